Background: an optimization exercise with open tools, aiming at small area and a short achievable clock period. Do not read the settings as production practice.
At most, simulation tests tie the RTL to the original design; equivalence was not proved.
Order is by start time. A run may have started before the one above it ended, and the first run may already hold edits.
Not every run is shown, and edits may drop behaviour that the tests do not exercise.
The RTL of runs 1 to 5 was laid out without a check of its function.
No activity file was given, so power comes from the tool's default toggle rates.

**flow/run.sh**
```bash
#!/bin/bash
# synth_recipe.tcl (not shown) runs the flow's synth.tcl, then flattens the netlist and writes it again
# the make line also repeats each setting of config.mk as NAME=value (left out here)
make -C /OpenROAD-flow-scripts/flow DESIGN_CONFIG=/design/flow/config.mk WORK_HOME=/design/flow/orfs CLKGATE_MAP_FILE= SYNTH_SCRIPT=/design/flow/synth_recipe.tcl finish
```
**flow/design.v**
```verilog
module fp_add (
    input  [15:0] a,
    input  [15:0] b,
    output [15:0] c
    );
    wire        sub   = a[15] ^ b[15];
    wire        a_gt  = a[14:0] > b[14:0];
    wire [14:0] big   = a_gt ? a[14:0] : b[14:0];
    wire [14:0] sml = a_gt ? b[14:0] : a[14:0];
    wire        sign  = a_gt ? a[15] : b[15];
    wire [4:0]  sh    = big[14:10] - sml[14:10];
    wire [10:0] al    = {1'b1, sml[9:0]} >> sh;
    wire [11:0] s     = {1'b0, 1'b1, big[9:0]} + {1'b0, al ^ {11{sub}}} + sub;
    wire [2:0]  lz    = s[10] ? 3'd0 : s[9] ? 3'd1 : s[8] ? 3'd2 : s[7] ? 3'd3 :
                        s[6] ? 3'd4 : s[5] ? 3'd5 : s[4] ? 3'd6 : 3'd0;
    wire [10:0] ns    = s[10:0] << lz;
    wire [4:0]  e_add = big[14:10] + s[11];
    wire [9:0]  m_add = s[11] ? s[10:1] : s[9:0];
    wire [4:0]  e_sub = big[14:10] - lz;
    assign c = sub ? {sign, e_sub, ns[9:0]} : {sign, e_add, m_add};
endmodule
module fp_mul (
    input  [15:0] a,
    input  [15:0] b,
    output [15:0] c
    );
    wire        zero = ~(|a) | ~(|b);
    wire [21:0] p    = {1'b1, a[9:0]} * {1'b1, b[9:0]};
    wire [4:0]  e    = a[14:10] + b[14:10] + 5'd17 + p[21];
    wire [9:0]  m    = p[21] ? p[20:11] : p[19:10];
    assign c = zero ? 16'b0 : {a[15] ^ b[15], e, m};
endmodule
module systolic_array_is
#(
  parameter INPUT_WIDTH = 16,
  parameter WEIGHT_WIDTH = 16,
  parameter PSUM_WIDTH = 16,
  parameter ARRAY_HEIGHT = 4,
  parameter ARRAY_WIDTH = 4
)(
  input clk,
  input rst_n,
  input process_en,
  input input_en,
  input [INPUT_WIDTH * ARRAY_HEIGHT - 1 : 0] packed_input_in,
  input [WEIGHT_WIDTH * ARRAY_WIDTH - 1 : 0] packed_weight_in,
  output [PSUM_WIDTH * ARRAY_HEIGHT - 1 : 0] packed_psum_out
);
  genvar x, y, k;
  wire [15:0] wsk_q [0:3][0:3];
  wire [15:0] wsk_d [0:3][0:3];
  generate
    for (y = 1; y < 4; y = y + 1) begin : wcol
      for (k = 0; k < y; k = k + 1) begin : wst
        reg [15:0] r;
        wire [15:0] src;
        if (k == 0) begin : first
          assign src = packed_weight_in[16*y +: 16];
        end else begin : next
          assign src = wsk_q[y][k-1];
        end
        assign wsk_d[y][k] = !rst_n ? 16'd0 : process_en ? src : r;
        always @(posedge clk) r <= wsk_d[y][k];
        assign wsk_q[y][k] = r;
      end
    end
  endgenerate
  wire [15:0] in_q   [0:3][0:3];    
  wire [15:0] in_d   [0:3][0:3];    
  wire [15:0] w_in   [0:3][0:3];    
  wire [15:0] w_next [0:3][0:3];    
  wire [15:0] wr_q   [0:3][0:3];    
  wire [15:0] wr_d   [0:3][0:3];
  wire [15:0] psum   [0:3][0:3];    
  generate
    for (x = 0; x < 4; x = x + 1) begin : row
      for (y = 0; y < 4; y = y + 1) begin : col
        reg [15:0] input_reg;
        wire [15:0] in_src;
        if (y == 0) begin : inport
          assign in_src = packed_input_in[16*x +: 16];
        end else begin : inleft
          assign in_src = in_q[x][y-1];
        end
        assign in_d[x][y] = !rst_n ? 16'd0 : input_en ? in_src : input_reg;
        always @(posedge clk) input_reg <= in_d[x][y];
        assign in_q[x][y] = input_reg;
        if (x == 0) begin : wtop
          if (y == 0) begin : w00
            assign w_in[x][y]   = packed_weight_in[15:0];
            assign w_next[x][y] = 16'd0;   
          end else begin : wsk
            assign w_in[x][y]   = wsk_q[y][y-1];
            assign w_next[x][y] = wsk_d[y][y-1];
          end
        end else begin : wbelow
          assign w_in[x][y]   = wr_q[x-1][y];
          assign w_next[x][y] = wr_d[x-1][y];
        end
        if (x < 3) begin : wreg
          reg [15:0] weight_reg;
          assign wr_d[x][y] = !rst_n ? 16'd0 : process_en ? w_in[x][y] : weight_reg;
          always @(posedge clk) weight_reg <= wr_d[x][y];
          assign wr_q[x][y] = weight_reg;
        end
        if (x == 0 && y == 0) begin : pe00
          reg [15:0] m00;
          wire [15:0] m00_d;
          fp_mul mul (.a(input_reg), .b(w_in[x][y]), .c(m00_d));
          always @(posedge clk)
            if (!rst_n) m00 <= 16'h8000;      
            else if (process_en) m00 <= m00_d;
          fp_add add (.a(m00), .b(16'h0000), .c(psum[x][y]));
        end else begin : pe
          reg  [15:0] prod;
          wire [15:0] prod_d;
          wire [15:0] sum;
          reg  [15:0] psum_reg;
          fp_mul mul (.a(in_d[x][y]), .b(w_next[x][y]), .c(prod_d));
          always @(posedge clk) prod <= prod_d;
          wire [15:0] psum_in;
          if (y == 0) begin : c0
            assign psum_in = 16'h0000;
          end else begin : cl
            assign psum_in = psum[x][y-1];
          end
          fp_add add (.a(prod), .b(psum_in), .c(sum));
          always @(posedge clk)
            if (!rst_n) psum_reg <= 16'd0;
            else if (process_en) psum_reg <= sum;
          assign psum[x][y] = psum_reg;
        end
      end
    end
  endgenerate
  generate
    for (x = 0; x < 4; x = x + 1) begin : dsk
      wire [15:0] st [0:3];
      assign st[0] = psum[x][3];
      for (k = 0; k < 3 - x; k = k + 1) begin : dst
        reg [15:0] r;
        always @(posedge clk)
          if (!rst_n) r <= 16'd0;
          else if (process_en) r <= st[k];
        assign st[k+1] = r;
      end
      assign packed_psum_out[16*x +: 16] = st[3-x];
    end
  endgenerate
endmodule
```
**flow/config.mk**
```make
export PLATFORM = sky130hd
export DESIGN_NAME = systolic_array_is
export DESIGN_NICKNAME = systolic_array_is
export VERILOG_FILES = /design/flow/design.v
export SDC_FILE = /design/flow/constraint.sdc
export NUM_CORES = 4
export LEC_CHECK = 0
export CAP_MARGIN = 20
export CORE_MARGIN = 2
export CORE_UTILIZATION = 40
export SLEW_MARGIN = 20
```
**flow/constraint.sdc**
```tcl
create_clock -name core_clock -period 26.0 [get_ports {clk}]
set_input_delay 5.2000 -clock core_clock [delete_from_list [all_inputs] [get_ports {clk}]]
set_output_delay 5.2000 -clock core_clock [all_outputs]
set_load 0.01 [all_outputs]
```
==> results of run 1 <==
synth_stat cells (171+ instances only):
library cell and count:
inv_1 2563, nor2_1 1943, nand2_1 1613, ha_1 1423, fa_1 1312, dfxtp_1 1136, mux2i_1 875, a21oi_1 651
xnor2_1 503, o21ai_0 497, clkbuf_1 490, mux2_2 348, a21o_1 267, nor3_1 225, xor2_1 190, and2_1 171
cell type report:
class | instances | share of cell area
Multi-Input combinational cell | 12168 | 0.6903
Sequential cell | 1136 | 0.1520
Inverter | 2604 | 0.06540
Tap cell | 4557 | 0.03811
Clock buffer | 197 | 0.02771
Timing Repair Buffer | 330 | 0.02034
Clock inverter | 66 | 0.005938
Antenna cell | 11 | 0.0001840
per-stage QoR:
| stage | area (sq um) | instances | hold WS [ns] | utilization | worst slack (ns) |
|---|---|---|---|---|---|
| 2_1_floorplan | 138100 | 16544 | 0.4221 | - | 9.828 |
| 3_3_place_gp | 144500 | 20795 | 0.4518 | 0.4210 | 9.159 |
| 3_5_place_dp | 144500 | 20795 | 0.4506 | 0.4210 | 8.970 |
| 4_1_cts | 149600 | 21058 | 0.4596 | 0.4357 | 9.858 |
| 5_1_grt | 149600 | 21063 | 0.5066 | 0.4358 | 8.976 |
| 6_report | 149600 | 21069 | 0.4619 | 0.4359 | 9.795 |
critical path, delay by kind of cell:
family,cells,cell delay [ns]
buf+inv,12,3.32
xor+xnor,2,0.27
simple gates,5,1.83
compound gates,12,2.41
mux,2,0.35
fa+ha+maj,9,3.35
per-layer routing:
| metal | GRT usage | share of wire | vias to the layer above |
|---|---|---|---|
| li1 | - | - | 54581 |
| met1 | 0.3350 | 0.48 | 54571 |
| met2 | 0.3554 | 0.43 | 3048 |
| met3 | 0.02891 | 0.061 | 529 |
| met4 | 0.06252 | 0.028 | 4 |
| met5 | 0 | 0.000067 | - |
power breakdown:
part	leakage, uW	switching [uW]	internal [uW]
combinational	0.0608	7610	4700
sequential	0.00927	201	1940
clock	0.00246	886	1270
cell families (layout without fill, tap and decap cells):
| logic type | count (synthesis) | after routing | synth area share |
|---|---|---|---|
| AOI/OAI and AO/OA | 2548 | 2548 | 0.1242 |
| xor gates and xnor gates | 698 | 698 | 0.04467 |
| adders and majority gates | 2736 | 2736 | 0.3192 |
| buffers and inverters | 3240 | 3197 | 0.08875 |
| DFF | 1136 | 1136 | 0.1647 |
| muxes | 1283 | 1283 | 0.1014 |
| other | 0 | 11 | 0 |
| and+or+nand+nor | 4903 | 4903 | 0.1571 |
worst paths after layout:
path	endpoint	slack [ns]	cells after the start
setup reg to reg	row[0].col[1].pe.psum_reg[14]$_SDFFE_PN0P_	12.42	51
hold / removal	row[2].col[1].pe.psum_reg[4]$_SDFFE_PN0P_	0.46	2
hold reg to reg	row[2].col[1].pe.psum_reg[4]$_SDFFE_PN0P_	0.46	2
setup / recovery	row[3].col[3].pe.prod[14]$_SDFF_PP0_	9.80	42
==> impl_metrics.json, run 1 <==
{
  "first_pass_iters": 6,
  "vdd_drop_max_mv": 0.5534,
  "final_common_cell": "inv_1",
  "num_rows": 215,
  "cts_tree": "done",
  "cts_hold_buf": 0,
  "crit_required_ns": 26.70,
  "period_minus_slack_ns": 16.20,
  "ys.flop_type": "dfxtp_1",
  "cp-startpoint": "process_en",
  "multiInputGateArea_sq_um": 103300,
  "post-route-period-util": 0.6233,
  "fillers": 34540,
  "synthDistinctLibCells": 126,
  "drc_errors": 0,
  "ant_nets": 0,
  "arrival_ns": 16.91,
  "syn_avg_cell_area_sq_um": 8.348,
  "gp_congestion": 0.9427,
  "clkLatencyLatePin_ns": 0.87,
  "clockBufferDepth": 4,
  "reg2reg_from": "row[0].col[0].pe00.m00[10]$_SDFFE_PN0P_",
  "grt_max_degree": 141,
  "ioPinCount": 196,
  "initial_utilization": 0.4023,
  "antenna_found_initial": 24,
  "power_uw": 16610,
  "fmax_mhz": 61.71,
  "wirelength_mm": 405.0,
  "detail_route.wl_per_cell_um": 19.22,
  "synth_edf_count": 0,
  "netlist_area_sq_um": 138100,
  "powerDensity_nw_per_um2": 111.0,
  "grt_usage": 0.2297,
  "layout-drive-gt1-share": 0.05891,
  "critPathCaptureType": "flip-flop",
  "port_buffers": 195,
  "drv_cap": 0,
  "setup_viol": 0,
  "grt_pass1_vias": 109971,
  "syn_nets": 19411,
  "post_cts_buffers": 0,
  "hold_start": "row[2].col[1].pe.psum_reg[4]$_SDFFE_PN0P_",
  "root_buffer": "clkbuf_16",
  "status": "finished clean",
  "synth_seq_cells": 1136,
  "cts.repair.resized": 0,
  "drv_slew": 0,
  "crit_type": "in -> reg",
  "finClkSkew_ns": 0.07034,
  "seqCellArea_sq_um": 22740,
  "dp_hpwl_mm": 324.8,
  "gr-total-overflow": 0,
  "via_per_inst": 5.351,
  "synthCells": 16544,
  "final_nets": 19254,
  "num_vias": 112733,
  "yosysTopAreaCell": "fa_1",
  "chipHeight_um": 591.6,
  "cts_made_buffers": 147,
  "max_stage_delay_ns": 0.75,
  "mostFrequentLayoutCells": "2562 x inv_1, 1940 x nor2_1, 1612 x nand2_1",
  "yosys_warnings": 1,
  "core-area_sq_um": 343300,
  "cts_sinks": 1136,
  "async_flop_share": 0,
  "dieArea_sq_um": 350000,
  "rsz0062_at_grt": "false",
  "die_w_um": 591.6,
  "tns_ns": 0,
  "synth_top_area_frac": 0.1902,
  "grt_pass1_wl_mm": 638.9,
  "hold_viol_final": 0,
  "largest_reg_flops": 256,
  "synth.area.top_cells": "fa_1 19%, dfxtp_1 16%, ha_1 13%",
  "syn_to_final_growth_pct": 8.338,
  "min_path_type": "reg -> reg",
  "crit_slowest_cell": "nor2_1",
  "clk_pin_slew_worst_paths_ns": 0.06,
  "cp-start-kind": "input port",
  "synth-seq-area-share": 0.1647,
  "cts_max_level": 4,
  "crit_top_cell": "inv_1",
  "drt_iter0_drc": 8498,
  "critPathMaxFanout": 57,
  "slew_headroom": 0.2520,
  "p_leak_uw": 0.07256,
  "tightest_slew_ns": 1.118
}
==> run 2: changes to the inputs <==
==> flow/design.v (replaced) <==
module fp_add (
    input  [15:0] a,
    input  [15:0] b,
    output [15:0] c
    );
    wire [4:0]  ea = a[14:10], eb = b[14:10];
    wire [9:0]  ma = a[9:0],   mb = b[9:0];
    wire        sub  = a[15] ^ b[15];
    wire [5:0]  dab  = {1'b0, ea} - {1'b0, eb};    
    wire [4:0]  dba  = eb - ea;
    wire        e_eq = (ea == eb);
    wire        m_gt = ma > mb;
    wire        gt   = (~dab[5] & ~e_eq) | (e_eq & m_gt);
    wire [4:0]  sh    = gt ? dab[4:0] : dba;
    wire [9:0]  big_m = gt ? ma : mb;
    wire [9:0]  sml_m = gt ? mb : ma;
    wire [4:0]  big_e = gt ? ea : eb;
    wire        sign  = gt ? a[15] : b[15];
    wire [10:0] al = sh[4] ? 11'd0 : ({1'b1, sml_m} >> sh[3:0]);
    wire [11:0] s  = {1'b0, 1'b1, big_m} + {1'b0, al ^ {11{sub}}} + {11'd0, sub};
    wire [2:0]  lz = s[10] ? 3'd0 : s[9] ? 3'd1 : s[8] ? 3'd2 : s[7] ? 3'd3 :
                     s[6] ? 3'd4 : s[5] ? 3'd5 : s[4] ? 3'd6 : 3'd0;
    wire [9:0]  m_sub = s[9:0] << lz;
    wire [4:0]  e_sub = big_e - {2'b0, lz};
    wire [4:0]  e_add = big_e + {4'd0, s[11]};
    wire [9:0]  m_add = s[11] ? s[10:1] : s[9:0];
    assign c = sub ? {sign, e_sub, m_sub} : {sign, e_add, m_add};
endmodule
module mant_mul (
  input  [9:0]  a,
  input  [9:0]  b,
  output [11:0] ph
);
  wire pp0_0 = a[0] & b[0];
  wire pp0_1 = a[0] & b[1];
  wire pp0_2 = a[0] & b[2];
  wire pp0_3 = a[0] & b[3];
  wire pp0_4 = a[0] & b[4];
  wire pp0_5 = a[0] & b[5];
  wire pp0_6 = a[0] & b[6];
  wire pp0_7 = a[0] & b[7];
  wire pp0_8 = a[0] & b[8];
  wire pp0_9 = a[0] & b[9];
  wire pp1_0 = a[1] & b[0];
  wire pp1_1 = a[1] & b[1];
  wire pp1_2 = a[1] & b[2];
  wire pp1_3 = a[1] & b[3];
  wire pp1_4 = a[1] & b[4];
  wire pp1_5 = a[1] & b[5];
  wire pp1_6 = a[1] & b[6];
  wire pp1_7 = a[1] & b[7];
  wire pp1_8 = a[1] & b[8];
  wire pp1_9 = a[1] & b[9];
  wire pp2_0 = a[2] & b[0];
  wire pp2_1 = a[2] & b[1];
  wire pp2_2 = a[2] & b[2];
  wire pp2_3 = a[2] & b[3];
  wire pp2_4 = a[2] & b[4];
  wire pp2_5 = a[2] & b[5];
  wire pp2_6 = a[2] & b[6];
  wire pp2_7 = a[2] & b[7];
  wire pp2_8 = a[2] & b[8];
  wire pp2_9 = a[2] & b[9];
  wire pp3_0 = a[3] & b[0];
  wire pp3_1 = a[3] & b[1];
  wire pp3_2 = a[3] & b[2];
  wire pp3_3 = a[3] & b[3];
  wire pp3_4 = a[3] & b[4];
  wire pp3_5 = a[3] & b[5];
  wire pp3_6 = a[3] & b[6];
  wire pp3_7 = a[3] & b[7];
  wire pp3_8 = a[3] & b[8];
  wire pp3_9 = a[3] & b[9];
  wire pp4_0 = a[4] & b[0];
  wire pp4_1 = a[4] & b[1];
  wire pp4_2 = a[4] & b[2];
  wire pp4_3 = a[4] & b[3];
  wire pp4_4 = a[4] & b[4];
  wire pp4_5 = a[4] & b[5];
  wire pp4_6 = a[4] & b[6];
  wire pp4_7 = a[4] & b[7];
  wire pp4_8 = a[4] & b[8];
  wire pp4_9 = a[4] & b[9];
  wire pp5_0 = a[5] & b[0];
  wire pp5_1 = a[5] & b[1];
  wire pp5_2 = a[5] & b[2];
  wire pp5_3 = a[5] & b[3];
  wire pp5_4 = a[5] & b[4];
  wire pp5_5 = a[5] & b[5];
  wire pp5_6 = a[5] & b[6];
  wire pp5_7 = a[5] & b[7];
  wire pp5_8 = a[5] & b[8];
  wire pp5_9 = a[5] & b[9];
  wire pp6_0 = a[6] & b[0];
  wire pp6_1 = a[6] & b[1];
  wire pp6_2 = a[6] & b[2];
  wire pp6_3 = a[6] & b[3];
  wire pp6_4 = a[6] & b[4];
  wire pp6_5 = a[6] & b[5];
  wire pp6_6 = a[6] & b[6];
  wire pp6_7 = a[6] & b[7];
  wire pp6_8 = a[6] & b[8];
  wire pp6_9 = a[6] & b[9];
  wire pp7_0 = a[7] & b[0];
  wire pp7_1 = a[7] & b[1];
  wire pp7_2 = a[7] & b[2];
  wire pp7_3 = a[7] & b[3];
  wire pp7_4 = a[7] & b[4];
  wire pp7_5 = a[7] & b[5];
  wire pp7_6 = a[7] & b[6];
  wire pp7_7 = a[7] & b[7];
  wire pp7_8 = a[7] & b[8];
  wire pp7_9 = a[7] & b[9];
  wire pp8_0 = a[8] & b[0];
  wire pp8_1 = a[8] & b[1];
  wire pp8_2 = a[8] & b[2];
  wire pp8_3 = a[8] & b[3];
  wire pp8_4 = a[8] & b[4];
  wire pp8_5 = a[8] & b[5];
  wire pp8_6 = a[8] & b[6];
  wire pp8_7 = a[8] & b[7];
  wire pp8_8 = a[8] & b[8];
  wire pp8_9 = a[8] & b[9];
  wire pp9_0 = a[9] & b[0];
  wire pp9_1 = a[9] & b[1];
  wire pp9_2 = a[9] & b[2];
  wire pp9_3 = a[9] & b[3];
  wire pp9_4 = a[9] & b[4];
  wire pp9_5 = a[9] & b[5];
  wire pp9_6 = a[9] & b[6];
  wire pp9_7 = a[9] & b[7];
  wire pp9_8 = a[9] & b[8];
  wire pp9_9 = a[9] & b[9];
  wire s0 = pp0_9 ^ pp1_8;
  wire c0 = pp0_9 & pp1_8;
  wire s1 = a[0] ^ pp1_9 ^ pp2_8;
  wire c1 = (a[0] & pp1_9) | (a[0] & pp2_8) | (pp1_9 & pp2_8);
  wire s2 = pp3_7 ^ pp4_6;
  wire c2 = pp3_7 & pp4_6;
  wire s3 = a[1] ^ pp2_9 ^ pp3_8;
  wire c3 = (a[1] & pp2_9) | (a[1] & pp3_8) | (pp2_9 & pp3_8);
  wire s4 = pp4_7 ^ pp5_6;
  wire c4 = pp4_7 & pp5_6;
  wire s5 = a[2] ^ pp3_9 ^ pp4_8;
  wire c5 = (a[2] & pp3_9) | (a[2] & pp4_8) | (pp3_9 & pp4_8);
  wire s6 = pp0_6 ^ pp1_5;
  wire c6 = pp0_6 & pp1_5;
  wire s7 = pp0_7 ^ pp1_6 ^ pp2_5;
  wire c7 = (pp0_7 & pp1_6) | (pp0_7 & pp2_5) | (pp1_6 & pp2_5);
  wire s8 = pp3_4 ^ pp4_3;
  wire c8 = pp3_4 & pp4_3;
  wire s9 = pp0_8 ^ pp1_7 ^ pp2_6;
  wire c9 = (pp0_8 & pp1_7) | (pp0_8 & pp2_6) | (pp1_7 & pp2_6);
  wire s10 = pp3_5 ^ pp4_4 ^ pp5_3;
  wire c10 = (pp3_5 & pp4_4) | (pp3_5 & pp5_3) | (pp4_4 & pp5_3);
  wire s11 = pp6_2 ^ pp7_1;
  wire c11 = pp6_2 & pp7_1;
  wire s12 = s0 ^ pp2_7 ^ pp3_6;
  wire c12 = (s0 & pp2_7) | (s0 & pp3_6) | (pp2_7 & pp3_6);
  wire s13 = pp4_5 ^ pp5_4 ^ pp6_3;
  wire c13 = (pp4_5 & pp5_4) | (pp4_5 & pp6_3) | (pp5_4 & pp6_3);
  wire s14 = pp7_2 ^ pp8_1 ^ pp9_0;
  wire c14 = (pp7_2 & pp8_1) | (pp7_2 & pp9_0) | (pp8_1 & pp9_0);
  wire s15 = c0 ^ s1 ^ s2;
  wire c15 = (c0 & s1) | (c0 & s2) | (s1 & s2);
  wire s16 = pp5_5 ^ pp6_4 ^ pp7_3;
  wire c16 = (pp5_5 & pp6_4) | (pp5_5 & pp7_3) | (pp6_4 & pp7_3);
  wire s17 = pp8_2 ^ pp9_1 ^ b[0];
  wire c17 = (pp8_2 & pp9_1) | (pp8_2 & b[0]) | (pp9_1 & b[0]);
  wire s18 = c1 ^ c2 ^ s3;
  wire c18 = (c1 & c2) | (c1 & s3) | (c2 & s3);
  wire s19 = s4 ^ pp6_5 ^ pp7_4;
  wire c19 = (s4 & pp6_5) | (s4 & pp7_4) | (pp6_5 & pp7_4);
  wire s20 = pp8_3 ^ pp9_2 ^ b[1];
  wire c20 = (pp8_3 & pp9_2) | (pp8_3 & b[1]) | (pp9_2 & b[1]);
  wire s21 = c3 ^ c4 ^ s5;
  wire c21 = (c3 & c4) | (c3 & s5) | (c4 & s5);
  wire s22 = pp5_7 ^ pp6_6 ^ pp7_5;
  wire c22 = (pp5_7 & pp6_6) | (pp5_7 & pp7_5) | (pp6_6 & pp7_5);
  wire s23 = pp8_4 ^ pp9_3 ^ b[2];
  wire c23 = (pp8_4 & pp9_3) | (pp8_4 & b[2]) | (pp9_3 & b[2]);
  wire s24 = c5 ^ a[3] ^ pp4_9;
  wire c24 = (c5 & a[3]) | (c5 & pp4_9) | (a[3] & pp4_9);
  wire s25 = pp5_8 ^ pp6_7 ^ pp7_6;
  wire c25 = (pp5_8 & pp6_7) | (pp5_8 & pp7_6) | (pp6_7 & pp7_6);
  wire s26 = pp8_5 ^ pp9_4 ^ b[3];
  wire c26 = (pp8_5 & pp9_4) | (pp8_5 & b[3]) | (pp9_4 & b[3]);
  wire s27 = a[4] ^ pp5_9 ^ pp6_8;
  wire c27 = (a[4] & pp5_9) | (a[4] & pp6_8) | (pp5_9 & pp6_8);
  wire s28 = pp7_7 ^ pp8_6 ^ pp9_5;
  wire c28 = (pp7_7 & pp8_6) | (pp7_7 & pp9_5) | (pp8_6 & pp9_5);
  wire s29 = a[5] ^ pp6_9 ^ pp7_8;
  wire c29 = (a[5] & pp6_9) | (a[5] & pp7_8) | (pp6_9 & pp7_8);
  wire s30 = pp0_4 ^ pp1_3;
  wire c30 = pp0_4 & pp1_3;
  wire s31 = pp0_5 ^ pp1_4 ^ pp2_3;
  wire c31 = (pp0_5 & pp1_4) | (pp0_5 & pp2_3) | (pp1_4 & pp2_3);
  wire s32 = pp3_2 ^ pp4_1;
  wire c32 = pp3_2 & pp4_1;
  wire s33 = s6 ^ pp2_4 ^ pp3_3;
  wire c33 = (s6 & pp2_4) | (s6 & pp3_3) | (pp2_4 & pp3_3);
  wire s34 = pp4_2 ^ pp5_1 ^ pp6_0;
  wire c34 = (pp4_2 & pp5_1) | (pp4_2 & pp6_0) | (pp5_1 & pp6_0);
  wire s35 = c6 ^ s7 ^ s8;
  wire c35 = (c6 & s7) | (c6 & s8) | (s7 & s8);
  wire s36 = pp5_2 ^ pp6_1 ^ pp7_0;
  wire c36 = (pp5_2 & pp6_1) | (pp5_2 & pp7_0) | (pp6_1 & pp7_0);
  wire s37 = c7 ^ c8 ^ s9;
  wire c37 = (c7 & c8) | (c7 & s9) | (c8 & s9);
  wire s38 = s10 ^ s11 ^ pp8_0;
  wire c38 = (s10 & s11) | (s10 & pp8_0) | (s11 & pp8_0);
  wire s39 = c9 ^ c10 ^ c11;
  wire c39 = (c9 & c10) | (c9 & c11) | (c10 & c11);
  wire s40 = s12 ^ s13 ^ s14;
  wire c40 = (s12 & s13) | (s12 & s14) | (s13 & s14);
  wire s41 = c12 ^ c13 ^ c14;
  wire c41 = (c12 & c13) | (c12 & c14) | (c13 & c14);
  wire s42 = s15 ^ s16 ^ s17;
  wire c42 = (s15 & s16) | (s15 & s17) | (s16 & s17);
  wire s43 = c15 ^ c16 ^ c17;
  wire c43 = (c15 & c16) | (c15 & c17) | (c16 & c17);
  wire s44 = s18 ^ s19 ^ s20;
  wire c44 = (s18 & s19) | (s18 & s20) | (s19 & s20);
  wire s45 = c18 ^ c19 ^ c20;
  wire c45 = (c18 & c19) | (c18 & c20) | (c19 & c20);
  wire s46 = s21 ^ s22 ^ s23;
  wire c46 = (s21 & s22) | (s21 & s23) | (s22 & s23);
  wire s47 = c21 ^ c22 ^ c23;
  wire c47 = (c21 & c22) | (c21 & c23) | (c22 & c23);
  wire s48 = s24 ^ s25 ^ s26;
  wire c48 = (s24 & s25) | (s24 & s26) | (s25 & s26);
  wire s49 = c24 ^ c25 ^ c26;
  wire c49 = (c24 & c25) | (c24 & c26) | (c25 & c26);
  wire s50 = s27 ^ s28 ^ b[4];
  wire c50 = (s27 & s28) | (s27 & b[4]) | (s28 & b[4]);
  wire s51 = c27 ^ c28 ^ s29;
  wire c51 = (c27 & c28) | (c27 & s29) | (c28 & s29);
  wire s52 = pp8_7 ^ pp9_6 ^ b[5];
  wire c52 = (pp8_7 & pp9_6) | (pp8_7 & b[5]) | (pp9_6 & b[5]);
  wire s53 = c29 ^ a[6] ^ pp7_9;
  wire c53 = (c29 & a[6]) | (c29 & pp7_9) | (a[6] & pp7_9);
  wire s54 = pp8_8 ^ pp9_7 ^ b[6];
  wire c54 = (pp8_8 & pp9_7) | (pp8_8 & b[6]) | (pp9_7 & b[6]);
  wire s55 = a[7] ^ pp8_9 ^ pp9_8;
  wire c55 = (a[7] & pp8_9) | (a[7] & pp9_8) | (pp8_9 & pp9_8);
  wire s56 = pp0_3 ^ pp1_2;
  wire c56 = pp0_3 & pp1_2;
  wire s57 = s30 ^ pp2_2 ^ pp3_1;
  wire c57 = (s30 & pp2_2) | (s30 & pp3_1) | (pp2_2 & pp3_1);
  wire s58 = c30 ^ s31 ^ s32;
  wire c58 = (c30 & s31) | (c30 & s32) | (s31 & s32);
  wire s59 = c31 ^ c32 ^ s33;
  wire c59 = (c31 & c32) | (c31 & s33) | (c32 & s33);
  wire s60 = c33 ^ c34 ^ s35;
  wire c60 = (c33 & c34) | (c33 & s35) | (c34 & s35);
  wire s61 = c35 ^ c36 ^ s37;
  wire c61 = (c35 & c36) | (c35 & s37) | (c36 & s37);
  wire s62 = c37 ^ c38 ^ s39;
  wire c62 = (c37 & c38) | (c37 & s39) | (c38 & s39);
  wire s63 = c39 ^ c40 ^ s41;
  wire c63 = (c39 & c40) | (c39 & s41) | (c40 & s41);
  wire s64 = c41 ^ c42 ^ s43;
  wire c64 = (c41 & c42) | (c41 & s43) | (c42 & s43);
  wire s65 = c43 ^ c44 ^ s45;
  wire c65 = (c43 & c44) | (c43 & s45) | (c44 & s45);
  wire s66 = c45 ^ c46 ^ s47;
  wire c66 = (c45 & c46) | (c45 & s47) | (c46 & s47);
  wire s67 = c47 ^ c48 ^ s49;
  wire c67 = (c47 & c48) | (c47 & s49) | (c48 & s49);
  wire s68 = c49 ^ c50 ^ s51;
  wire c68 = (c49 & c50) | (c49 & s51) | (c50 & s51);
  wire s69 = c51 ^ c52 ^ s53;
  wire c69 = (c51 & c52) | (c51 & s53) | (c52 & s53);
  wire s70 = c53 ^ c54 ^ s55;
  wire c70 = (c53 & c54) | (c53 & s55) | (c54 & s55);
  wire s71 = c55 ^ a[8] ^ pp9_9;
  wire c71 = (c55 & a[8]) | (c55 & pp9_9) | (a[8] & pp9_9);
  wire s72 = pp0_2 ^ pp1_1;
  wire c72 = pp0_2 & pp1_1;
  wire s73 = s56 ^ pp2_1 ^ pp3_0;
  wire c73 = (s56 & pp2_1) | (s56 & pp3_0) | (pp2_1 & pp3_0);
  wire s74 = c56 ^ s57 ^ pp4_0;
  wire c74 = (c56 & s57) | (c56 & pp4_0) | (s57 & pp4_0);
  wire s75 = c57 ^ s58 ^ pp5_0;
  wire c75 = (c57 & s58) | (c57 & pp5_0) | (s58 & pp5_0);
  wire s76 = c58 ^ s59 ^ s34;
  wire c76 = (c58 & s59) | (c58 & s34) | (s59 & s34);
  wire s77 = c59 ^ s60 ^ s36;
  wire c77 = (c59 & s60) | (c59 & s36) | (s60 & s36);
  wire s78 = c60 ^ s61 ^ s38;
  wire c78 = (c60 & s61) | (c60 & s38) | (s61 & s38);
  wire s79 = c61 ^ s62 ^ s40;
  wire c79 = (c61 & s62) | (c61 & s40) | (s62 & s40);
  wire s80 = c62 ^ s63 ^ s42;
  wire c80 = (c62 & s63) | (c62 & s42) | (s63 & s42);
  wire s81 = c63 ^ s64 ^ s44;
  wire c81 = (c63 & s64) | (c63 & s44) | (s64 & s44);
  wire s82 = c64 ^ s65 ^ s46;
  wire c82 = (c64 & s65) | (c64 & s46) | (s65 & s46);
  wire s83 = c65 ^ s66 ^ s48;
  wire c83 = (c65 & s66) | (c65 & s48) | (s66 & s48);
  wire s84 = c66 ^ s67 ^ s50;
  wire c84 = (c66 & s67) | (c66 & s50) | (s67 & s50);
  wire s85 = c67 ^ s68 ^ s52;
  wire c85 = (c67 & s68) | (c67 & s52) | (s68 & s52);
  wire s86 = c68 ^ s69 ^ s54;
  wire c86 = (c68 & s69) | (c68 & s54) | (s69 & s54);
  wire s87 = c69 ^ s70 ^ b[7];
  wire c87 = (c69 & s70) | (c69 & b[7]) | (s70 & b[7]);
  wire s88 = c70 ^ s71 ^ b[8];
  wire c88 = (c70 & s71) | (c70 & b[8]) | (s71 & b[8]);
  wire s89 = c71 ^ a[9] ^ b[9];
  wire c89 = (c71 & a[9]) | (c71 & b[9]) | (a[9] & b[9]);
  wire [21:0] r0 = {1'b0, c89, c88, c87, c86, c85, c84, c83, c82, c81, c80, c79, c78, c77, c76, c75, c74, c73, c72, s72, pp0_1, pp0_0};
  wire [21:0] r1 = {1'b0, 1'b1, s89, s88, s87, s86, s85, s84, s83, s82, s81, s80, s79, s78, s77, s76, s75, s74, s73, pp2_0, pp1_0, 1'b0};
  wire [9:0] lg = r0[9:0] & r1[9:0];
  wire [9:0] lp = r0[9:0] | r1[9:0];
  wire G90 = lg[9] | (lp[9] & lg[8]);
  wire P90 = lp[9] & lp[8];
  wire G91 = G90 | (P90 & lg[7]);
  wire P91 = P90 & lp[7];
  wire G92 = lg[6] | (lp[6] & lg[5]);
  wire P92 = lp[6] & lp[5];
  wire G93 = G91 | (P91 & G92);
  wire P93 = P91 & P92;
  wire G94 = lg[4] | (lp[4] & lg[3]);
  wire P94 = lp[4] & lp[3];
  wire G95 = G94 | (P94 & lg[2]);
  wire P95 = P94 & lp[2];
  wire G96 = lg[1] | (lp[1] & lg[0]);
  wire P96 = lp[1] & lp[0];
  wire G97 = G95 | (P95 & G96);
  wire P97 = P95 & P96;
  wire G98 = G93 | (P93 & G97);
  wire P98 = P93 & P97;
  wire cin = G98;
  wire [11:0] tg = r0[21:10] & r1[21:10];
  wire [11:0] tp = r0[21:10] ^ r1[21:10];
  wire k0 = tg[0] | (tp[0] & cin);
  wire g1_1 = tg[1] | (tp[1] & k0);
  wire p1_1 = tp[1] & tp[0];
  wire g1_3 = tg[3] | (tp[3] & tg[2]);
  wire p1_3 = tp[3] & tp[2];
  wire g1_5 = tg[5] | (tp[5] & tg[4]);
  wire p1_5 = tp[5] & tp[4];
  wire g1_7 = tg[7] | (tp[7] & tg[6]);
  wire p1_7 = tp[7] & tp[6];
  wire g1_9 = tg[9] | (tp[9] & tg[8]);
  wire p1_9 = tp[9] & tp[8];
  wire g1_11 = tg[11] | (tp[11] & tg[10]);
  wire p1_11 = tp[11] & tp[10];
  wire g2_2 = tg[2] | (tp[2] & g1_1);
  wire p2_2 = tp[2] & p1_1;
  wire g2_3 = g1_3 | (p1_3 & g1_1);
  wire p2_3 = p1_3 & p1_1;
  wire g2_6 = tg[6] | (tp[6] & g1_5);
  wire p2_6 = tp[6] & p1_5;
  wire g2_7 = g1_7 | (p1_7 & g1_5);
  wire p2_7 = p1_7 & p1_5;
  wire g2_10 = tg[10] | (tp[10] & g1_9);
  wire p2_10 = tp[10] & p1_9;
  wire g2_11 = g1_11 | (p1_11 & g1_9);
  wire p2_11 = p1_11 & p1_9;
  wire g3_4 = tg[4] | (tp[4] & g2_3);
  wire p3_4 = tp[4] & p2_3;
  wire g3_5 = g1_5 | (p1_5 & g2_3);
  wire p3_5 = p1_5 & p2_3;
  wire g3_6 = g2_6 | (p2_6 & g2_3);
  wire p3_6 = p2_6 & p2_3;
  wire g3_7 = g2_7 | (p2_7 & g2_3);
  wire p3_7 = p2_7 & p2_3;
  wire g4_8 = tg[8] | (tp[8] & g3_7);
  wire p4_8 = tp[8] & p3_7;
  wire g4_9 = g1_9 | (p1_9 & g3_7);
  wire p4_9 = p1_9 & p3_7;
  wire g4_10 = g2_10 | (p2_10 & g3_7);
  wire p4_10 = p2_10 & p3_7;
  wire g4_11 = g2_11 | (p2_11 & g3_7);
  wire p4_11 = p2_11 & p3_7;
  wire [11:0] tcar = {g4_10, g4_9, g4_8, g3_7, g3_6, g3_5, g3_4, g2_3, g2_2, g1_1, k0, cin};
  assign ph = tp ^ tcar;
endmodule
module mul_normalizer (
  input  [15:0] a,
  input  [15:0] b,
  input  [11:0] ph,
  output [15:0] c
);
  wire       zero = ~(|a) | ~(|b);
  wire [4:0] e0   = a[14:10] + b[14:10] + 5'd17;
  wire [4:0] e    = ph[11] ? e0 + 5'd1 : e0;
  wire [9:0] m    = ph[11] ? ph[10:1] : ph[9:0];
  assign c = zero ? 16'b0 : {a[15] ^ b[15], e, m};
endmodule
module fp_mul (
    input  [15:0] a,
    input  [15:0] b,
    output [15:0] c
    );
    wire [11:0] ph;
    mant_mul        u1 (.a(a[9:0]), .b(b[9:0]), .ph(ph));
    mul_normalizer  u2 (.a(a), .b(b), .ph(ph), .c(c));
endmodule
module systolic_array_is
#(
  parameter INPUT_WIDTH = 16,
  parameter WEIGHT_WIDTH = 16,
  parameter PSUM_WIDTH = 16,
  parameter ARRAY_HEIGHT = 4,
  parameter ARRAY_WIDTH = 4
)(
  input clk,
  input rst_n,
  input process_en,
  input input_en,
  input [INPUT_WIDTH * ARRAY_HEIGHT - 1 : 0] packed_input_in,
  input [WEIGHT_WIDTH * ARRAY_WIDTH - 1 : 0] packed_weight_in,
  output [PSUM_WIDTH * ARRAY_HEIGHT - 1 : 0] packed_psum_out
);
  genvar x, y, k;
  wire [15:0] wsk_q [0:3][0:3];
  wire [15:0] wsk_m [0:3][0:3];    
  generate
    for (y = 1; y < 4; y = y + 1) begin : wcol
      for (k = 0; k < y; k = k + 1) begin : wst
        reg [15:0] r;
        wire [15:0] src;
        if (k == 0) begin : first
          assign src = packed_weight_in[16*y +: 16];
        end else begin : next
          assign src = wsk_q[y][k-1];
        end
        assign wsk_m[y][k] = process_en ? src : r;
        always @(posedge clk) r <= rst_n ? wsk_m[y][k] : 16'd0;
        assign wsk_q[y][k] = r;
      end
    end
  endgenerate
  wire [15:0] in_q   [0:3][0:3];    
  wire [15:0] in_m   [0:3][0:3];    
  wire [15:0] w_in   [0:3][0:3];    
  wire [15:0] w_m    [0:3][0:3];    
  wire [15:0] wr_q   [0:3][0:3];    
  wire [15:0] wr_m   [0:3][0:3];
  wire [15:0] psum   [0:3][0:3];    
  generate
    for (x = 0; x < 4; x = x + 1) begin : row
      for (y = 0; y < 4; y = y + 1) begin : col
        reg [15:0] input_reg;
        wire [15:0] in_src;
        if (y == 0) begin : inport
          assign in_src = packed_input_in[16*x +: 16];
        end else begin : inleft
          assign in_src = in_q[x][y-1];
        end
        assign in_m[x][y] = input_en ? in_src : input_reg;
        always @(posedge clk) input_reg <= rst_n ? in_m[x][y] : 16'd0;
        assign in_q[x][y] = input_reg;
        if (x == 0) begin : wtop
          if (y == 0) begin : w00
            assign w_in[x][y]   = packed_weight_in[15:0];
            assign w_m[x][y]    = 16'd0;   
          end else begin : wsk
            assign w_in[x][y]   = wsk_q[y][y-1];
            assign w_m[x][y]    = wsk_m[y][y-1];
          end
        end else begin : wbelow
          assign w_in[x][y]   = wr_q[x-1][y];
          assign w_m[x][y]    = wr_m[x-1][y];
        end
        if (x < 3) begin : wreg
          reg [15:0] weight_reg;
          assign wr_m[x][y] = process_en ? w_in[x][y] : weight_reg;
          always @(posedge clk) weight_reg <= rst_n ? wr_m[x][y] : 16'd0;
          assign wr_q[x][y] = weight_reg;
        end
        if (x == 0 && y == 0) begin : pe00
          wire [15:0] prod;
          wire [15:0] sum;
          reg  [15:0] psum_reg;
          fp_mul mul (.a(input_reg), .b(w_in[x][y]), .c(prod));
          fp_add add (.a(prod), .b(16'h0000), .c(sum));
          always @(posedge clk)
            if (!rst_n) psum_reg <= 16'd0;
            else if (process_en) psum_reg <= sum;
          assign psum[x][y] = psum_reg;
        end else begin : pe
          reg  [11:0] ph;
          wire [11:0] ph_d;
          wire [15:0] prod;
          wire [15:0] sum;
          reg  [15:0] psum_reg;
          wire [15:0] psum_in;
          mant_mul mm (.a(in_m[x][y][9:0]), .b(w_m[x][y][9:0]), .ph(ph_d));
          always @(posedge clk) ph <= ph_d;
          mul_normalizer mn (.a(input_reg), .b(w_in[x][y]), .ph(ph), .c(prod));
          if (y == 0) begin : c0
            assign psum_in = 16'h0000;
          end else begin : cl
            assign psum_in = psum[x][y-1];
          end
          fp_add add (.a(prod), .b(psum_in), .c(sum));
          always @(posedge clk)
            if (!rst_n) psum_reg <= 16'd0;
            else if (process_en) psum_reg <= sum;
          assign psum[x][y] = psum_reg;
        end
      end
    end
  endgenerate
  generate
    for (x = 0; x < 4; x = x + 1) begin : dsk
      wire [15:0] st [0:3];
      assign st[0] = psum[x][3];
      for (k = 0; k < 3 - x; k = k + 1) begin : dst
        reg [15:0] r;
        always @(posedge clk)
          if (!rst_n) r <= 16'd0;
          else if (process_en) r <= st[k];
        assign st[k+1] = r;
      end
      assign packed_psum_out[16*x +: 16] = st[3-x];
    end
  endgenerate
endmodule
==> run 2 against run 1 <==
Effect of this change:
- global-route usage is 1.3 points lower
- clock power fell by 4%
- synthesized cell count fell by 6.4%
- critical path depth is 12 higher
- largest cell class unchanged
- largest power group unchanged
==> impl_metrics.json, run 2 <==
{
  "num_vias": 105457,
  "period_minus_slack_ns": 17.76,
  "clkLatencyLatePin_ns": 0.85,
  "initial_utilization": 0.4010,
  "cts.repair.resized": 0,
  "ant_nets": 0,
  "largest_reg_flops": 256,
  "yosysMostFrequentCell": "nor2_1",
  "vdd_drop_max_mv": 0.09110,
  "r2r_setup_slack_ns": 12.77,
  "grt_pass1_vias": 102493,
  "hold_ws_ns": 0.4757,
  "crit_slowest_cell": "clkdlybuf4s50_1",
  "tns_ns": 0,
  "core-area_sq_um": 323200,
  "gr-total-overflow": 0,
  "rsz0062_at_grt": "false",
  "fmax_mhz": 56.29,
  "netlist_area_sq_um": 129600,
  "drt-met1-wl_mm": 177.7,
  "crit_type": "in -> reg",
  "cts_made_buffers": 142,
  "cts_sinks": 1076,
  "clockBufferDepth": 4,
  "critPathBufInv": 5,
  "hold_viol_final": 0,
  "synth_top_area_frac": 0.2212,
  "wirelength_mm": 361.6,
  "grt_pass1_wl_mm": 579.2,
  "critPathCaptureType": "flip-flop",
  "yosysTopAreaCell": "fa_1",
  "cp-start-kind": "input port",
  "final_nets": 17852,
  "min_path_type": "reg -> reg",
  "detail_route.wl_per_cell_um": 18.20,
  "drt_iter0_drc": 7660,
  "placed_cell_area_sq_um": 136800,
  "grt_max_degree": 184,
  "crit_top_cell": "fa_1",
  "tightest_slew_ns": 1.086,
  "die_w_um": 573.2,
  "synth-seq-area-share": 0.1662,
  "dp_hpwl_mm": 285.2,
  "ys.flop_type": "dfxtp_1",
  "synth_edf_count": 0,
  "post-route-period-util": 0.6832,
  "ioPinCount": 196,
  "met3WireLength_mm": 21.29,
  "wl_met2_mm": 154.8,
  "gp_congestion": 0.9059,
  "syn_nets": 17906,
  "final_common_cell": "nor2_1",
  "layout_setup_ws_ns": 8.236,
  "port_buffers": 195,
  "via_per_inst": 5.308,
  "status": "finished clean",
  "dieArea_sq_um": 328600,
  "antenna_found_initial": 2,
  "critPathMaxFanout": 13,
  "powerDensity_nw_per_um2": 106.6,
  "syn_avg_cell_area_sq_um": 8.369,
  "drv_slew": 0,
  "power_uw": 15100,
  "setup_viol": 0,
  "mostFrequentLayoutCells": "2633 x nor2_1, 1992 x inv_1, 1432 x fa_1",
  "arrival_ns": 18.43,
  "layout-drive-gt1-share": 0.07208,
  "chipHeight_um": 573.2,
  "dpl_worst_slack_ns": 7.619,
  "crit_required_ns": 26.67,
  "max_stage_delay_ns": 0.85,
  "finClkSkew_ns": 0.04497,
  "grt_usage": 0.2162,
  "dr.max_layer_used": "met4",
  "cts_hold_buf": 0,
  "async_flop_share": 0,
  "num_rows": 209,
  "final_area_sq_um": 141700,
  "cts_max_level": 4,
  "clk_pin_slew_worst_paths_ns": 0.05,
  "synth.area.top_cells": "fa_1 22%, dfxtp_1 17%, mux2i_1 8.5%",
  "synthCells": 15486,
  "cts_tree": "done",
  "critPathTopFamily": "compound AO/OA/AOI/OAI gates",
  "slew_headroom": 0.2553,
  "drv_cap": 0,
  "synth_seq_cells": 1076,
  "first_pass_iters": 7,
  "post_cts_buffers": 0,
  "drc_errors": 0,
  "synthDistinctLibCells": 128,
  "root_buffer": "clkbuf_16",
  "synthTopCellsByCount": "2635 x nor2_1, 1993 x inv_1, 1432 x fa_1, 1103 x mux2i_1, 1076 x dfxtp_1",
  "p_leak_uw": 0.06250,
  "syn_to_final_growth_pct": 9.339,
  "yosys_warnings": 1
}
[run 2: routing by layer]
layer / up-vias / global-route usage
li1: 51132 / -
met1: 51221 / 0.3246
met2: 2741 / 0.3273
met3: 363 / 0.02827
met4: 0 / 0.04911
met5: - / 0
[run 2: worst paths after layout]
| check | from | endpoint | depth (start not counted) |
|---|---|---|---|
| setup reg to reg | row[0].col[0].input_reg[1]$_SDFFE_PN0P_ | row[0].col[0].pe00.psum_reg[14]$_SDFFE_PN0P_ | 54 |
| hold / removal | row[2].col[3].pe.psum_reg[10]$_SDFFE_PN0P_ | row[2].col[3].pe.psum_reg[10]$_SDFFE_PN0P_ | 2 |
| setup / recovery | packed_weight_in[4] | row[0].col[0].pe00.psum_reg[14]$_SDFFE_PN0P_ | 54 |
| hold reg to reg | row[2].col[3].pe.psum_reg[10]$_SDFFE_PN0P_ | row[2].col[3].pe.psum_reg[10]$_SDFFE_PN0P_ | 2 |
[run 2: power by group]
part	internal (uW)	leakage (uW)	switching (uW)	total (uW)
clock	1250	0.00237	837	2080
combinational	4280	0.0513	6630	10900
sequential	1880	0.00879	237	2110
total	7400	0.0625	7710	15100
[run 2: logic make-up (layout without fill, tap and decap cells)]
group                      Yosys count  count (layout)  share of synthesized area
xor gates and xnor gates           654             654                    0.04494
buffers and inverters             2713            2765                    0.07905
adders and majority gates         2364            2364                     0.3097
AOI/OAI and AO/OA                 2380            2380                     0.1193
DFF                               1076            1076                     0.1662
other                                0               3                          0
muxes                             1296            1296                     0.1082
and+or+nand+nor                   5003            5003                     0.1725
[run 2: through the flow]
stage	util	instances
3_5_place_dp	0.4232	19611
2_1_floorplan	-	15486
5_1_grt	0.4384	19864
3_3_place_gp	0.4231	19610
4_1_cts	0.4382	19861
6_report	0.4384	19866
[run 2: cell type report]
class | instances | area (sq um)
clock inverters | 68 | 828.3
inverters | 1995 | 7496
multi-input cells | 11697 | 97930
well taps | 4325 | 5411
diodes | 3 | 7.507
repair buffers | 520 | 4442
clock buffers | 182 | 4041
flip-flops and latches | 1076 | 21540
fillers | 32458 | 181500
[run 2: tightest hold or removal path, cell delays in order (launching register included)]
cell and delay, ns:
dfxtp_1 0.31, nor2_1 0.08, a211oi_1 0.04
==> run 3: changes to the inputs <==
--- a/flow/design.v
+++ b/flow/design.v
@@ -1 +1,39 @@
+module add_zero (
+  input  [15:0] m,
+  output [15:0] f
+);
+  wire        sg = m[15];
+  wire [4:0]  e  = m[14:10];
+  wire [10:0] M  = {1'b1, m[9:0]};
+  wire        nz = |m[14:0];
+  reg [10:0] lowmask;
+  always @(*) begin
+    case (e)
+      5'd0:  lowmask = 11'h3ff;
+      5'd1:  lowmask = 11'h1ff;
+      5'd2:  lowmask = 11'h0ff;
+      5'd3:  lowmask = 11'h07f;
+      5'd4:  lowmask = 11'h03f;
+      5'd5:  lowmask = 11'h01f;
+      5'd6:  lowmask = 11'h00f;
+      5'd7:  lowmask = 11'h007;
+      5'd8:  lowmask = 11'h003;
+      5'd9:  lowmask = 11'h001;
+      default: lowmask = 11'h000;
+    endcase
+  end
+  wire        in_range = (e <= 5'd10);
+  wire [11:0] inc  = {1'b0, M | lowmask} + 12'd1;
+  wire [11:0] s    = {inc[11], (inc[10:0] & ~lowmask) | (M & lowmask)};
+  wire [10:0] dec  = (M & ~lowmask) - 11'd1;
+  wire [10:0] d    = (dec & ~lowmask) | (M & lowmask);
+  wire [15:0] r_add = s[11] ? {sg, e + 5'd1, s[10:1]} : {sg, e, s[9:0]};
+  wire [2:0]  lz = d[10] ? 3'd0 : d[9] ? 3'd1 : d[8] ? 3'd2 : d[7] ? 3'd3 :
+                   d[6] ? 3'd4 : d[5] ? 3'd5 : d[4] ? 3'd6 : 3'd0;
+  wire [9:0]  m_sub = d[9:0] << lz;
+  wire [15:0] r_sub = {sg, e - {2'b0, lz}, m_sub};
+  assign f = !nz     ? (sg ? 16'h0000 : 16'h0400) :
+             !in_range ? m :
+             sg      ? r_sub : r_add;
+endmodule
 module fp_add (
@@ -481,3 +519,3 @@
           fp_mul mul (.a(input_reg), .b(w_in[x][y]), .c(prod));
-          fp_add add (.a(prod), .b(16'h0000), .c(sum));
+          add_zero add (.m(prod), .f(sum));
           always @(posedge clk)
@@ -492,3 +530,2 @@
           reg  [15:0] psum_reg;
-          wire [15:0] psum_in;
           mant_mul mm (.a(in_m[x][y][9:0]), .b(w_m[x][y][9:0]), .ph(ph_d));
@@ -497,7 +534,6 @@
           if (y == 0) begin : c0
-            assign psum_in = 16'h0000;
+            add_zero add (.m(prod), .f(sum));
           end else begin : cl
-            assign psum_in = psum[x][y-1];
+            fp_add add (.a(prod), .b(psum[x][y-1]), .c(sum));
           end
-          fp_add add (.a(prod), .b(psum_in), .c(sum));
           always @(posedge clk)
==> flow/flow/run.sh (new file) <==
#!/bin/bash
# Own flow: the standard layout (standard.sh: ORFS, standard synthesis),
# with repair_timing aiming for extra setup slack so that the critical paths
# get sized and buffered even though the 26 ns clock has slack to spare.
# The SDC (clock period, input/output delays, load) is the standard flow's, unchanged.
set -euo pipefail
MARGIN=${MARGIN:-13}
bash standard.sh SETUP_SLACK_MARGIN=$MARGIN finish > standard.log 2>&1
==> flow/standard.sh (new file) <==
#!/bin/bash
# synth_recipe.tcl (not shown) runs the flow's synth.tcl, then flattens the netlist and writes it again
# the make line also repeats each setting of config.mk as NAME=value (left out here)
make -C /OpenROAD-flow-scripts/flow DESIGN_CONFIG=/design/flow/config.mk WORK_HOME=/design/flow/orfs CLKGATE_MAP_FILE= SYNTH_SCRIPT=/design/flow/synth_recipe.tcl "${@:-finish}"
removed: flow/run.sh
==> run 3 against run 2 <==
Effect of this change:
- power is 4.0% lower
- critical endpoint is now row[0].col[0].pe00.psum_reg[9]$_SDFFE_PN0P_
- sequential share of layout area is 0.24 points lower
- wire length is 5.5% higher
- first-iteration DRC count is 7.0% higher
- synthesized cell count is 0.64% higher
- via count is 2.2% higher
- non-clock buffer count is 68 higher
- maximum frequency is 36% higher
- worst setup slack better by 4.7 ns
- largest cell class unchanged
- worst hold slack better by 0.0038 ns
==> impl_metrics.json, run 3 <==
{
  "status": "finished clean",
  "finClkSkew_ns": 0.05143,
  "wirelength_mm": 381.6,
  "ant_nets": 0,
  "min_path_type": "reg -> reg",
  "synth_top_family_by_area": "adder cells",
  "post-route-period-util": 0.5035,
  "rsz0062_at_grt": "true",
  "initial_utilization": 0.4027,
  "hold_end": "row[1].col[3].pe.psum_reg[10]$_SDFFE_PN0P_",
  "synthCells": 15585,
  "slew_headroom": 0.2466,
  "p_leak_uw": 0.06309,
  "cts_tree": "done",
  "met1_usage": 0.3355,
  "final_nets": 17987,
  "cts_sinks": 1076,
  "syn_nets": 17992,
  "clk_pin_slew_worst_paths_ns": 0.06,
  "synthDistinctLibCells": 138,
  "num_vias": 107823,
  "yosys_warnings": 2,
  "grt_pass1_vias": 104832,
  "synthMuxAreaShare": 0.1049,
  "crit_slowest_cell": "fa_1",
  "async_flop_share": 0,
  "root_buffer": "clkbuf_16",
  "yosys.area_share.xor_xnor": 0.04405,
  "yosys.area_share.simple": 0.1723,
  "grt_pass1_wl_mm": 603.7,
  "clkLatencyLatePin_ns": 0.86,
  "crit_required_ns": 26.72,
  "min_path_cells": 2,
  "powerDensity_nw_per_um2": 100.7,
  "grt_max_degree": 149,
  "die_w_um": 575.6,
  "yosysMostFrequentCell": "nor2_1",
  "grt_util_met3": 0.02864,
  "netlist_area_sq_um": 130700,
  "crit_type": "in -> reg",
  "dp_hpwl_mm": 300.1,
  "critPathMaxFanout": 5,
  "ys.flop_type": "dfxtp_1",
  "hold_start": "row[1].col[3].pe.psum_reg[10]$_SDFFE_PN0P_",
  "r2r_setup_slack_ns": 15.00,
  "max_stage_delay_ns": 0.55,
  "synthTopCellsByCount": "2546 x nor2_1, 1956 x inv_1, 1428 x fa_1, 1076 x dfxtp_1, 1055 x mux2i_1",
  "setup_viol": 0,
  "arrival_ns": 13.81,
  "synth.area.top_cells": "fa_1 22%, dfxtp_1 16%, ha_1 8.1%",
  "cts_max_level": 4,
  "critPathCaptureType": "flip-flop",
  "port_buffers": 195,
  "synth_fa_ha_area_frac": 0.3049,
  "hold_viol_final": 0,
  "grt_usage": 0.2262,
  "first_pass_iters": 6,
  "grt_use_met2": 0.3428,
  "tightest_slew_ns": 1.099,
  "synth_seq_cells": 1076,
  "largest_reg_flops": 256,
  "clockBufferDepth": 4,
  "drv_slew": 0,
  "reg2reg_from": "row[0].col[1].input_reg[3]$_SDFF_PN0_",
  "busiest_layer": "met2",
  "vdd_drop_max_mv": 0.07514,
  "syn_avg_cell_area_sq_um": 8.386,
  "drc_errors": 0,
  "drt_iter0_drc": 8198,
  "cts_hold_buf": 0,
  "gp_congestion": 0.9242,
  "synth_top_area_frac": 0.2187,
  "num_rows": 209,
  "synth_edf_count": 0,
  "gr-total-overflow": 0,
  "syn_to_final_growth_pct": 10.19,
  "drv_cap": 0,
  "synth-seq-area-share": 0.1648,
  "dieArea_sq_um": 331300,
  "cp-start-kind": "input port",
  "antenna_found_initial": 5,
  "final_common_cell": "nor2_1",
  "core-area_sq_um": 324500,
  "ioPinCount": 196,
  "dpl_worst_slack_ns": 10.53,
  "fmax_mhz": 76.39,
  "chipHeight_um": 575.6,
  "reg2reg_depth": 38,
  "detail_route.wl_per_cell_um": 19.06,
  "crit_top_cell": "fa_1",
  "via_per_inst": 5.386,
  "layout-drive-gt1-share": 0.08501,
  "period_minus_slack_ns": 13.09,
  "reg2reg_to": "row[0].col[1].pe.psum_reg[14]$_SDFFE_PN0P_",
  "layout_setup_ws_ns": 12.91,
  "cts_made_buffers": 148,
  "tns_ns": 0,
  "mostFrequentLayoutCells": "2541 x nor2_1, 1943 x inv_1, 1425 x fa_1",
  "yosysTopAreaCell": "fa_1",
  "synth-compound-area-share": 0.1304
}
## run 3: changes by cell type in the layout (fill, tap and decap cells not counted), moves of 14 or more
cell / before / now
buf_4: 320 / 374
a221oi_1: 23 / 47
o31ai_1: 28 / 42
nand2_1: 920 / 944
xnor2_1: 411 / 385
nor2_1: 2633 / 2541
mux2i_1: 1094 / 1028
a31oi_1: 108 / 133
inv_1: 1992 / 1943
nor3_1: 155 / 172
ha_1: 856 / 840
or3_1: 38 / 66
## run 3: layout make-up
type / instances / area [sq um]
Fill cell: 32196 / 180500
Multi-Input combinational cell: 11802 / 99510
Sequential cell: 1076 / 21540
Inverter: 1964 / 7398
Tap cell: 4325 / 5411
Timing Repair Buffer: 588 / 5027
Clock buffer: 186 / 4145
Clock inverter: 77 / 978.4
Antenna cell: 2 / 5.005
## run 3: cell families after synthesis
group           Yosys count
compound gates         2550
flops                  1076
fa+ha+maj              2341
simple gates           5007
buf+inv                2707
xor+xnor                642
mux                    1262
## run 3: how the worst max path moves through the flow
stage / start / endpoint / slack, ns
after floorplan: packed_weight_in[7] / row[0].col[0].pe00.psum_reg[14]$_SDFFE_PN0P_ / 12.35
after global placement: packed_weight_in[3] / row[0].col[0].pe00.psum_reg[14]$_SDFFE_PN0P_ / 10.57
after detailed placement: packed_weight_in[3] / row[0].col[0].pe00.psum_reg[14]$_SDFFE_PN0P_ / 10.53
after CTS: packed_weight_in[7] / row[0].col[0].pe00.psum_reg[14]$_SDFFE_PN0P_ / 12.95
after global routing: packed_weight_in[6] / row[0].col[0].pe00.psum_reg[14]$_SDFFE_PN0P_ / 12.60
final: packed_weight_in[7] / row[0].col[0].pe00.psum_reg[9]$_SDFFE_PN0P_ / 12.91
## run 3: worst max-delay path, delay by kind of cell
| family | cells | cell delay (ns) |
|---|---|---|
| compound gates | 11 | 1.90 |
| fa+ha+maj | 8 | 3.45 |
| buf+inv | 8 | 0.84 |
| mux | 2 | 0.54 |
| simple gates | 7 | 1.86 |
## run 3: layer usage
metal / part of all wire / up-vias / routed length [um]
met5: 0 / - / 0
met4: 0.027 / 0 / 10320
met3: 0.060 / 460 / 22840
met2: 0.43 / 3005 / 164200
met1: 0.48 / 52340 / 184300
li1: - / 52018 / -
## run 3: per-stage QoR
step	std cells	total power, uW	cell area (sq um)	hold WS (ns)	util
final	20020	14500	144000	0.4795	0.4438
after global routing	20019	15700	144000	0.5027	0.4438
after CTS	19992	14280	143400	0.4803	0.4418
after detailed placement	19706	11990	138000	0.4726	0.4252
after global placement	19706	11970	138000	0.4706	0.4251
after floorplan	15585	9796	130900	0.4407	-
## run 3: what timing repair did
item                       CTS  global route
pin swaps                   18            37
setup buffers               23            24
setup endpoints to repair   35            61
resized for setup           73            98
gates cloned                 0             1
## run 3: power by group
| part | switching [uW] | total, uW | internal (uW) |
|---|---|---|---|
| combinational | 6280 | 10200 | 3950 |
| sequential | 214 | 2080 | 1870 |
| clock | 876 | 2190 | 1310 |
==> run 4: changes to the inputs <==
--- a/flow/design.v
+++ b/flow/design.v
@@ -421,12 +421,22 @@
 module mul_normalizer (
+  input         zero,    
+  input         sign,    
+  input  [4:0]  e0,      
+  input  [11:0] ph,      
+  output [15:0] c
+);
+  wire [4:0] e = ph[11] ? e0 + 5'd1 : e0;
+  wire [9:0] m = ph[11] ? ph[10:1] : ph[9:0];
+  assign c = zero ? 16'b0 : {sign, e, m};
+endmodule
+module mul_operands (
   input  [15:0] a,
   input  [15:0] b,
-  input  [11:0] ph,
-  output [15:0] c
+  output        zero,
+  output        sign,
+  output [4:0]  e0
 );
-  wire       zero = ~(|a) | ~(|b);
-  wire [4:0] e0   = a[14:10] + b[14:10] + 5'd17;
-  wire [4:0] e    = ph[11] ? e0 + 5'd1 : e0;
-  wire [9:0] m    = ph[11] ? ph[10:1] : ph[9:0];
-  assign c = zero ? 16'b0 : {a[15] ^ b[15], e, m};
+  assign zero = ~(|a) | ~(|b);
+  assign sign = a[15] ^ b[15];
+  assign e0   = a[14:10] + b[14:10] + 5'd17;
 endmodule
@@ -438,4 +448,7 @@
     wire [11:0] ph;
+    wire        zero, sign;
+    wire [4:0]  e0;
     mant_mul        u1 (.a(a[9:0]), .b(b[9:0]), .ph(ph));
-    mul_normalizer  u2 (.a(a), .b(b), .ph(ph), .c(c));
+    mul_operands    u2 (.a(a), .b(b), .zero(zero), .sign(sign), .e0(e0));
+    mul_normalizer  u3 (.zero(zero), .sign(sign), .e0(e0), .ph(ph), .c(c));
 endmodule
@@ -515,11 +528,19 @@
         if (x == 0 && y == 0) begin : pe00
+          reg  [11:0] ph;
+          reg  [4:0]  pe0;
+          reg         psign, pzero;
+          wire [11:0] ph_d;
+          wire [4:0]  e0_d;
+          wire        sign_d, zero_d;
           wire [15:0] prod;
-          wire [15:0] sum;
-          reg  [15:0] psum_reg;
-          fp_mul mul (.a(input_reg), .b(w_in[x][y]), .c(prod));
-          add_zero add (.m(prod), .f(sum));
+          mant_mul     mm (.a(input_reg[9:0]), .b(w_in[x][y][9:0]), .ph(ph_d));
+          mul_operands mo (.a(input_reg), .b(w_in[x][y]), .zero(zero_d), .sign(sign_d), .e0(e0_d));
           always @(posedge clk)
-            if (!rst_n) psum_reg <= 16'd0;
-            else if (process_en) psum_reg <= sum;
-          assign psum[x][y] = psum_reg;
+            if (!rst_n) begin
+              ph <= 12'd0; pe0 <= 5'd0; psign <= 1'b1; pzero <= 1'b0;
+            end else if (process_en) begin
+              ph <= ph_d; pe0 <= e0_d; psign <= sign_d; pzero <= zero_d;
+            end
+          mul_normalizer mn (.zero(pzero), .sign(psign), .e0(pe0), .ph(ph), .c(prod));
+          add_zero add (.m(prod), .f(psum[x][y]));
         end else begin : pe
@@ -532,3 +553,6 @@
           always @(posedge clk) ph <= ph_d;
-          mul_normalizer mn (.a(input_reg), .b(w_in[x][y]), .ph(ph), .c(prod));
+          wire        zero, sign;
+          wire [4:0]  e0;
+          mul_operands   mo (.a(input_reg), .b(w_in[x][y]), .zero(zero), .sign(sign), .e0(e0));
+          mul_normalizer mn (.zero(zero), .sign(sign), .e0(e0), .ph(ph), .c(prod));
           if (y == 0) begin : c0
--- a/flow/flow/run.sh
+++ b/flow/flow/run.sh
@@ -6,3 +6,3 @@
 set -euo pipefail
-MARGIN=${MARGIN:-13}
+MARGIN=${MARGIN:-16}
 bash standard.sh SETUP_SLACK_MARGIN=$MARGIN finish > standard.log 2>&1
==> run 4 against run 3 <==
Effect of this change:
- still clean
- clock skew down 0.0041 ns
- wire length up 5.8%
- first-iteration DRC count up 5.2%
- critical path depth up 24
- final cell count up 2.9%
- count of clock-buffer cells in the layout up 9
- critical endpoint is now row[0].col[1].pe.psum_reg[14]$_SDFFE_PN0P_
==> impl_metrics.json, run 4 <==
{
  "status": "finished clean",
  "placed_cell_area_sq_um": 137100,
  "largest_reg_flops": 256,
  "fmax_mhz": 91.58,
  "crit_slowest_cell": "or4_4",
  "final_area_sq_um": 153600,
  "final_common_cell": "nor2_1",
  "mostFrequentLayoutCells": "2445 x nor2_1, 1931 x inv_1, 1355 x fa_1",
  "tightest_slew_ns": 1.003,
  "detail_route.wl_per_cell_um": 19.60,
  "clockBufferDepth": 4,
  "yosysTopAreaCell": "fa_1",
  "drt_iter0_drc": 8621,
  "cp-start-kind": "flip-flop",
  "wirelength_mm": 403.7,
  "cts_hold_buf": 0,
  "p_leak_uw": 0.06702,
  "antenna_found_initial": 5,
  "root_buffer": "clkbuf_16",
  "num_vias": 111269,
  "initial_utilization": 0.4019,
  "powerDensity_nw_per_um2": 122.4,
  "synth_edf_count": 0,
  "vdd_drop_max_mv": 0.3146,
  "core-area_sq_um": 321100,
  "synthTopCellsByCount": "2544 x nor2_1, 1986 x inv_1, 1428 x fa_1, 1083 x mux2i_1, 1079 x dfxtp_1",
  "grt_pass1_vias": 107859,
  "syn_nets": 17862,
  "chipHeight_um": 572.1,
  "critPathCaptureType": "flip-flop",
  "period_minus_slack_ns": 10.92,
  "yosysMostFrequentCell": "nor2_1",
  "via_per_inst": 5.403,
  "num_rows": 208,
  "clkLatencyLatePin_ns": 0.84,
  "synth-seq-area-share": 0.1673,
  "min_path_type": "reg -> reg",
  "cts_max_level": 4,
  "post-route-period-util": 0.4200,
  "setup_viol": 0,
  "power_uw": 18790,
  "grt_max_degree": 171,
  "first_pass_iters": 6,
  "max_stage_delay_ns": 0.45,
  "ant_nets": 0,
  "cts_sinks": 1079,
  "die_w_um": 572.1,
  "drv_cap": 0,
  "crit_top_cell": "ha_4",
  "ioPinCount": 196,
  "cts_made_buffers": 141,
  "crit_required_ns": 26.69,
  "grt_usage": 0.2408,
  "synth.area.top_cells": "fa_1 22%, dfxtp_1 17%, mux2i_1 8.4%",
  "drc_errors": 0,
  "dp_hpwl_mm": 293.6,
  "gr-total-overflow": 0,
  "critPathMaxFanout": 4,
  "grt_pass1_wl_mm": 627.0,
  "arrival_ns": 11.61,
  "finClkSkew_ns": 0.04734,
  "port_buffers": 195,
  "rsz0062_at_grt": "true",
  "fin_util": 0.4781,
  "gp_congestion": 0.9321,
  "synthDistinctLibCells": 117,
  "dieArea_sq_um": 327300,
  "synthCells": 15455,
  "synth_seq_cells": 1079,
  "syn_to_final_growth_pct": 18.96,
  "syn_avg_cell_area_sq_um": 8.352,
  "yosys_warnings": 2,
  "synth_top_area_frac": 0.2215,
  "final_nets": 18586,
  "netlist_area_sq_um": 129100,
  "drv_slew": 0,
  "hold_viol_final": 0,
  "cts_tree": "done",
  "crit_type": "reg -> reg",
  "fillers": 30734,
  "slew_headroom": 0.3314,
  "layout-drive-gt1-share": 0.1638,
  "clk_pin_slew_worst_paths_ns": 0.06,
  "async_flop_share": 0,
  "tns_ns": 0,
  "ys.flop_type": "dfxtp_1"
}
[run 4: changes by cell type after synthesis, moves of 28 or more]
cell / before / now
clkbuf_1: 597 / 629
nand2b_1: 126 / 93
mux2i_1: 1055 / 1083
a31oi_1: 133 / 83
mux2_2: 134 / 165
buf_2: 56 / 15
o22ai_1: 26 / 56
inv_1: 1956 / 1986
o21ai_0: 625 / 592
[run 4: what timing repair did]
item / CTS / global route
pin swaps: 333 / 345
resized for setup: 650 / 460
setup endpoints to repair: 220 / 204
cloned: 47 / 7
setup buffers: 530 / 197
[run 4: final timing paths]
kind	slack, ns	startpoint	end	cells after the start
setup / recovery	15.08	row[0].col[0].pe00.pe0[0]$_SDFFE_PN0P_	row[0].col[1].pe.psum_reg[14]$_SDFFE_PN0P_	60
hold / removal	0.48	row[2].col[3].pe.psum_reg[10]$_SDFFE_PN0P_	row[2].col[3].pe.psum_reg[10]$_SDFFE_PN0P_	2
setup reg to reg	15.08	row[0].col[0].pe00.pe0[0]$_SDFFE_PN0P_	row[0].col[1].pe.psum_reg[14]$_SDFFE_PN0P_	60
hold reg to reg	0.48	row[2].col[3].pe.psum_reg[10]$_SDFFE_PN0P_	row[2].col[3].pe.psum_reg[10]$_SDFFE_PN0P_	2
[run 4: cell type report]
class | count | area [sq um] | area share
sequential | 1079 | 21630 | 0.1409
antenna | 1 | 2.502 | 0.00001630
clock buffer | 195 | 4089 | 0.02663
inverter | 1995 | 7525 | 0.04901
tap | 4305 | 5386 | 0.03508
timing repair buffer | 1305 | 12580 | 0.08193
clock inverter | 56 | 643.1 | 0.004188
multi-input combinational | 11657 | 101700 | 0.6623
[run 4: power breakdown]
| group | switching [uW] | internal, uW | leakage, uW |
|---|---|---|---|
| registers | 231 | 1880 | 0.00882 |
| logic | 8380 | 6270 | 0.0559 |
| clock network | 837 | 1210 | 0.00231 |
[run 4: cell families (layout without fill, tap and decap cells)]
group,Yosys count,after routing,synth area share
other cells,0,1,0
xor+xnor,648,648,0.04418
buf+inv,2723,3551,0.07939
flops,1079,1079,0.1673
compound gates,2420,2420,0.1215
mux,1307,1308,0.1084
simple gates,4930,4933,0.1699
fa+ha+maj,2348,2348,0.3092
[run 4: worst max-delay path: cells and delay by family, from the launching register on]
kind,cells,cell delay [ns]
AO/OA/AOI/OAI,25,5.11
XOR/XNOR,3,0.66
adder cells (fa/ha/maj),6,1.25
buffers and inverters,9,0.93
flip-flops,1,0.37
multiplexers,1,0.32
AND/OR/NAND/NOR,16,2.18
[run 4: layer usage]
metal  track usage  vias up  routed length [um]
met3       0.03608      593               28560
met2        0.3701     3550              176400
met4       0.06937        2               12820
met1        0.3483    54423              185900
li1              -    52701                   -
met5             0        -                  13
[run 4: stage by stage]
stage	setup WS [ns]	hold WS, ns	std cells
global route	14.78	0.5054	20593
CTS	15.30	0.4742	20387
floorplan	14.50	0.4248	15455
detailed placement	12.48	0.4606	19559
global placement	12.53	0.4503	19557
finish	15.08	0.4756	20593
==> run 5: changes to the inputs <==
--- a/flow/design.v
+++ b/flow/design.v
@@ -528,19 +528,9 @@
         if (x == 0 && y == 0) begin : pe00
-          reg  [11:0] ph;
-          reg  [4:0]  pe0;
-          reg         psign, pzero;
-          wire [11:0] ph_d;
-          wire [4:0]  e0_d;
-          wire        sign_d, zero_d;
+          reg  [15:0] m00;
           wire [15:0] prod;
-          mant_mul     mm (.a(input_reg[9:0]), .b(w_in[x][y][9:0]), .ph(ph_d));
-          mul_operands mo (.a(input_reg), .b(w_in[x][y]), .zero(zero_d), .sign(sign_d), .e0(e0_d));
+          fp_mul mul (.a(input_reg), .b(w_in[x][y]), .c(prod));
           always @(posedge clk)
-            if (!rst_n) begin
-              ph <= 12'd0; pe0 <= 5'd0; psign <= 1'b1; pzero <= 1'b0;
-            end else if (process_en) begin
-              ph <= ph_d; pe0 <= e0_d; psign <= sign_d; pzero <= zero_d;
-            end
-          mul_normalizer mn (.zero(pzero), .sign(psign), .e0(pe0), .ph(ph), .c(prod));
-          add_zero add (.m(prod), .f(psum[x][y]));
+            if (!rst_n) m00 <= 16'h8000;
+            else if (process_en) m00 <= prod;
+          add_zero add (.m(m00), .f(psum[x][y]));
         end else begin : pe
==> run 5 against run 4 <==
Effect of this change:
- synthesized cell count shrank 0.21%
- wire length is 1.6% lower
- die area grew 1.9%
- first-iteration DRC count down 12%
- still clean
- via count fell by 1.1%
- sequential share of layout area fell by 0.050 points
- sequential cell count increased by 7
- largest power group unchanged
- sequential power about the same
- largest cell class unchanged
- power about the same
- critical path type is now in -> reg
- core utilization down 0.37 points
- worst hold slack improved by 0.0029 ns
==> impl_metrics.json, run 5 <==
{
  "status": "finished clean",
  "dieArea_sq_um": 333300,
  "tns_ns": 0,
  "gp_congestion": 0.9218,
  "clockBufferDepth": 4,
  "ioPinCount": 196,
  "port_buffers": 195,
  "critPathCaptureType": "flip-flop",
  "ys.flop_type": "dfxtp_1",
  "reg2reg_depth": 52,
  "min_path_cells": 1,
  "mostFrequentLayoutCells": "1952 x inv_1, 1671 x nor2_1, 1350 x fa_1",
  "hold_viol_final": 0,
  "rsz0062_at_grt": "true",
  "min_path_type": "reg -> reg",
  "power_uw": 18800,
  "root_buffer": "clkbuf_16",
  "critPathMaxFanout": 6,
  "num_rows": 210,
  "syn_to_final_growth_pct": 18.03,
  "grt_pass1_wl_mm": 617.4,
  "synthTopCellsByCount": "2001 x inv_1, 1765 x nor2_1, 1428 x fa_1, 1097 x mux2i_1, 1086 x dfxtp_1",
  "layout-drive-gt1-share": 0.1611,
  "crit_required_ns": 26.71,
  "chipHeight_um": 577.3,
  "crit_type": "in -> reg",
  "synth.area.top_cells": "fa_1 22%, dfxtp_1 17%, mux2i_1 8.4%",
  "dp_hpwl_mm": 291.0,
  "grt_max_degree": 192,
  "yosysMostFrequentCell": "inv_1",
  "p_leak_uw": 0.06743,
  "netlist_area_sq_um": 131500,
  "syn_avg_cell_area_sq_um": 8.526,
  "first_pass_iters": 6,
  "drt_iter0_drc": 7584,
  "crit_top_cell": "maj3_2",
  "die_w_um": 577.3,
  "drc_errors": 0,
  "initial_utilization": 0.4019,
  "clk_pin_slew_worst_paths_ns": 0.06,
  "synth-seq-area-share": 0.1653,
  "synth_seq_cells": 1086,
  "yosysTopAreaCell": "fa_1",
  "num_vias": 110049,
  "synthCells": 15422,
  "max_stage_delay_ns": 0.50,
  "cp-start-kind": "input port",
  "powerDensity_nw_per_um2": 121.2,
  "placed_cell_area_sq_um": 139100,
  "cts_sinks": 1086,
  "arrival_ns": 11.47,
  "yosys_warnings": 2,
  "tightest_slew_ns": 1.085,
  "finClkSkew_ns": 0.06031,
  "final_common_cell": "inv_1",
  "antenna_found_initial": 10,
  "ant_nets": 0,
  "vdd_drop_max_mv": 0.3742,
  "synth_top_area_frac": 0.2174,
  "slew_headroom": 0.2716,
  "synth_edf_count": 0,
  "cts_max_level": 4,
  "crit_slowest_cell": "fa_1",
  "period_minus_slack_ns": 10.76,
  "largest_reg_flops": 256,
  "post-route-period-util": 0.4139,
  "final_nets": 18467,
  "via_per_inst": 5.364,
  "grt_pass1_vias": 106512,
  "hold_start": "row[3].col[3].pe.psum_reg[10]$_SDFFE_PN0P_",
  "cts_tree": "done",
  "detail_route.wl_per_cell_um": 19.37,
  "fmax_mhz": 92.93,
  "r2r_setup_slack_ns": 16.19,
  "grt_usage": 0.2318,
  "syn_nets": 17827,
  "drv_cap": 0,
  "final_area_sq_um": 155200,
  "synthDistinctLibCells": 133,
  "reg2reg_from": "row[0].col[0].pe00.m00[14]$_SDFFE_PN0P_",
  "reg2reg_to": "row[0].col[1].pe.psum_reg[14]$_SDFFE_PN0P_",
  "drv_slew": 0,
  "cts_made_buffers": 148,
  "setup_viol": 0,
  "gr-total-overflow": 0,
  "critPathBufInv": 3,
  "clkLatencyLatePin_ns": 0.84,
  "critPathTopFamily": "adder cells",
  "wirelength_mm": 397.3,
  "async_flop_share": 0,
  "hold_end": "row[3].col[3].pe.psum_reg[10]$_SDFFE_PN0P_",
  "core-area_sq_um": 327100
}
run 5: cell count changes after synthesis, sizes merged, moves of 22 or more:
cell,before,now
nor2b,135,787
nand3,200,173
nand2b,93,120
mux2,166,204
a211oi,172,76
a221oi,58,36
nand2,954,1008
o211a,15,62
o21ai,611,581
nor2,2548,1770
and2,131,189
run 5: worst max-delay path by stage:
stage / startpoint / end / slack, ns / cells after the start
global route: process_en / row[3].col[2].pe.ph[9]$_DFF_P_ / 15.06 / 30
finish: packed_weight_in[3] / flip-flop / 15.24 / 31
global placement: process_en / row[3].col[2].pe.ph[11]$_DFF_P_ / 12.60 / 27
CTS: process_en / row[0].col[3].pe.ph[9]$_DFF_P_ / 15.35 / 25
detailed placement: process_en / row[3].col[2].pe.ph[11]$_DFF_P_ / 12.58 / 27
floorplan: process_en / row[3].col[0].pe.ph[11]$_DFF_P_ / 14.28 / 30
run 5: per-stage QoR:
step / util / instances / hold slack, ns / setup WS (ns)
2_1_floorplan: - / 15422 / 0.4355 / 14.28
3_3_place_gp: 0.4251 / 19542 / 0.4565 / 12.60
3_5_place_dp: 0.4251 / 19542 / 0.4695 / 12.58
4_1_cts: 0.4610 / 20273 / 0.4828 / 15.35
5_1_grt: 0.4744 / 20515 / 0.4935 / 15.06
6_report: 0.4744 / 20518 / 0.4785 / 15.24
run 5: repair_timing:
item                       4_1_cts  5_1_grt
setup endpoints to repair      260      212
resized for setup              543      548
cloned                          47       13
setup buffers                  428      228
pin swaps                      253      311
hold buffers                     0        0
run 5: layout make-up:
| type | instances | area (sq um) |
|---|---|---|
| fill | 31169 | 171900 |
| multi-input combinational | 11606 | 103500 |
| sequential | 1086 | 21780 |
| timing repair buffer | 1209 | 11980 |
| inverter | 2011 | 7592 |
| tap | 4346 | 5438 |
| clock buffer | 195 | 4184 |
| clock inverter | 61 | 659.4 |
| antenna | 4 | 10.01 |
run 5: report_power, final:
part | switching [uW] | internal [uW] | total, uW
sequential | 253 | 1890 | 2140
combinational | 8330 | 6260 | 14600
clock | 837 | 1230 | 2070
total | 9420 | 9380 | 18800
run 5: routing by layer:
layer / up-vias / GRT usage / wire (um)
met5: - / 0 / 56
li1: 52337 / - / -
met1: 53901 / 0.3390 / 186600
met3: 561 / 0.03825 / 28020
met4: 10 / 0.05574 / 10350
met2: 3240 / 0.3542 / 172300
run 5: logic make-up after synthesis:
| logic type | synth area share |
|---|---|
| simple gates | 0.1792 |
| buf+inv | 0.07878 |
| fa+ha+maj | 0.3035 |
| compound gates | 0.1162 |
| mux | 0.1132 |
| flops | 0.1653 |
| xor+xnor | 0.04374 |
==> run 6: changes to the inputs <==
--- a/flow/design.v
+++ b/flow/design.v
@@ -4,35 +4,49 @@
 );
-  wire        sg = m[15];
-  wire [4:0]  e  = m[14:10];
+  wire        nz, sg;
+  wire [4:0]  e;
+  wire [11:0] r;
+  wire [9:0]  lowmask;
+  zero_mask  u0 (.e(m[14:10]), .lowmask(lowmask));
+  zero_front u1 (.m(m), .lowmask(lowmask), .nz(nz), .sg(sg), .e(e), .r(r));
+  zero_back  u2 (.nz(nz), .sg(sg), .e(e), .r(r), .f(f));
+endmodule
+module zero_front (
+  input  [15:0] m,
+  input  [9:0]  lowmask,   
+  output        nz,        
+  output        sg,        
+  output [4:0]  e,
+  output [11:0] r          
+);
+  assign sg = m[15];
+  assign e  = m[14:10];
+  assign nz = |m[14:0];
   wire [10:0] M  = {1'b1, m[9:0]};
-  wire        nz = |m[14:0];
-  reg [10:0] lowmask;
-  always @(*) begin
-    case (e)
-      5'd0:  lowmask = 11'h3ff;
-      5'd1:  lowmask = 11'h1ff;
-      5'd2:  lowmask = 11'h0ff;
-      5'd3:  lowmask = 11'h07f;
-      5'd4:  lowmask = 11'h03f;
-      5'd5:  lowmask = 11'h01f;
-      5'd6:  lowmask = 11'h00f;
-      5'd7:  lowmask = 11'h007;
-      5'd8:  lowmask = 11'h003;
-      5'd9:  lowmask = 11'h001;
-      default: lowmask = 11'h000;
-    endcase
-  end
+  wire [10:0] lm = {1'b0, lowmask};
   wire        in_range = (e <= 5'd10);
-  wire [11:0] inc  = {1'b0, M | lowmask} + 12'd1;
-  wire [11:0] s    = {inc[11], (inc[10:0] & ~lowmask) | (M & lowmask)};
-  wire [10:0] dec  = (M & ~lowmask) - 11'd1;
-  wire [10:0] d    = (dec & ~lowmask) | (M & lowmask);
-  wire [15:0] r_add = s[11] ? {sg, e + 5'd1, s[10:1]} : {sg, e, s[9:0]};
-  wire [2:0]  lz = d[10] ? 3'd0 : d[9] ? 3'd1 : d[8] ? 3'd2 : d[7] ? 3'd3 :
-                   d[6] ? 3'd4 : d[5] ? 3'd5 : d[4] ? 3'd6 : 3'd0;
-  wire [9:0]  m_sub = d[9:0] << lz;
+  wire [11:0] inc = {1'b0, M | lm} + 12'd1;
+  wire [11:0] s   = {inc[11], (inc[10:0] & ~lm) | (M & lm)};
+  wire [10:0] dec = (M & ~lm) - 11'd1;
+  wire [10:0] d   = (dec & ~lm) | (M & lm);
+  assign r = !in_range ? {1'b0, M} : sg ? {1'b0, d} : s;
+endmodule
+module zero_mask (
+  input  [4:0] e,
+  output [9:0] lowmask
+);
+  assign lowmask = 10'h3ff >> e;
+endmodule
+module zero_back (
+  input         nz,
+  input         sg,
+  input  [4:0]  e,
+  input  [11:0] r,
+  output [15:0] f
+);
+  wire [15:0] r_add = r[11] ? {sg, e + 5'd1, r[10:1]} : {sg, e, r[9:0]};
+  wire [2:0]  lz = r[10] ? 3'd0 : r[9] ? 3'd1 : r[8] ? 3'd2 : r[7] ? 3'd3 :
+                   r[6] ? 3'd4 : r[5] ? 3'd5 : r[4] ? 3'd6 : 3'd0;
+  wire [9:0]  m_sub = r[9:0] << lz;
   wire [15:0] r_sub = {sg, e - {2'b0, lz}, m_sub};
-  assign f = !nz     ? (sg ? 16'h0000 : 16'h0400) :
-             !in_range ? m :
-             sg      ? r_sub : r_add;
+  assign f = !nz ? (sg ? 16'h0000 : 16'h0400) : sg ? r_sub : r_add;
 endmodule
@@ -43,5 +57,20 @@
     );
+    wire        sub, sign;
+    wire [4:0]  big_e;
+    wire [9:0]  big_m;
+    wire [10:0] al;
+    fp_align u1 (.a(a), .b(b), .sub(sub), .sign(sign), .big_e(big_e), .big_m(big_m), .al(al));
+    fp_sum   u2 (.sub(sub), .sign(sign), .big_e(big_e), .big_m(big_m), .al(al), .c(c));
+endmodule
+module fp_align (
+    input  [15:0] a,
+    input  [15:0] b,
+    output        sub,
+    output        sign,
+    output [4:0]  big_e,
+    output [9:0]  big_m,
+    output [10:0] al
+    );
     wire [4:0]  ea = a[14:10], eb = b[14:10];
     wire [9:0]  ma = a[9:0],   mb = b[9:0];
-    wire        sub  = a[15] ^ b[15];
     wire [5:0]  dab  = {1'b0, ea} - {1'b0, eb};    
@@ -52,7 +81,17 @@
     wire [4:0]  sh    = gt ? dab[4:0] : dba;
-    wire [9:0]  big_m = gt ? ma : mb;
     wire [9:0]  sml_m = gt ? mb : ma;
-    wire [4:0]  big_e = gt ? ea : eb;
-    wire        sign  = gt ? a[15] : b[15];
-    wire [10:0] al = sh[4] ? 11'd0 : ({1'b1, sml_m} >> sh[3:0]);
+    assign sub   = a[15] ^ b[15];
+    assign sign  = gt ? a[15] : b[15];
+    assign big_m = gt ? ma : mb;
+    assign big_e = gt ? ea : eb;
+    assign al    = sh[4] ? 11'd0 : ({1'b1, sml_m} >> sh[3:0]);
+endmodule
+module fp_sum (
+    input         sub,
+    input         sign,
+    input  [4:0]  big_e,
+    input  [9:0]  big_m,
+    input  [10:0] al,
+    output [15:0] c
+    );
     wire [11:0] s  = {1'b0, 1'b1, big_m} + {1'b0, al ^ {11{sub}}} + {11'd0, sub};
@@ -529,8 +568,18 @@
           reg  [15:0] m00;
+          reg  [9:0]  lm00;
           wire [15:0] prod;
-          fp_mul mul (.a(input_reg), .b(w_in[x][y]), .c(prod));
+          wire [9:0]  lm_d;
+          fp_mul    mul (.a(input_reg), .b(w_in[x][y]), .c(prod));
+          zero_mask zm  (.e(prod[14:10]), .lowmask(lm_d));
           always @(posedge clk)
-            if (!rst_n) m00 <= 16'h8000;
-            else if (process_en) m00 <= prod;
-          add_zero add (.m(m00), .f(psum[x][y]));
+            if (!rst_n) begin
+              m00 <= 16'h8000; lm00 <= 10'h3ff;
+            end else if (process_en) begin
+              m00 <= prod; lm00 <= lm_d;
+            end
+          wire        znz, zsg;
+          wire [4:0]  ze;
+          wire [11:0] zr;
+          zero_front zf (.m(m00), .lowmask(lm00), .nz(znz), .sg(zsg), .e(ze), .r(zr));
+          zero_back  zb (.nz(znz), .sg(zsg), .e(ze), .r(zr), .f(psum[x][y]));
         end else begin : pe
@@ -548,5 +597,16 @@
           if (y == 0) begin : c0
-            add_zero add (.m(prod), .f(sum));
+            wire        znz, zsg;
+            wire [4:0]  ze;
+            wire [11:0] zr;
+            wire [9:0]  lm;
+            zero_mask  zm (.e(prod[14:10]), .lowmask(lm));
+            zero_front zf (.m(prod), .lowmask(lm), .nz(znz), .sg(zsg), .e(ze), .r(zr));
+            zero_back  zb (.nz(znz), .sg(zsg), .e(ze), .r(zr), .f(sum));
           end else begin : cl
-            fp_add add (.a(prod), .b(psum[x][y-1]), .c(sum));
+            wire        sub, sign;
+            wire [4:0]  big_e;
+            wire [9:0]  big_m;
+            wire [10:0] al;
+            fp_align fa (.a(prod), .b(psum[x][y-1]), .sub(sub), .sign(sign), .big_e(big_e), .big_m(big_m), .al(al));
+            fp_sum   fs (.sub(sub), .sign(sign), .big_e(big_e), .big_m(big_m), .al(al), .c(sum));
           end
--- a/flow/config.mk
+++ b/flow/config.mk
@@ -7,5 +7,8 @@
 export LEC_CHECK = 0
+export ABC_AREA = 1
 export CAP_MARGIN = 20
 export CORE_MARGIN = 2
-export CORE_UTILIZATION = 40
+export CORE_UTILIZATION = 45
 export SLEW_MARGIN = 20
+export SYNTH_HIERARCHICAL = 1
+export SYNTH_MINIMUM_KEEP_SIZE = 650
==> run 6 against run 5 <==
Effect of this change:
- clock skew shrank 0.018 ns
- sequential cell count is the same
- critical path depth grew 8
- critical path type unchanged
==> impl_metrics.json, run 6 <==
{
  "core-area_sq_um": 290800,
  "cp-startpoint": "packed_weight_in[7]",
  "syn_to_final_growth_pct": 10.92,
  "setup_viol": 0,
  "yosysTopAreaCell": "fa_1",
  "reg2reg_from": "row[0].col[0].pe00.m00[1]$_SDFFE_PN0P_",
  "num_rows": 198,
  "min_path_cells": 2,
  "cp-start-kind": "input port",
  "grt_pass1_wl_mm": 660.8,
  "synthCells": 19064,
  "critPathBufInv": 11,
  "critPathTopFamily": "adder cells",
  "largest_reg_flops": 256,
  "yosys_warnings": 7,
  "port_buffers": 195,
  "status": "finished clean",
  "grt_pass1_vias": 114633,
  "dp_hpwl_mm": 322.3,
  "gr-total-overflow": 0,
  "cts_tree": "done",
  "period_minus_slack_ns": 10.05,
  "crit_type": "in -> reg",
  "r2r_setup_slack_ns": 16.40,
  "cts_max_level": 4,
  "hold_start": "row[1].col[3].pe.psum_reg[12]$_SDFFE_PN0P_",
  "syn_avg_cell_area_sq_um": 6.900,
  "detail_route.wl_per_cell_um": 18.82,
  "synth-seq-area-share": 0.1653,
  "cts_hold_buf": 0,
  "fmax_mhz": 99.54,
  "arrival_ns": 10.74,
  "gp_congestion": 0.9394,
  "mostFrequentLayoutCells": "4238 x nand2_1, 3565 x inv_1, 1522 x nor2_1",
  "layout-drive-gt1-share": 0.07884,
  "hold_end": "dsk[1].dst[0].r[12]$_SDFFE_PN0P_",
  "first_pass_iters": 9,
  "dieArea_sq_um": 296700,
  "clkLatencyLatePin_ns": 0.85,
  "critPathMaxFanout": 4,
  "die_w_um": 544.7,
  "clockBufferDepth": 4,
  "drv_cap": 0,
  "hold_viol_final": 0,
  "netlist_area_sq_um": 131500,
  "tns_ns": 0,
  "synth.area.top_cells": "fa_1 22%, dfxtp_1 17%, nand2_1 13%",
  "dpl_worst_slack_ns": 13.43,
  "synthDistinctLibCells": 76,
  "ys.flop_type": "dfxtp_1",
  "ioPinCount": 196,
  "synth_edf_count": 0,
  "slew_headroom": 0.1944,
  "rsz0062_at_grt": "true",
  "initial_utilization": 0.4523,
  "final_common_cell": "nand2_1",
  "chipHeight_um": 544.7,
  "async_flop_share": 0,
  "wirelength_mm": 430.6,
  "drt_iter0_drc": 10184,
  "synth_seq_cells": 1086,
  "critPathCaptureType": "flip-flop",
  "cts_sinks": 1086,
  "crit_required_ns": 26.70,
  "tightest_slew_ns": 1.197,
  "final_nets": 21263,
  "reg2reg_to": "row[0].col[1].pe.psum_reg[14]$_SDFFE_PN0P_",
  "synthTopCellsByCount": "4521 x nand2_1, 3607 x inv_1, 1538 x nor2_1, 1428 x fa_1, 1205 x o21ai_0",
  "finClkSkew_ns": 0.04261,
  "syn_nets": 21462,
  "post-route-period-util": 0.3864,
  "grt_usage": 0.2821,
  "min_path_type": "reg -> reg",
  "via_per_inst": 5.260,
  "yosysMostFrequentCell": "nand2_1",
  "num_vias": 120328,
  "clk_pin_slew_worst_paths_ns": 0.06,
  "max_stage_delay_ns": 0.57,
  "crit_slowest_cell": "fa_2",
  "ant_nets": 0,
  "drc_errors": 0,
  "drv_slew": 0,
  "antenna_found_initial": 4,
  "cts_made_buffers": 148,
  "layout_setup_ws_ns": 15.95,
  "root_buffer": "clkbuf_16",
  "reg2reg_depth": 59,
  "crit_top_cell": "nand2_2",
  "synth_top_area_frac": 0.2173,
  "grt_max_degree": 192
}
==> run 6: changes by cell type after synthesis, moves of 287 or more <==
cell,delta
nand2_1,+3514
a21oi_1,+303
mux2i_1,-1057
inv_1,+1606
o21ai_0,+652
xnor2_1,-287
nor2b_1,-787
nand3_1,+669
==> run 6: worst max-delay path by stage <==
stage,endpoint,slack (ns),depth (start not counted)
final,row[0].col[0].pe00.lm00[4]$_SDFFE_PN1P_,15.95,39
after CTS,row[0].col[1].pe.psum_reg[14]$_SDFFE_PN0P_,15.83,57
after global placement,row[2].col[2].pe.ph[5]$_DFF_P_,13.48,26
after global routing,row[0].col[0].pe00.lm00[4]$_SDFFE_PN1P_,15.66,39
after floorplan,row[1].col[0].pe.ph[5]$_DFF_P_,15.63,30
after detailed placement,row[1].col[1].pe.ph[5]$_DFF_P_,13.43,26
==> run 6: timing repair <==
action | 4_1_cts | 5_1_grt
pin swaps | 14 | 90
setup endpoints to repair | 219 | 176
resized for setup | 232 | 361
buffers inserted | 24 | 136
gates cloned | 25 | 25
==> run 6: routing by layer <==
metal / track usage / up-vias / wire length (um)
met5: 0 / - / 13
met4: 0.09080 / 2 / 15170
met3: 0.03329 / 596 / 30280
met2: 0.4473 / 3792 / 191300
met1: 0.3987 / 57312 / 193800
li1: - / 58626 / -
==> run 6: area by class of cell <==
class	count	area, sq um
Timing Repair Buffer	463	5424
Clock buffer	187	4083
Timing Repair inverter	8	73.82
Antenna cell	2	5.005
Tap cell	3900	4880
Multi-Input combinational cell	13356	94280
Inverter	3802	14390
Fill cell	29561	144900
Clock inverter	74	1022
Sequential cell	1086	21750
==> run 6: worst min-delay path: stages, from the launching register on <==
cell,delay [ns]
dfxtp_1,0.29
inv_1,0.06
a21oi_1,0.06
==> run 6: kinds of logic (layout without fill, tap and decap cells) <==
group | after synthesis | in the layout | synth area share
flip-flops | 1086 | 1086 | 0.1653
XOR/XNOR | 488 | 488 | 0.03355
other | 0 | 2 | 0
AND/OR/NAND/NOR | 7668 | 7672 | 0.2428
multiplexers | 41 | 41 | 0.003129
buffers and inverters | 4626 | 4534 | 0.1349
AO/OA/AOI/OAI | 2889 | 2889 | 0.1233
adder cells (fa/ha/maj) | 2266 | 2266 | 0.2970
==> run 6: stage by stage <==
step | instances | instance area, sq um | util | hold WS [ns]
2_1_floorplan | 19064 | 133300 | - | 0.4339
3_3_place_gp | 22405 | 136100 | 0.4679 | 0.4439
3_5_place_dp | 22405 | 136100 | 0.4679 | 0.4478
4_1_cts | 22715 | 142900 | 0.4912 | 0.4570
5_1_grt | 22877 | 145900 | 0.5016 | 0.4830
6_report | 22878 | 145900 | 0.5017 | 0.4553
==> run 6: modules after synthesis, one instance, submodules excluded <==
module,times used,cells,area [sq um]
mant_mul,16,434,3269
systolic_array_is,1,12120,79230
Power of run 6 is not shown: the default activity estimate is doubtful for this run.
==> run 7: changes to the inputs <==
--- a/flow/config.mk
+++ b/flow/config.mk
@@ -7,6 +7,6 @@
 export LEC_CHECK = 0
-export ABC_AREA = 1
 export CAP_MARGIN = 20
 export CORE_MARGIN = 2
-export CORE_UTILIZATION = 45
+export CORE_UTILIZATION = 55
+export PLACE_DENSITY = 0.65
 export SLEW_MARGIN = 20
==> run 7 against run 6 <==
Effect of this change:
- via count down 6.9%
- clock skew fell by 0.0093 ns
- worst hold slack improved by 0.015 ns
- first-iteration DRC count fell by 11%
- synthesized area rose by 1.0%
- core utilization up 13 points
- count of clock-buffer cells in the layout decreased by 9
- worst setup slack got worse by 0.21 ns
==> impl_metrics.json, run 7 <==
{
  "status": "finished clean",
  "tightest_slew_ns": 1.124,
  "clockBufferDepth": 3,
  "mostFrequentLayoutCells": "1870 x inv_1, 1401 x nor2_1, 1323 x fa_1",
  "port_buffers": 195,
  "grt_usage": 0.3148,
  "min_path_type": "reg -> reg",
  "drv_slew": 0,
  "largest_reg_flops": 256,
  "via_per_inst": 5.837,
  "grt_max_degree": 105,
  "synth.area.top_cells": "fa_1 22%, dfxtp_1 16%, ha_1 7.9%",
  "synth_seq_cells": 1086,
  "cts_sinks": 1086,
  "min_path_cells": 2,
  "yosys_warnings": 7,
  "seqCellArea_sq_um": 21800,
  "critPathMaxFanout": 8,
  "cp-start-kind": "input port",
  "num_vias": 111966,
  "reg2reg_depth": 51,
  "fin_cells": 19181,
  "layout_setup_ws_ns": 15.74,
  "post-route-period-util": 0.3946,
  "period_minus_slack_ns": 10.26,
  "ioPinCount": 196,
  "gp_congestion": 0.9557,
  "gr-total-overflow": 0,
  "async_flop_share": 0,
  "final_nets": 18281,
  "finClkSkew_ns": 0.03332,
  "final_common_cell": "inv_1",
  "syn_avg_cell_area_sq_um": 8.563,
  "antenna_found_initial": 8,
  "tns_ns": 0,
  "synthDistinctLibCells": 126,
  "synth_top_area_frac": 0.2151,
  "core-area_sq_um": 240500,
  "dpl_worst_slack_ns": 12.54,
  "clkLatencyLatePin_ns": 0.83,
  "rsz0062_at_grt": "true",
  "syn_nets": 17919,
  "hold_end": "row[1].col[0].pe.psum_reg[8]$_SDFFE_PN0P_",
  "dieArea_sq_um": 245600,
  "grt_pass1_wl_mm": 615.3,
  "ys.flop_type": "dfxtp_1",
  "drt_iter0_drc": 9072,
  "synthCells": 15521,
  "reg2reg_to": "row[0].col[1].pe.psum_reg[14]$_SDFFE_PN0P_",
  "fmax_mhz": 97.48,
  "num_rows": 180,
  "netlist_area_sq_um": 132900,
  "yosysTopAreaCell": "fa_1",
  "layout-drive-gt1-share": 0.1426,
  "setup_viol": 0,
  "root_buffer": "clkbuf_16",
  "initial_utilization": 0.5526,
  "ant_nets": 0,
  "clk_pin_slew_worst_paths_ns": 0.06,
  "hold_viol_final": 0,
  "drv_cap": 0,
  "slew_headroom": 0.2453,
  "wirelength_mm": 396.4,
  "dp_cells": 18352,
  "reg2reg_from": "row[0].col[0].pe00.lm00[1]$_SDFFE_PN1P_",
  "cts_tree": "done",
  "syn_to_final_growth_pct": 14.11,
  "dp_hpwl_mm": 291.0,
  "hold_ws_ns": 0.4707,
  "critPathCaptureType": "flip-flop",
  "drc_errors": 0,
  "crit_required_ns": 26.76,
  "die_w_um": 495.6,
  "detail_route.wl_per_cell_um": 20.67,
  "grt_pass1_vias": 107865,
  "arrival_ns": 11.02,
  "chipHeight_um": 495.6,
  "first_pass_iters": 5,
  "crit_type": "in -> reg",
  "hold_start": "row[1].col[0].pe.psum_reg[8]$_SDFFE_PN0P_",
  "fillers": 20881,
  "yosysMostFrequentCell": "inv_1",
  "cts_made_buffers": 135,
  "multiInputGateArea_sq_um": 104900,
  "cp-startpoint": "process_en",
  "synthTopCellsByCount": "1942 x inv_1, 1428 x fa_1, 1422 x nor2_1, 1274 x nand2_1, 1086 x dfxtp_1",
  "synth_edf_count": 0,
  "cts_max_level": 4,
  "r2r_setup_slack_ns": 15.83,
  "synth-seq-area-share": 0.1636
}
==> run 7: cell types whose count changed after synthesis, moves of 117 or more <==
cell and change:
xnor2_1 +277, o21ai_0 -676, nand2b_1 +117, and2_1 +1037, mux2i_1 +759, a21o_1 +174, inv_1 -1665, nand3_1 -652
a21oi_1 -259, mux2_2 +474, inv_2 -136, nand2_1 -3247, nand2_2 -141
==> run 7: how the worst max path moves through the flow <==
stage / endpoint / cells past startpoint / slack (ns)
after floorplan: row[0].col[0].pe00.lm00[9]$_SDFFE_PN1P_ / 27 / 15.26
after global placement: row[3].col[1].pe.ph[8]$_DFF_P_ / 23 / 12.55
after detailed placement: row[3].col[1].pe.ph[8]$_DFF_P_ / 23 / 12.54
after CTS: row[0].col[0].pe00.lm00[9]$_SDFFE_PN1P_ / 28 / 15.81
after global routing: row[0].col[1].pe.psum_reg[14]$_SDFFE_PN0P_ / 52 / 15.48
final: row[3].col[2].pe.ph[8]$_DFF_P_ / 24 / 15.74
==> run 7: layout make-up <==
cell class                 count  share of cell area
sequential                  1086              0.1438
inverter                    1954             0.04892
antenna                        5          0.00008250
tap                         3185             0.02628
timing repair buffer         855             0.05850
clock inverter                67            0.005412
clock buffer                 178             0.02520
multi-input combinational  11851              0.6918
==> run 7: worst max-delay path, stage by stage <==
cell and delay, ns:
buf_16 0.13, buf_16 0.14, buf_16 0.15, buf_12 0.14, buf_16 0.14, mux2_4 0.33
and2_4 0.15, fa_2 0.58, inv_2 0.05, fa_2 0.54, inv_2 0.04, fa_1 0.50
fa_1 0.46, o22ai_1 0.14, a211o_1 0.14, a21oi_2 0.03, a221o_1 0.35, fa_2 0.37
fa_2 0.39, a211oi_2 0.25, o211ai_1 0.15, o21ai_1 0.14, fa_1 0.43, inv_1 0.06
==> run 7: cells by family after synthesis <==
| kind of cell | synth area share |
|---|---|
| adder cells (fa/ha/maj) | 0.2940 |
| flip-flops | 0.1636 |
| AO/OA/AOI/OAI | 0.1346 |
| multiplexers | 0.1086 |
| AND/OR/NAND/NOR | 0.1822 |
| XOR/XNOR | 0.04274 |
| buffers and inverters | 0.07433 |
==> run 7: layer usage <==
metal | vias to the layer above | track usage | routed length, um
met1 | 54580 | 0.4531 | 180400
met3 | 625 | 0.05268 | 29200
met4 | 6 | 0.09683 | 13730
met5 | - | 0 | 43
met2 | 3855 | 0.4836 | 173100
li1 | 52900 | - | -
==> run 7: repair_timing <==
| action | 4_1_cts | 5_1_grt |
|---|---|---|
| setup buffers | 191 | 324 |
| pin swaps | 113 | 280 |
| hold buffers | 0 | 0 |
| gates cloned | 39 | 25 |
| gates resized for setup | 385 | 585 |
| endpoints found under the setup margin | 258 | 213 |
| hold endpoints to repair | 0 | 0 |
==> run 7: metrics by stage <==
step / area, sq um / util
final: 151700 / 0.6305
after global routing: 151700 / 0.6305
after CTS: 146300 / 0.6083
after detailed placement: 137700 / 0.5724
after global placement: 137700 / 0.5724
after floorplan: 134100 / -
==> run 7: per-module statistics from Yosys (local to each module, per instance) <==
| module | flops+latches | cells |
|---|---|---|
| mant_mul | 0 | 335 |
| systolic_array_is | 1086 | 10161 |
Power of run 7 is not shown: the default activity estimate is doubtful for this run.
==> run 8: changes to the inputs <==
--- a/flow/config.mk
+++ b/flow/config.mk
@@ -7,8 +7,6 @@
 export LEC_CHECK = 0
+export ABC_AREA = 1
 export CAP_MARGIN = 20
 export CORE_MARGIN = 2
-export CORE_UTILIZATION = 55
-export PLACE_DENSITY = 0.65
+export CORE_UTILIZATION = 45
 export SLEW_MARGIN = 20
-export SYNTH_HIERARCHICAL = 1
-export SYNTH_MINIMUM_KEEP_SIZE = 650
==> run 8 against run 7 <==
Effect of this change:
- wire length is 1.8% higher
- global-route usage shrank 3.9 points
- count of clock-buffer cells in the layout grew 3
- worst setup slack better by 0.096 ns
- still clean on timing, DRC and antenna
- core utilization down 11 points
- design area decreased by 4.2%
- sequential cell count did not move
- first-iteration DRC count grew 6.3%
- final cell count increased by 13%
- critical path depth grew 3
- worst hold slack worse by 0.012 ns
==> impl_metrics.json, run 8 <==
{
  "status": "finished clean",
  "r2r_setup_slack_ns": 16.43,
  "grt_usage": 0.2760,
  "cts_made_buffers": 141,
  "ys.flop_type": "dfxtp_1",
  "slew_headroom": 0.2856,
  "drt_iter0_drc": 9645,
  "reg2reg_from": "row[0].col[0].pe00.m00[15]$_SDFFE_PN1P_",
  "clockBufferDepth": 3,
  "mostFrequentLayoutCells": "2756 x nor2_1, 2754 x inv_1, 2381 x nand2_1",
  "syn_avg_cell_area_sq_um": 7.221,
  "layout_setup_ws_ns": 15.84,
  "fillers": 27222,
  "multiInputGateArea_sq_um": 93390,
  "root_buffer": "clkbuf_16",
  "die_w_um": 531.9,
  "gr-total-overflow": 0,
  "syn_to_final_growth_pct": 15.87,
  "seqCellArea_sq_um": 21740,
  "synth_seq_cells": 1086,
  "reg2reg_depth": 56,
  "hold_ws_ns": 0.4582,
  "initial_utilization": 0.4528,
  "rsz0062_at_grt": "true",
  "num_rows": 193,
  "synth_edf_count": 0,
  "chipHeight_um": 531.9,
  "hold_viol_final": 0,
  "synthDistinctLibCells": 79,
  "port_buffers": 195,
  "drc_errors": 0,
  "worstSetupEndpoint": "row[1].col[3].pe.ph[9]$_DFF_P_",
  "ioPinCount": 196,
  "drv_slew": 0,
  "antenna_found_initial": 10,
  "yosys_warnings": 1,
  "synth-seq-area-share": 0.1733,
  "setup_viol": 0,
  "crit_top_cell": "fa_2",
  "ant_nets": 0,
  "layout-drive-gt1-share": 0.1199,
  "synthTopCellsByCount": "2862 x inv_1, 2810 x nor2_1, 2437 x nand2_1, 1428 x fa_1, 1320 x o21ai_0",
  "core-area_sq_um": 277000,
  "via_per_inst": 5.337,
  "drv_cap": 0,
  "tightest_slew_ns": 1.062,
  "largest_reg_flops": 256,
  "dieArea_sq_um": 283000,
  "arrival_ns": 10.85,
  "post-route-period-util": 0.3909,
  "crit_required_ns": 26.69,
  "first_pass_iters": 6,
  "final_common_cell": "nor2_1",
  "period_minus_slack_ns": 10.16,
  "critPathMaxFanout": 21,
  "cts_sinks": 1086,
  "min_path_type": "reg -> reg",
  "yosysTopAreaCell": "fa_1",
  "detail_route.wl_per_cell_um": 18.65,
  "num_vias": 115462,
  "final_nets": 20213,
  "async_flop_share": 0,
  "synthCells": 17369,
  "dp_hpwl_mm": 291.7,
  "yosysMostFrequentCell": "inv_1",
  "critPathCaptureType": "flip-flop",
  "syn_nets": 19767,
  "clkLatencyLatePin_ns": 0.84,
  "crit_type": "in -> reg",
  "gp_congestion": 0.9300,
  "grt_max_degree": 165,
  "max_stage_delay_ns": 0.51,
  "synth.area.top_cells": "fa_1 23%, dfxtp_1 17%, inv_1 8.6%",
  "dpl_worst_slack_ns": 13.52,
  "cp-startpoint": "process_en",
  "grt_pass1_vias": 110286,
  "tns_ns": 0,
  "wirelength_mm": 403.5,
  "cts_max_level": 4,
  "cp-start-kind": "input port",
  "clk_pin_slew_worst_paths_ns": 0.06,
  "synth_top_area_frac": 0.2279,
  "cts_tree": "done",
  "finClkSkew_ns": 0.03904,
  "reg2reg_to": "row[0].col[1].pe.psum_reg[14]$_SDFFE_PN0P_",
  "crit_slowest_cell": "fa_1",
  "fmax_mhz": 98.40,
  "grt_pass1_wl_mm": 625.3,
  "netlist_area_sq_um": 125400
}
[run 8: changes by cell type after synthesis, moves of 162 or more]
cell,previous run,this run
mux2i_1,799,45
a21o_1,199,37
xnor2_1,402,128
o21ai_1,18,297
nand2_1,1274,2437
inv_1,1942,2862
nand3_1,190,724
mux2_2,475,0
o21ai_0,529,1320
and2_1,1039,9
or2_2,40,303
nor2_1,1422,2810
[run 8: through the flow]
step / util / cell area (sq um) / std cells
3_3_place_gp: 0.4778 / 132300 / 20834
2_1_floorplan: - / 127600 / 17369
4_1_cts: 0.5059 / 140100 / 21211
5_1_grt: 0.5247 / 145300 / 21633
6_report: 0.5247 / 145300 / 21635
3_5_place_dp: 0.4778 / 132300 / 20834
[run 8: cells by family (layout without fill, tap and decap cells)]
group,count (synthesis),count (layout),share of synthesized area
and+or+nand+nor,6856,6857,0.2308
DFF,1086,1086,0.1733
other,0,4,0
adders and majority gates,2266,2266,0.3115
xor gates and xnor gates,514,514,0.03625
muxes,45,45,0.003591
AOI/OAI and AO/OA,3013,3016,0.1351
buffers and inverters,3589,4142,0.1094
[run 8: layer usage]
layer	global-route usage	routed length [um]	vias up
met5	0	65	-
met4	0.07849	13180	4
met3	0.04368	29410	628
met2	0.4302	175300	3673
met1	0.3937	185500	55159
li1	-	-	55998
[run 8: cell type report]
cell class | instances | share of cell area
Clock inverter | 73 | 0.007068
Timing Repair inverter | 7 | 0.0005252
Antenna cell | 4 | 0.00006888
Timing Repair Buffer | 910 | 0.06420
Clock buffer | 181 | 0.02656
Multi-Input combinational cell | 12698 | 0.6426
Sequential cell | 1086 | 0.1496
Tap cell | 3705 | 0.03190
Inverter | 2971 | 0.07746
[run 8: worst min-delay path by stage]
stage	from	end	slack (ns)	cells after the start
floorplan	row[0].col[3].pe.psum_reg[12]$_SDFFE_PN0P_	dsk[0].dst[0].r[12]$_SDFFE_PN0P_	0.43	2
global placement	row[2].col[3].pe.psum_reg[13]$_SDFFE_PN0P_	dsk[2].dst[0].r[13]$_SDFFE_PN0P_	0.44	2
detailed placement	row[2].col[3].pe.psum_reg[13]$_SDFFE_PN0P_	dsk[2].dst[0].r[13]$_SDFFE_PN0P_	0.45	2
CTS	row[2].col[3].pe.psum_reg[13]$_SDFFE_PN0P_	dsk[2].dst[0].r[13]$_SDFFE_PN0P_	0.46	2
global route	row[1].col[3].pe.psum_reg[8]$_SDFFE_PN0P_	dsk[1].dst[0].r[8]$_SDFFE_PN0P_	0.48	2
finish	row[1].col[3].pe.psum_reg[12]$_SDFFE_PN0P_	dsk[1].dst[0].r[12]$_SDFFE_PN0P_	0.46	2
[run 8: critical path: cells and delay by family]
kind                       cells  cell delay [ns]
AOI/OAI and AO/OA              6             0.82
buffers and inverters          6             0.68
xor gates and xnor gates       1             0.15
and+or+nand+nor                7             0.97
adders and majority gates      7             2.97
[run 8: repair_timing]
| item | CTS | global route |
|---|---|---|
| setup buffers | 81 | 404 |
| pin swaps | 7 | 168 |
| resized for setup | 276 | 420 |
| cloned | 42 | 16 |
| hold buffers | 0 | 0 |
| endpoints found under the hold margin | 0 | 0 |
| setup endpoints to repair | 209 | 104 |
Power of run 8 is left out: the tool's default activity adds up to more than one toggle a clock period on the data nets, which glitch-free logic cannot reach.
==> run 9: changes to the inputs <==
--- a/flow/design.v
+++ b/flow/design.v
@@ -571,4 +571,12 @@
           wire [9:0]  lm_d;
-          fp_mul    mul (.a(input_reg), .b(w_in[x][y]), .c(prod));
-          zero_mask zm  (.e(prod[14:10]), .lowmask(lm_d));
+          wire [11:0] ph00;
+          wire        zero00, sign00;
+          wire [4:0]  e000;
+          wire [9:0]  lm0, lm1;
+          mant_mul       mm (.a(input_reg[9:0]), .b(w_in[x][y][9:0]), .ph(ph00));
+          mul_operands   mo (.a(input_reg), .b(w_in[x][y]), .zero(zero00), .sign(sign00), .e0(e000));
+          mul_normalizer mn (.zero(zero00), .sign(sign00), .e0(e000), .ph(ph00), .c(prod));
+          zero_mask      zm (.e(e000), .lowmask(lm0));
+          assign lm1  = (e000 == 5'd31) ? 10'h3ff : {1'b0, lm0[9:1]};
+          assign lm_d = zero00 ? 10'h3ff : ph00[11] ? lm1 : lm0;
           always @(posedge clk)
--- a/flow/config.mk
+++ b/flow/config.mk
@@ -8,5 +8,7 @@
 export ABC_AREA = 1
-export CAP_MARGIN = 20
+export CAP_MARGIN = 10
 export CORE_MARGIN = 2
 export CORE_UTILIZATION = 45
-export SLEW_MARGIN = 20
+export SLEW_MARGIN = 10
+export SYNTH_HIERARCHICAL = 1
+export SYNTH_MINIMUM_KEEP_SIZE = 650
==> run 9 against run 8 <==
Effect of this change:
- global-route usage down 0.86 points
- die area is 5.1% higher
- wire length grew 3.3%
- first-iteration DRC count down 6.3%
- sequential cell count stayed put
- worst hold slack worse by 0.0016 ns
- sequential share of layout area hardly changed
- critical path depth down 3
- non-clock buffer count is 436 lower
- core utilization fell by 2.5 points
- maximum frequency increased by 3.5%
- synthesized cell count rose by 10%
==> impl_metrics.json, run 9 <==
{
  "status": "finished clean",
  "wirelength_mm": 416.8,
  "grt_usage": 0.2674,
  "slew_headroom": 0.3163,
  "synth-seq-area-share": 0.1649,
  "max_stage_delay_ns": 0.53,
  "clkLatencyLatePin_ns": 0.84,
  "r2r_setup_slack_ns": 16.39,
  "finClkSkew_ns": 0.03816,
  "crit_required_ns": 26.77,
  "initial_utilization": 0.4527,
  "hold_viol_final": 0,
  "synth_top_area_frac": 0.2168,
  "cts_tree": "done",
  "gr-total-overflow": 0,
  "syn_nets": 21504,
  "clockBufferDepth": 4,
  "dp_hpwl_mm": 303.3,
  "cts_max_level": 4,
  "yosysTopAreaCell": "fa_1",
  "period_minus_slack_ns": 9.823,
  "fmax_mhz": 101.8,
  "cts_hold_buf": 0,
  "tightest_slew_ns": 1.016,
  "grt_pass1_vias": 114200,
  "arrival_ns": 10.60,
  "drv_cap": 0,
  "core-area_sq_um": 291300,
  "dieArea_sq_um": 297400,
  "async_flop_share": 0,
  "port_buffers": 195,
  "netlist_area_sq_um": 131900,
  "grt_pass1_wl_mm": 639.7,
  "yosys_warnings": 7,
  "seqCellArea_sq_um": 21740,
  "synth_seq_cells": 1086,
  "largest_reg_flops": 256,
  "synthCells": 19102,
  "rsz0062_at_grt": "true",
  "final_nets": 21294,
  "first_pass_iters": 8,
  "drc_errors": 0,
  "dp_cells": 22419,
  "post-route-period-util": 0.3778,
  "chipHeight_um": 545.4,
  "crit_type": "in -> reg",
  "die_w_um": 545.4,
  "mostFrequentLayoutCells": "4233 x nand2_1, 3593 x inv_1, 1558 x nor2_1",
  "fin_cells": 22895,
  "yosysMostFrequentCell": "nand2_1",
  "syn_to_final_growth_pct": 10.41,
  "syn_avg_cell_area_sq_um": 6.904,
  "clk_pin_slew_worst_paths_ns": 0.06,
  "synthTopCellsByCount": "4496 x nand2_1, 3612 x inv_1, 1564 x nor2_1, 1428 x fa_1, 1251 x o21ai_0",
  "cts_made_buffers": 143,
  "num_rows": 198,
  "drv_slew": 0,
  "synth_edf_count": 0,
  "via_per_inst": 5.216,
  "layout_setup_ws_ns": 16.18,
  "synth.area.top_cells": "fa_1 22%, dfxtp_1 16%, nand2_1 13%",
  "ioPinCount": 196,
  "grt_max_degree": 96,
  "drt_iter0_drc": 9038,
  "detail_route.wl_per_cell_um": 18.20,
  "min_path_type": "reg -> reg",
  "ys.flop_type": "dfxtp_1",
  "gp_congestion": 0.9281,
  "tns_ns": 0,
  "crit_slowest_cell": "fa_1",
  "synthDistinctLibCells": 79,
  "fillers": 29568,
  "critPathMaxFanout": 11,
  "antenna_found_initial": 5,
  "layout-drive-gt1-share": 0.07360,
  "cp-start-kind": "input port",
  "fin_util": 0.4998,
  "crit_top_cell": "nand2_1",
  "multiInputGateArea_sq_um": 94030,
  "dpl_worst_slack_ns": 12.89,
  "final_common_cell": "nand2_1",
  "setup_viol": 0,
  "cts_sinks": 1086,
  "worstPathCellList": "clkdlybuf4s50_1, nand2_1, nand2_1, nand2_1, fa_1, fa_1, fa_1, fa_1, inv_2, nor2_1, nor2_1, o211ai_1, nor2_1, nor2_1, nand2_1, fa_2, fa_2, nand2_1, nand2_1, nand3_1, nand2_2, inv_2, fa_1, inv_1",
  "critPathCaptureType": "flip-flop",
  "ant_nets": 0,
  "num_vias": 119425,
  "root_buffer": "clkbuf_16"
}
-- run 9: cell types whose count changed in the layout (fill, tap and decap cells not counted), moves of 133 or more --
cell     before   now
o21ai_4     140     7
inv_1      2754  3593
nor2_1     2756  1558
nand2_1    2381  4233
or2_2       252    34
buf_4       584   188
a21oi_1     701   927
nand2_2     104   267
-- run 9: cell families after synthesis --
logic type      count (synthesis)  share of synthesized area
mux                            34                   0.002581
simple gates                 7619                     0.2405
compound gates               2969                     0.1273
xor+xnor                      484                    0.03271
buf+inv                      4640                     0.1354
fa+ha+maj                    2270                     0.2966
flops                        1086                     0.1649
-- run 9: worst paths after layout --
| path | to | cells after the start | startpoint |
|---|---|---|---|
| max | row[1].col[0].pe.ph[8]$_DFF_P_ | 24 | packed_input_in[20] |
| min | dsk[1].dst[0].r[13]$_SDFFE_PN0P_ | 2 | row[1].col[3].pe.psum_reg[13]$_SDFFE_PN0P_ |
| max reg2reg | row[0].col[1].pe.psum_reg[14]$_SDFFE_PN0P_ | 58 | row[0].col[0].pe00.lm00[1]$_SDFFE_PN1P_ |
| min reg2reg | dsk[1].dst[0].r[13]$_SDFFE_PN0P_ | 2 | row[1].col[3].pe.psum_reg[13]$_SDFFE_PN0P_ |
-- run 9: through the flow --
stage | area, sq um | hold slack, ns
finish | 145600 | 0.4567
detailed placement | 136100 | 0.4489
global route | 145600 | 0.4761
floorplan | 133300 | 0.4339
global placement | 136100 | 0.4447
CTS | 142500 | 0.4576
-- run 9: per-layer routing --
metal,routed length (um),vias up,global-route usage
met4,17250,10,0.09452
met3,23750,605,0.02476
li1,-,58810,-
met5,70,-,0
met2,193500,3310,0.4478
met1,182200,56690,0.3595
-- run 9: what timing repair did --
item,4_1_cts,5_1_grt
endpoints found under the setup margin,216,169
cloned,32,37
gates resized for setup,200,305
buffers inserted,19,140
pin swaps,4,58
-- run 9: per-module statistics from Yosys (local to each module, per instance) --
module,cells,flip-flops and latches,times used,cell area [sq um]
mant_mul,434,0,16,3269
systolic_array_is,12158,1086,1,79570
-- run 9: critical path: cells and delay by family --
family / cells / cell delay, ns
simple gates: 12 / 1.55
buf+inv: 4 / 0.60
compound gates: 1 / 0.10
fa+ha+maj: 7 / 3.14
-- run 9: cell type report --
type | instances | share of cell area
timing repair inverter | 8 | 0.0005585
antenna | 1 | 0.00001719
sequential | 1086 | 0.1493
tap | 3900 | 0.03351
clock buffer | 194 | 0.02828
multi-input combinational | 13380 | 0.6458
inverter | 3799 | 0.09850
timing repair buffer | 474 | 0.03953
clock inverter | 53 | 0.004477
Power of run 9 is not shown: the default activity estimate is doubtful for this run.
==> run 10: changes to the inputs <==
--- a/flow/config.mk
+++ b/flow/config.mk
@@ -8,6 +8,6 @@
 export ABC_AREA = 1
-export CAP_MARGIN = 10
+export CAP_MARGIN = 20
 export CORE_MARGIN = 2
 export CORE_UTILIZATION = 45
-export SLEW_MARGIN = 10
+export SLEW_MARGIN = 20
 export SYNTH_HIERARCHICAL = 1
==> run 10 against run 9 <==
Effect of this change:
- worst hold slack unchanged
- sequential cell count unchanged
- final cell count stayed put
- via count unchanged
- maximum frequency is the same
- worst setup slack stayed put
- wire length did not move
- sequential share of layout area did not move
- synthesized cell count unchanged
- core utilization did not move
- design area unchanged
==> impl_metrics.json, run 10 <==
{
  "clockBufferDepth": 4,
  "grt_max_degree": 96,
  "post-route-period-util": 0.3778,
  "async_flop_share": 0,
  "final_common_cell": "nand2_1",
  "num_vias": 119425,
  "synth_seq_cells": 1086,
  "chipHeight_um": 545.4,
  "synthCells": 19102,
  "arrival_ns": 10.60,
  "reg2reg_from": "row[0].col[0].pe00.lm00[1]$_SDFFE_PN1P_",
  "dieArea_sq_um": 297400,
  "yosys.area_share.simple": 0.2405,
  "ant_nets": 0,
  "cp-start-kind": "input port",
  "status": "finished clean",
  "via_per_inst": 5.216,
  "yosysMostFrequentCell": "nand2_1",
  "layout-drive-gt1-share": 0.07360,
  "wirelength_mm": 416.8,
  "clkLatencyLatePin_ns": 0.84,
  "synthTopCellsByCount": "4496 x nand2_1, 3612 x inv_1, 1564 x nor2_1, 1428 x fa_1, 1251 x o21ai_0",
  "hold_start": "row[1].col[3].pe.psum_reg[13]$_SDFFE_PN0P_",
  "netlist_area_sq_um": 131900,
  "initial_utilization": 0.4527,
  "cp-startpoint": "packed_input_in[20]",
  "cts_tree": "done",
  "antenna_found_initial": 5,
  "synthMuxAreaShare": 0.002581,
  "synth-seq-area-share": 0.1649,
  "setup_viol": 0,
  "min_path_type": "reg -> reg",
  "syn_nets": 21504,
  "largest_reg_flops": 256,
  "port_buffers": 195,
  "slew_headroom": 0.3163,
  "gp_congestion": 0.9281,
  "mostFrequentLayoutCells": "4233 x nand2_1, 3593 x inv_1, 1558 x nor2_1",
  "root_buffer": "clkbuf_16",
  "critPathCaptureType": "flip-flop",
  "yosys_warnings": 7,
  "crit_type": "in -> reg",
  "gr-total-overflow": 0,
  "cts_max_level": 4,
  "detail_route.wl_per_cell_um": 18.20,
  "grt_pass1_vias": 114200,
  "critPathMaxFanout": 11,
  "syn_avg_cell_area_sq_um": 6.904,
  "synthDistinctLibCells": 79,
  "drt_iter0_drc": 9038,
  "synth-compound-area-share": 0.1273,
  "finClkSkew_ns": 0.03816,
  "period_minus_slack_ns": 9.823,
  "cts_made_buffers": 143,
  "tns_ns": 0,
  "crit_required_ns": 26.77,
  "rsz0062_at_grt": "true",
  "synth_edf_count": 0,
  "ys.flop_type": "dfxtp_1",
  "tightest_slew_ns": 1.016,
  "cts_hold_buf": 0,
  "dp_cells": 22419,
  "first_pass_iters": 8,
  "num_rows": 198,
  "yosysTopAreaCell": "fa_1",
  "drv_cap": 0,
  "final_nets": 21294,
  "fin_cells": 22895,
  "syn_to_final_growth_pct": 10.41,
  "synth_top_family_by_area": "adder cells",
  "clk_pin_slew_worst_paths_ns": 0.06,
  "core-area_sq_um": 291300,
  "ioPinCount": 196,
  "fmax_mhz": 101.8,
  "synth.area.top_cells": "fa_1 22%, dfxtp_1 16%, nand2_1 13%",
  "synth_fa_ha_area_frac": 0.2966,
  "synth_top_area_frac": 0.2168,
  "drv_slew": 0,
  "hold_viol_final": 0,
  "grt_usage": 0.2674,
  "yosys.area_share.xor_xnor": 0.03271,
  "drc_errors": 0,
  "grt_pass1_wl_mm": 639.7,
  "dp_hpwl_mm": 303.3,
  "cts_sinks": 1086,
  "die_w_um": 545.4
}
## run 10: logic make-up after synthesis
logic type,after synthesis
AO/OA/AOI/OAI,2969
adder cells (fa/ha/maj),2270
XOR/XNOR,484
multiplexers,34
buffers and inverters,4640
flip-flops,1086
AND/OR/NAND/NOR,7619
## run 10: worst max-delay path, stage by stage
cell and delay [ns]:
clkdlybuf4s50_1 0.45, nand2_1 0.21, nand2_1 0.47, nand2_1 0.14, fa_1 0.49, fa_1 0.47, fa_1 0.49, fa_1 0.53
inv_2 0.05, nor2_1 0.08, nor2_1 0.06, o211ai_1 0.10, nor2_1 0.06, nor2_1 0.10, nand2_1 0.11, fa_2 0.41
fa_2 0.36, nand2_1 0.07, nand2_1 0.08, nand3_1 0.10, nand2_2 0.07, inv_2 0.05, fa_1 0.39, inv_1 0.05
## run 10: worst paths after layout
check | end | slack, ns | cells past startpoint
setup reg to reg | row[0].col[1].pe.psum_reg[14]$_SDFFE_PN0P_ | 16.39 | 58
hold / removal | dsk[1].dst[0].r[13]$_SDFFE_PN0P_ | 0.46 | 2
hold reg to reg | dsk[1].dst[0].r[13]$_SDFFE_PN0P_ | 0.46 | 2
setup / recovery | row[1].col[0].pe.ph[8]$_DFF_P_ | 16.18 | 24
## run 10: metrics by stage
step / util / setup WS (ns) / area (sq um) / hold WS (ns)
global route: 0.4998 / 15.72 / 145600 / 0.4761
finish: 0.4998 / 16.18 / 145600 / 0.4567
floorplan: - / 15.65 / 133300 / 0.4339
global placement: 0.4671 / 12.96 / 136100 / 0.4447
detailed placement: 0.4671 / 12.89 / 136100 / 0.4489
CTS: 0.4893 / 15.96 / 142500 / 0.4576
## run 10: Yosys stat by module, one instance, submodules excluded
module	cells	times used
systolic_array_is	12158	1
mant_mul	434	16
## run 10: what timing repair did
action / CTS / global route
buffers inserted: 19 / 140
endpoints found under the hold margin: 0 / 0
endpoints found under the setup margin: 216 / 169
cloned: 32 / 37
gates resized for setup: 200 / 305
pin swaps: 4 / 58
## run 10: area by class of cell
cell class,instances,area (sq um)
multi-input cells,13380,94030
well taps,3900,4880
clock inverters,53,651.9
repair buffers,474,5756
flip-flops and latches,1086,21740
inverters,3799,14340
repair inverters,8,81.33
diodes,1,2.502
fillers,29568,145700
clock buffers,194,4118
## run 10: metal layers
| layer | wire [um] | track usage | part of all wire |
|---|---|---|---|
| met1 | 182200 | 0.3595 | 0.44 |
| met4 | 17250 | 0.09452 | 0.041 |
| met5 | 70 | 0 | 0.00017 |
| met2 | 193500 | 0.4478 | 0.46 |
| met3 | 23750 | 0.02476 | 0.057 |
Power of run 10 is not shown: the default activity estimate is doubtful for this run.

==> what the ideal ports hide <==
The flow's constraints put no driver on any port. The routed layouts listed below were extracted and timed again, unchanged, in two steps. Step 1: set_driving_cell puts a clkbuf_16 on clk and a buf_2 on each other input, an assumption about the parent block. Step 2 adds t to the input delays and takes it off the output delays; t is the mean of the earliest and latest rising clock arrival at the registers after step 1. Input paths then give back, and output paths get back, about the clock's delay inside the block. a / b / c = no drivers / after step 1 / after step 2; a / b = the first two.
run | shift t [ns] | setup WS [ns] | worst hold slack (ns)
run 1 | 0.947 | 9.795 / 9.852 / 8.905 | 0.462 / 0.462 / 0.462
run 2 | 0.917 | 8.236 / 8.311 / 7.393 | 0.476 / 0.476 / 0.476
run 3 | 0.938 | 12.909 / 12.965 / 12.027 | 0.479 / 0.479 / 0.479
run 4 | 0.925 | 15.081 / 15.023 / 14.098 | 0.476 / 0.476 / 0.476
run 5 | 0.914 | 15.239 / 15.116 / 14.201 | 0.479 / 0.479 / 0.479
run 6 | 0.939 | 15.954 / 15.884 / 14.946 | 0.455 / 0.455 / 0.455
run 7 | 0.897 | 15.741 / 15.398 / 14.500 | 0.471 / 0.471 / 0.471
run 8 | 0.923 | 15.838 / 15.671 / 14.748 | 0.458 / 0.458 / 0.458
run 9 | 0.915 | 16.177 / 15.936 / 15.021 | 0.457 / 0.457 / 0.457
run 10 | 0.915 | 16.177 / 15.936 / 15.021 | 0.457 / 0.457 / 0.457
After both steps every run listed still meets setup and hold. The setup slack of run 7, which loses most, moves by -0.343 ns with the drivers and by -1.241 ns with both steps.
